What follows belongs to an exercise in optimizing a design on an open flow for small area, a short achievable clock period and few clock cycles; a production flow would make more cautious choices. Function was checked by simulation only, so behaviour that the tests miss may differ from the original. The runs stand in the order in which they began. Some may have run side by side, so a run need not build on the results above it, and the first need not be the original design. The series may have gaps, and a smaller design here may also do less where the tests do not look. Power figures rest on the tool's default switching activity, not on a simulated workload.

===== flow/run.sh =====
#!/bin/bash
# synth_recipe.tcl (not shown) runs the flow's synth.tcl, then flattens the netlist and writes it again
# the make line also repeats each setting of config.mk as NAME=value (left out here)
make -C /OpenROAD-flow-scripts/flow DESIGN_CONFIG=/design/flow/config.mk WORK_HOME=/design/flow/orfs CLKGATE_MAP_FILE= SYNTH_SCRIPT=/design/flow/synth_recipe.tcl finish

===== flow/constraint.sdc =====
create_clock -name core_clock -period 15.0 [get_ports {clk}]
set_input_delay 3.0000 -clock core_clock [delete_from_list [all_inputs] [get_ports {clk}]]
set_output_delay 3.0000 -clock core_clock [all_outputs]
set_load 0.01 [all_outputs]

===== flow/design.v =====
`timescale 1ns / 1ps
module SimpleCPU(clk, rst, data_fromRAM, wrEn, addr_toRAM, data_toRAM, pCounter);
parameter SIZE = 14;
input clk, rst;
input wire [31:0] data_fromRAM;
output reg wrEn;
output reg [SIZE-1:0] addr_toRAM;
output reg [31:0] data_toRAM;
output reg [SIZE-1:0] pCounter;
reg [SIZE-1:0] pCounterNext;
reg [ 3:0] opcode, opcodeNext;
reg [13:0] operand1, operand2, operand1Next, operand2Next;
reg [31:0] num1, num2, num1Next, num2Next;
reg [ 2:0] state, stateNext;
always @(posedge clk) begin
  state    <= stateNext;
  pCounter <= pCounterNext;
  opcode   <= opcodeNext;
  operand1 <= operand1Next;
  operand2 <= operand2Next;
  num1     <= num1Next;
  num2     <= num2Next;
end
always @* begin
  stateNext    = state;
  pCounterNext = pCounter;
  opcodeNext   = opcode;
  operand1Next = operand1;
  operand2Next = operand2;
  num1Next     = num1;
  num2Next     = num2;
  addr_toRAM   = 0;
  wrEn         = 0;
  data_toRAM   = 0;
  if (rst) begin
    stateNext    = 0;
    pCounterNext = 0;
    opcodeNext   = 0;
    operand1Next = 0;
    operand2Next = 0;
    num1Next     = 0;
    num2Next     = 0;
    addr_toRAM   = 0;
    wrEn         = 0;
    data_toRAM   = 0;
  end else 
    case (state)
      0: begin          
         pCounterNext = pCounter;
         opcodeNext   = opcode;
         operand1Next = 0;
         operand2Next = 0;
         addr_toRAM   = pCounter;
         num1Next     = 0;
         num2Next     = 0;
         wrEn         = 0;
         data_toRAM   = 0;
         stateNext    = 1;
      end
      1: begin           
         pCounterNext = pCounter;
         opcodeNext   = data_fromRAM[31:28];
         operand1Next = data_fromRAM[27:14];
         operand2Next = data_fromRAM[13: 0];
         addr_toRAM   = data_fromRAM[27:14];
         num1Next     = 0;
         num2Next     = 0;
         wrEn         = 0;
         data_toRAM   = 0;
         if(opcodeNext == 4'b0001 || opcodeNext == 4'b0011 || opcodeNext == 4'b0101 || opcodeNext == 4'b0111 || opcodeNext == 4'b1001 || opcodeNext == 4'b1101 || opcodeNext == 4'b1111)  
	     stateNext = 5;
	 if(opcodeNext == 4'b0000 || opcodeNext == 4'b0010 || opcodeNext == 4'b0100 || opcodeNext == 4'b0110 || opcodeNext == 4'b1000 || opcodeNext == 4'b1010 || opcodeNext == 4'b1011 || opcodeNext == 4'b1100 || opcodeNext == 4'b1110)  
             stateNext = 2;
      end 
      2: begin          
         pCounterNext = pCounter;
         opcodeNext   = opcode;
         operand1Next = operand1;
         operand2Next = operand2;
         addr_toRAM   = operand2;
	 num1Next     = data_fromRAM;
	 num2Next     = 0;
	 wrEn         = 0;
	 data_toRAM   = 0;
	 if(opcodeNext == 4'b1010 || opcodeNext == 4'b1011)  
	    stateNext = 6;
	 else if(opcodeNext == 4'b1100)  
	    stateNext = 4;
	 else
            stateNext = 3;
      end
      3: begin          
	 pCounterNext = pCounter + 1;
	 opcodeNext   = opcode;
	 operand1Next = operand1;
	 operand2Next = operand2;
	 addr_toRAM   = operand1;
	 num1Next     = num1;
	 num2Next     = data_fromRAM;
	 wrEn = 1;
	 if(opcode == 4'b0000)        
	     data_toRAM = num1 + data_fromRAM;   
	 if(opcode == 4'b0010)        
	     data_toRAM = ~(num1 & num2Next);
	 if(opcode == 4'b0100) begin  
	     if(num2Next < 32)
		 data_toRAM = num1 >> num2Next;
	     else begin 
		 num2Next   = num2Next - 32;
		 data_toRAM = num1 << num2Next;
	     end
	 end
	 if(opcode == 4'b0110) begin  
	    if(num1 < num2Next)
	       data_toRAM = 1;
	    else
	       data_toRAM = 0;
	 end
	 if(opcodeNext == 4'b1000)    
	     data_toRAM = data_fromRAM;
	 if(opcode == 4'b1110)        
	     data_toRAM = num1 * data_fromRAM;
	 stateNext = 0;
      end
      4: begin    
	 opcodeNext   = opcode;
	 operand1Next = operand1;
	 operand2Next = operand2;
	 addr_toRAM   = operand1; 
	 num1Next     = num1;
	 num2Next     = data_fromRAM;
	 wrEn = 0;
	 if(data_fromRAM == 0)
	    pCounterNext = num1;				 
	 else 
	   pCounterNext = pCounter + 1;
	 stateNext = 0;	
      end
      5: begin 
         pCounterNext = pCounter + 1; 
         opcodeNext   = opcode;
         operand1Next = operand1;
         operand2Next = operand2;
         addr_toRAM   = operand1;
         num1Next     = data_fromRAM;
         num2Next     = operand2;
         wrEn         = 1;
	 if(opcodeNext == 4'b0001)   
	     data_toRAM = num1Next + operand2;
         else if(opcodeNext == 4'b0011)   
             data_toRAM = ~(num1Next & operand2);
	 if(opcodeNext == 4'b0101) begin  
	     if(operand2 < 32)       
	         data_toRAM = num1Next >> operand2;
             else begin
	         operand2Next = operand2 - 32;
	         data_toRAM = num1Next << operand2Next;
             end
	 end
	 if(opcodeNext == 4'b0111) begin  
             if(num1Next < operand2)
	         data_toRAM = 1;
	     else
	         data_toRAM = 0;
	 end
         if(opcodeNext == 4'b1001)        
             data_toRAM = operand2;			
	 if(opcodeNext == 4'b1101) begin    
	     wrEn         = 0;
             pCounterNext = data_fromRAM + operand2;
	     data_toRAM   = 32'hFFFF_FFFF;
	 end
         if(opcodeNext == 4'b1111)   
	     data_toRAM = num1Next * operand2;
	     stateNext  = 0;
      end
      6: begin
	 pCounterNext = pCounter;
         opcodeNext   = opcode;
         operand1Next = operand1;
         operand2Next = operand2;
	 if(opcode == 4'b1010) begin    
             addr_toRAM = data_fromRAM;
	     num1Next   = num1;
	     num2Next   = data_fromRAM;
	     wrEn       = 0;
	 end
         else begin   
             addr_toRAM = num1;
	     num1Next   = num1;
	     num2Next   = data_fromRAM;
             wrEn       = 0;
	 end
	     stateNext  = 7; 
      end
      7: begin 
         pCounterNext = pCounter + 1;
         opcodeNext   = opcode;
         operand1Next = operand1;
         operand2Next = operand2;
         num1Next     = num1;
         wrEn         = 1;
	 if(opcode == 4'b1010) begin   
	     addr_toRAM = operand1;
	     data_toRAM = data_fromRAM;
	 end
	     else begin   
	          addr_toRAM = num1;
	          data_toRAM = num2;
	     end
	 stateNext = 0; 
      end
      default: begin
         stateNext    = 0;
         pCounterNext = 0;
         opcodeNext   = 0;
         operand1Next = 0;
         operand2Next = 0;
         num1Next     = 0;
         num2Next     = 0;
         addr_toRAM   = 0;
         wrEn         = 0;
         data_toRAM   = 0;
       end
    endcase
end
endmodule

===== flow/config.mk =====
export PLATFORM = sky130hd
export DESIGN_NAME = SimpleCPU
export DESIGN_NICKNAME = SimpleCPU
export VERILOG_FILES = /design/flow/design.v
export SDC_FILE = /design/flow/constraint.sdc
export NUM_CORES = 4
export LEC_CHECK = 0
export CAP_MARGIN = 20
export CORE_MARGIN = 2
export CORE_UTILIZATION = 40
export SETUP_SLACK_MARGIN = 0.3
export SLEW_MARGIN = 20

==> results of run 1 <==
synth_stat cells (all sizes together) (18+ instances only):
library cell,number
fa,682
mux2i,147
clkbuf,364
xnor2,151
o21a,27
mux4,67
a22oi,77
and3,29
inv,719
nor2,537
buf,107
or3,24
o221ai,22
nor2b,21
nand2,753
nand4,26
o21ai,259
and2,352
a31oi,68
ha,277
a221oi,48
o31ai,18
o211ai,34
o22ai,50
nand3,80
nor4,28
nor3,99
xor2,63
nand2b,33
a21oi,295
a211oi,77
dfxtp,113
a21o,45
metrics by stage:
stage / instances / setup slack, ns / total power, mW / hold slack, ns / instance area (um^2)
after floorplan: 5907 / 1.25 / 1.36 / 0.445 / 45900
after global placement: 7256 / 0.582 / 1.99 / 0.458 / 48500
after detailed placement: 7256 / 0.485 / 1.99 / 0.465 / 48500
after CTS: 7288 / 0.453 / 2.43 / 0.475 / 49100
after global routing: 7289 / 0.307 / 2.61 / 0.494 / 49100
final: 7294 / 0.324 / 2.49 / 0.482 / 49100
worst max path at each step:
stage                    start        endpoint  slack, ns
2_1_floorplan  data_fromRAM[2]  data_toRAM[31]       1.25
3_3_place_gp   data_fromRAM[7]  data_toRAM[28]       0.58
3_5_place_dp   data_fromRAM[7]  data_toRAM[31]       0.48
4_1_cts        data_fromRAM[7]  data_toRAM[31]       0.45
5_1_grt        data_fromRAM[7]  data_toRAM[26]       0.31
6_report       data_fromRAM[8]  data_toRAM[31]       0.32
sequential cells by signal (all words and copies together), names as in the netlist:
name and flops:
operand1 14, state 3, opcode 4, num1 32, pCounter 14, operand2 14
num2 32
layer usage:
metal,vias to the layer above,GRT usage [%],part of all wire (%)
met5,-,0,0.029
li1,19300,-,-
met1,23100,48.6,37
met3,840,11.8,12
met4,10,26.5,8.0
met2,3085,60.3,43
power by group through the flow:
stage          Combinational [mW]  Clock [mW]  Sequential [mW]
2_1_floorplan                1.03           0            0.334
3_3_place_gp                 1.63           0            0.358
3_5_place_dp                 1.64           0            0.358
4_1_cts                      1.65       0.432            0.352
5_1_grt                      1.81       0.441            0.354
6_report                     1.70       0.429            0.354
tightest hold or removal path, stage by stage, from the launching register on:
cell and delay, ns:
dfxtp_1 0.33, nand2_1 0.06, a21oi_1 0.05
cells by family (layout without fill, tap and decap cells):
logic type / Yosys count / after routing
AOI/OAI and AO/OA: 1170 / 1170
xor gates and xnor gates: 214 / 214
adders and majority gates: 959 / 959
buffers and inverters: 1203 / 1072
DFF: 113 / 113
muxes: 226 / 226
other: 0 / 6
and+or+nand+nor: 2022 / 2022
area by class of cell:
cell class | count | area (um^2)
antenna | 6 | 15.0
clock buffer | 18 | 439
clock inverter | 14 | 131
fill | 11800 | 64900
inverter | 732 | 2750
multi-input combinational | 4591 | 39100
sequential | 113 | 2280
tap | 1512 | 1890
timing repair buffer | 308 | 2510
repair_timing:
action,CTS,global route
endpoints found under the setup margin,0,4
resized for setup,0,3
setup buffers,0,0
==> summary.md, run 1 <==
| Metric | Value |
|---|---|
| Largest net degree at the start of global routing | `78` |
| RSZ-0062 raised after global routing | `false` |
| Die X | `343 um` |
| Layout cell share with drive strength beyond 1 | `7.18%` |
| CTS H-tree lvls | `4` |
| Area share of fa/ha/maj cells after synthesis | `37.3%` |
| FP Rows | `124` |
| Fin. Hold Viols | `0` |
| Fmax | `68.1 MHz` |
| Slew HR | `17.5%` |
| Most frequent cells in the layout | `nand2_1 (753), inv_1 (714), fa_1 (682)` |
| Worst hold path depth | `2` |
| Synth Warn # | `1` |
| Number of global-route vias before repair | `46100` |
| DPL Wire Length | `175 mm` |
| NumNets Final | `6756` |
| Required @ worst endpoint | `12.00 ns` |
| Worst Skew | `0.0128 ns` |
| Worst min-delay path category | `reg2reg` |
| Root buffer cell | `clkbuf_16` |
| Vias per inst | `6.35` |
| Synth Register Bits | `113` |
| Routed WL | `234 mm` |
| Die Span Y | `343 um` |
| Most common cell on crit path | `fa_1` |
| Worst reg2reg path depth | `10` |
| Antenna violations before repair | `16` |
| CP arrival | `11.68 ns` |
| WHS Endpoint | `operand1[12]` |
| Largest family of logic cells by synthesized area | `adder cells` |
| Max FO, Critical Path | `20` |
| XOR/XNOR share of the synthesized area | `4.08%` |
| GRT Util Overall | `39.6%` |
| Post-synth top flop | `dfxtp_1` |
| Slowest stage delay, CP | `0.68 ns` |
| Area delta synth->final | `7.09%` |
| Worst Setup End Kind | `output pin` |
| Buf/Inv on CP | `5` |
| Reg-to-reg slack, setup | `10.39 ns` |
| Simple-gate share of the synthesized area | `20.4%` |
| I/O pins | `95` |
| Yosys cell types | `90` |
| Register area share after synthesis | `4.93%` |
| Gpl congestion | `1.08` |
| Multiplexer share of the synthesized area | `6.79%` |
| Internal Power | `1.10 mW` |
| CTS Buffer Depth | `2` |
| Pwr Density | `50.6 nW/um^2` |
| Syn avg cell area | `7.77 um^2` |
| CTS Hold Buffers Added | `0` |
| Startpoint types | `input port` |
| Family with the most delay on the worst path | `adder cells` |
| Share of the synthesized area in the top cell type | `29.8%` |
| Leak | `21.5 nW` |
| CTS clock-pin slew for the worst setup and hold paths | `0.07 ns` |
| First-pass GRT wire length | `335 mm` |
| Sw Ratio | `55.9%` |
| Initial Util | `40.2%` |
| Worst slew pin tran | `1.24 ns` |
| Hold Startpoint | `operand1[12]` |
| Final Max Tran Viols | `0` |
| Drt drc | `0` |
| Area leader, netlist | `fa_1` |
| Crit-path slowest cell | `nor4_1` |
| Finished Core Util | `43.1%` |
| Num Clock Sinks | `113` |
| Tmin final | `14.68 ns` |
| Synth Area in Compound Gates | `16.6%` |
| Final setup viols | `0` |
| Total number of vias | `46300` |
| Core area | `114000 um^2` |
| Gate Count Post-Synth | `5907` |
| Die area | `117000 um^2` |
| Flop pwr share | `14.2%` |
| Worst path depth | `23` |
| R2r startpoint | `operand2[2]` |
| Detailed Routing Iterations Pass 1 | `8` |
| Max-cap violation count | `0` |
| Buffers on Ports | `94` |
| Synthesized cell area | `45900 um^2` |
| Worst r2r dst | `pCounter[12]` |
| Critical path class | `in2out` |
| Maximum VDD drop | `96.8 uV` |
| CTS tree | `built` |
| EDFF count, synth | `0` |
| Status | `no timing/DRC/antenna violations` |
| Num CTS Buffers | `17` |
| Async set-reset flop share out of synthesis | `0%` |
| Clock Latency Late Sink | `0.51 ns` |
| Avg WL per Cell | `32.1 um` |
| Comb pwr share | `68.5%` |
| Net Switching | `1.39 mW` |
| Critical path cell sequence | `buf_2 -> buf_4 -> ha_1 -> fa_1 -> fa_1 -> fa_1 -> fa_1 -> fa_1 -> inv_1 -> fa_1 -> inv_1 -> ha_1 -> nand4_1 -> nor3_1 -> nand4_1 -> a31oi_1 -> a41oi_1 -> a21oi_1 -> a31oi_1 -> nand3_1 -> a41oi_1 -> nor4_1 -> clkdlybuf4s50_1` |
| Most common cell after layout, fill and taps aside | `nand2_1` |
| Synth area leaders | `fa_1 (30%), ha_1 (7.6%), nand2_1 (6.2%)` |
| DRT antenna net count | `0` |
| Clock Power Share | `17.3%` |
| Setup Total Neg Slack | `0 ns` |
| Final period util | `97.8%` |
| Detailed Route Iter0 Violations | `5828` |
| Syn nets | `6900` |
| Congestion Overflow GR | `0` |
Testbench counts, summed over its fixed seeds: cycles 171,297.
==> run 2, diff against run 1 <==
==> flow/design.v (replaced) <==
`timescale 1ns / 1ps
module SimpleCPU(clk, rst, data_fromRAM, wrEn, addr_toRAM, data_toRAM, pCounter);
parameter SIZE = 14;
parameter K = 4;                
input clk, rst;
input wire [31:0] data_fromRAM;
output wire wrEn;
output wire [SIZE-1:0] addr_toRAM;
output wire [31:0] data_toRAM;
output wire [SIZE-1:0] pCounter;
localparam ARR = 4'd0,   
           FN  = 4'd1,   
           FC  = 4'd2,   
           RL  = 4'd3,   
           R2F = 4'd4,   
           I1  = 4'd5,   
           I2  = 4'd6,   
           Z1  = 4'd7,   
           Z2  = 4'd8,   
           ZA  = 4'd9,   
           ZT  = 4'd10,  
           ML  = 4'd11,  
           MI  = 4'd12;  
reg [3:0]  state;
reg [13:0] pc;         
reg        seq;        
reg        stale;      
reg [13:0] addr_r;
reg        we_r;
reg [31:0] dout;       
reg [13:0] wa;         
reg        wv;
reg [13:0] A_r;
reg [3:0]  op;
reg [31:0] X, Y;
reg        xarr, yarr, two, rdir, xh;
assign wrEn       = we_r & ~rst;
assign addr_toRAM = addr_r;
assign data_toRAM = dout;
assign pCounter   = pc;
wire [31:0] din = data_fromRAM;
wire [3:0]  dop = din[31:28];
wire [13:0] da  = din[27:14];
wire [13:0] db  = din[13:0];
wire [13:0] wa_e = we_r ? addr_r : wa;
wire        wv_e = we_r | wv;
wire        hitA = wv_e & (da == wa_e);
wire        hitB = wv_e & (db == wa_e);
wire [13:0] pc1   = pc + 14'd1;
wire [13:0] pcur  = seq ? pc1 : pc;
wire [13:0] pnext = pc + {12'd0, seq, ~seq};
wire        dz    = (dout == 32'd0);
wire d_imm   = dop[0] & (dop != 4'd11);
wire d_useA  = ~(dop == 4'd8 || dop == 4'd9 || dop == 4'd10 || dop == 4'd12);
wire d_useB  = ~dop[0] & (dop != 4'd12) | (dop == 4'd11);
wire d_mc    = (dop == 4'd4 || dop == 4'd5 || dop == 4'd14 || dop == 4'd15);
wire d_rA    = d_useA & ~hitA;
wire d_rB    = d_useB & ~hitB;
wire [31:0] xv = xarr ? din : X;
wire [31:0] yv = yarr ? din : Y;
wire        sub = (op == 4'd6) | (op == 4'd7);
wire [32:0] sum = {1'b0, xv} + {1'b0, yv ^ {32{sub}}} + {32'd0, sub};
reg  [31:0] res;
always @* begin
  case (op)
    4'd0, 4'd1: res = sum[31:0];
    4'd2, 4'd3: res = ~(xv & yv);
    4'd6, 4'd7: res = {31'd0, ~sum[32]};
    default:    res = yv;
  endcase
end
wire [13:0] wr_addr = (op == 4'd11) ? xv[13:0] : A_r;
wire [13:0] tgt_hit = dout[13:0] + db;
wire [13:0] tgt_rd  = din[13:0] + Y[13:0];
wire        m_shift = (op == 4'd4) | (op == 4'd5);
wire        s_big   = |yv[31:6];
wire [31:0] s_onehot = 32'd1 << yv[4:0];
wire [31:0] xv_rev;
wire [31:0] acc;
wire [31:0] acc_rev;
genvar gi;
generate
  for (gi = 0; gi < 32; gi = gi + 1) begin : g_rev
    assign xv_rev[gi]  = xv[31-gi];
    assign acc_rev[gi] = acc[31-gi];
  end
endgenerate
wire        ml_last = m_shift ? (s_big | (yv[4:0] < K)) : ((yv >> K) == 32'd0);
reg [31:0] pp;
integer j;
always @* begin
  pp = 32'd0;
  for (j = 0; j < K; j = j + 1)
    if (Y[j]) pp = pp + (X << j);
end
assign acc = dout + pp;
wire mi_last = ((Y >> K) == 32'd0);
wire mi_next_last = ((Y >> (2*K)) == 32'd0);
always @(posedge clk) begin
  if (rst) begin
    state  <= FN;
    pc     <= 14'd0;
    seq    <= 1'b0;
    stale  <= 1'b0;
    addr_r <= 14'd0;
    we_r   <= 1'b0;
    dout   <= 32'd0;
    wa     <= 14'd0;
    wv     <= 1'b0;
    A_r    <= 14'd0;
    op     <= 4'd0;
    X      <= 32'd0;
    Y      <= 32'd0;
    xarr   <= 1'b0;
    yarr   <= 1'b0;
    two    <= 1'b0;
    rdir   <= 1'b0;
    xh     <= 1'b0;
  end else begin
    we_r <= 1'b0;
    case (state)
      ARR: begin
        if (we_r) begin
          wa <= addr_r;
          wv <= 1'b1;
        end
        if (stale) begin
          pc     <= pcur;
          addr_r <= pcur;
          seq    <= 1'b0;
          stale  <= 1'b0;
          state  <= FN;
        end else begin
          op   <= dop;
          A_r  <= da;
          pc   <= pcur;
          xarr <= 1'b0;
          yarr <= 1'b0;
          two  <= 1'b0;
          xh   <= 1'b0;
          if (hitA) X <= dout;
          if (d_imm) Y <= {18'd0, db};
          else if (hitB) Y <= dout;
          case (dop)
            4'd10: begin  
              yarr <= 1'b1;
              if (hitB) begin
                addr_r <= dout[13:0];
                state  <= RL;
              end else begin
                addr_r <= db;
                state  <= I1;
              end
            end
            4'd12: begin  
              Y  <= 32'd0;
              xh <= hitA;
              if (hitB) begin
                if (!dz) begin
                  addr_r <= pnext;
                  seq    <= 1'b1;
                  state  <= FN;
                end else if (hitA) begin
                  addr_r <= dout[13:0];
                  pc     <= dout[13:0];
                  seq    <= 1'b0;
                  state  <= FN;
                end else begin
                  addr_r <= da;
                  state  <= ZA;
                end
              end else begin
                addr_r <= db;
                state  <= Z1;
              end
            end
            4'd13: begin  
              if (hitA) begin
                addr_r <= tgt_hit;
                pc     <= tgt_hit;
                seq    <= 1'b0;
                state  <= FN;
              end else begin
                addr_r <= da;
                state  <= ZA;
              end
            end
            default: begin
              if (d_rB && d_rA) begin
                addr_r <= db;
                two    <= 1'b1;
                xarr   <= 1'b1;
                state  <= R2F;
              end else if (d_rB) begin
                addr_r <= db;
                yarr   <= 1'b1;
                state  <= RL;
              end else if (d_rA) begin
                addr_r <= da;
                xarr   <= 1'b1;
                state  <= RL;
              end else if (d_mc) begin
                state  <= ML;
              end else begin
                addr_r <= pnext;
                seq    <= 1'b1;
                state  <= FC;
              end
            end
          endcase
        end
      end
      R2F: begin
        addr_r <= A_r;
        state  <= RL;
      end
      RL: begin
        if (two) Y <= din;
        if (m_shift || op == 4'd14 || op == 4'd15) begin
          state <= ML;
        end else begin
          addr_r <= pc1;
          seq    <= 1'b1;
          state  <= FC;
        end
      end
      FC: begin
        dout   <= res;
        wv     <= 1'b0;
        addr_r <= wr_addr;
        we_r   <= 1'b1;
        stale  <= (wr_addr == addr_r);
        state  <= ARR;
      end
      FN: begin
        state <= ARR;
      end
      I1: begin
        state <= I2;
      end
      I2: begin
        addr_r <= din[13:0];
        state  <= RL;
      end
      Z1: begin
        addr_r <= pc1;
        state  <= Z2;
      end
      Z2: begin
        if (din != 32'd0) begin
          seq   <= 1'b1;
          state <= ARR;
        end else if (xh) begin
          addr_r <= X[13:0];
          pc     <= X[13:0];
          seq    <= 1'b0;
          state  <= FN;
        end else begin
          addr_r <= A_r;
          state  <= ZA;
        end
      end
      ZA: begin
        state <= ZT;
      end
      ZT: begin
        addr_r <= tgt_rd;
        pc     <= tgt_rd;
        seq    <= 1'b0;
        state  <= FN;
      end
      ML: begin
        if (m_shift) begin
          Y    <= s_big ? 32'd0 : s_onehot;
          rdir <= ~yv[5];
          X    <= yv[5] ? xv : xv_rev;
        end else begin
          Y    <= yv;
          X    <= xv;
          rdir <= 1'b0;
        end
        dout <= 32'd0;
        wv   <= 1'b0;
        if (ml_last) begin
          addr_r <= pc1;
          seq    <= 1'b1;
        end
        state <= MI;
      end
      MI: begin
        X <= X << K;
        Y <= Y >> K;
        if (mi_last) begin
          dout   <= rdir ? acc_rev : acc;
          we_r   <= 1'b1;
          addr_r <= A_r;
          stale  <= (A_r == addr_r);
          state  <= ARR;
        end else begin
          dout <= acc;
          if (mi_next_last) begin
            addr_r <= pc1;
            seq    <= 1'b1;
          end
        end
      end
      default: begin
        state <= FN;
        addr_r <= pc;
        seq <= 1'b0;
      end
    endcase
  end
end
endmodule
==> summary.md, run 2 <==
| Metric | Value |
|---|---|
| Met1 WL | `49.4 mm` |
| Most frequent cell after synthesis | `nor2_1` |
| Num CTS Buffers | `17` |
| Setup Total Neg Slack | `0 ns` |
| Antenna diodes | `0` |
| Synth Warn # | `1` |
| Register area share after synthesis | `13.6%` |
| Biggest regs | `X: 32 flops, Y: 32 flops, dout: 32 flops` |
| Worst slew pin tran | `1.25 ns` |
| Seq. cell area | `3390 um^2` |
| CTS Buffer Depth | `2` |
| Family with the most delay on the worst path | `compound AO/OA/AOI/OAI gates` |
| DRT antenna net count | `0` |
| Hold Slack | `0.457 ns` |
| Finished Core Util | `44.2%` |
| Buffers on Ports | `94` |
| I/O pins | `95` |
| EDFF count, synth | `0` |
| Fin. Hold Viols | `0` |
| Post-synth top flop | `dfxtp_1` |
| Congestion Overflow GR | `0` |
| Gate Count Post-Synth | `3541` |
| Design area | `27200 um^2` |
| Pwr Density | `98.6 nW/um^2` |
| CTS clock-pin slew for the worst setup and hold paths | `0.08 ns` |
| Layout cell share with drive strength beyond 1 | `7.54%` |
| Required @ worst endpoint | `15.38 ns` |
| Yosys cell types | `106` |
| Initial Util | `40.4%` |
| First-pass GRT wire length | `177 mm` |
| Slew HR | `14.8%` |
| Root buffer cell | `clkbuf_16` |
| CTS H-tree lvls | `4` |
| Die Span Y | `253 um` |
| Largest net degree at the start of global routing | `116` |
| Most frequent cells in the layout | `nor2_1 (360), nand2_1 (353), a21oi_1 (329)` |
| Status | `no timing/DRC/antenna violations` |
| CTS Hold Buffers Added | `0` |
| Core area | `61600 um^2` |
| Top sig layer | `met4` |
| Area share of fa/ha/maj cells after synthesis | `9.59%` |
| Synthesized cell area | `24900 um^2` |
| Placed cell areas | `26700 um^2` |
| Synth Register Bits | `169` |
| Syn avg cell area | `7.02 um^2` |
| Clock Latency Late Sink | `0.49 ns` |
| Simple-gate share of the synthesized area | `21.3%` |
| Setup Fix Bufs, Post-CTS | `0` |
| Detailed Route Iter0 Violations | `4867` |
| Die area | `64200 um^2` |
| Setup slack after layout | `5.55 ns` |
| CP arrival | `9.84 ns` |
| Most common cell after layout, fill and taps aside | `nor2_1` |
| Most frequent cells after synthesis | `nor2_1 (364), nand2_1 (354), a21oi_1 (330)` |
| Drt drc | `0` |
| Tmin final | `9.45 ns` |
| Final Max Tran Viols | `0` |
| Area of the multi-input gates | `20100 um^2` |
| Buf/Inv on CP | `2` |
| Synth Area in Compound Gates | `33.8%` |
| Final period util | `63.0%` |
| Met3 Wirelength | `16.7 mm` |
| Fmax | `106 MHz` |
| Routed WL | `123 mm` |
| Antenna violations before repair | `0` |
| Vias per inst | `6.72` |
| Syn nets | `3760` |
| Critical path class | `reg2reg` |
| Max-cap violation count | `0` |
| Final setup viols | `0` |
| GRT Util Overall | `37.2%` |
| Area leader, netlist | `dfxtp_1` |
| FP Rows | `91` |
| Num Clock Sinks | `169` |
| Multiplexer share of the synthesized area | `7.08%` |
| Share of the synthesized area in the top cell type | `13.6%` |
| CTS tree | `built` |
| Worst slack, placed | `5.70 ns` |
| Area delta synth->final | `9.50%` |
| Slowest stage delay, CP | `0.57 ns` |
| Synth area leaders | `dfxtp_1 (14%), ha_1 (8.9%), a21oi_1 (6.6%)` |
| Leak | `11.0 nW` |
| Worst min-delay path category | `reg2reg` |
| Total number of vias | `29200` |
| Maximum VDD drop | `78.2 uV` |
| Startpoint types | `flop` |
| Met2 wire len | `48.6 mm` |
| Worst Skew | `0.0215 ns` |
| Async set-reset flop share out of synthesis | `0%` |
| DPL Wire Length | `91.0 mm` |
| Filler Cells Inserted | `6396` |
| RSZ-0062 raised after global routing | `false` |
| Die X | `253 um` |
| Resized cells post-CTS | `0` |
| XOR/XNOR share of the synthesized area | `8.70%` |
| Largest family of logic cells by synthesized area | `compound AO/OA/AOI/OAI gates` |
| Worst Setup End Kind | `flop` |
| Max FO, Critical Path | `9` |
| Gpl congestion | `1.04` |
| Detailed Routing Iterations Pass 1 | `10` |
| Number of global-route vias before repair | `26400` |
| NumNets Final | `3720` |
| Crit-path slowest cell | `dfxtp_1` |
| Avg WL per Cell | `28.3 um` |
run 2: cell count changes in the layout (fill, tap and decap cells not counted), moves of 112 or more:
cell	change
fa_1	-674
inv_1	-600
nand2_1	-400
and2_1	-325
nor2_1	-171
buf_4	-112
run 2: final timing paths:
path / slack [ns] / cells after the start / from / end
worst min register to register: 0.46 / 2 / wa[12] / wa[12]
worst min-delay path: 0.46 / 2 / wa[12] / wa[12]
worst max-delay path: 5.55 / 44 / X[1] / dout[31]
worst max register to register: 5.55 / 44 / X[1] / dout[31]
run 2: routing by layer:
metal | vias to the layer above | track usage, %
met5 | - | 0
met4 | 0 | 20.6
met3 | 428 | 10.7
met2 | 2077 | 52.7
met1 | 13600 | 50.1
li1 | 13100 | -
run 2: cells by family (layout without fill, tap and decap cells):
| family | count (synthesis) | after routing |
|---|---|---|
| adder cells (fa/ha/maj) | 186 | 186 |
| AO/OA/AOI/OAI | 1257 | 1257 |
| multiplexers | 164 | 164 |
| XOR/XNOR | 247 | 247 |
| AND/OR/NAND/NOR | 1145 | 1145 |
| buffers and inverters | 373 | 345 |
| flip-flops | 169 | 169 |
run 2: final cells by class:
| type | count | share of cell area, % |
|---|---|---|
| tap | 837 | 3.84 |
| timing repair buffer | 198 | 6.37 |
| inverter | 116 | 1.60 |
| clock inverter | 11 | 0.427 |
| multi-input combinational | 2999 | 73.7 |
| clock buffer | 20 | 1.64 |
| sequential | 169 | 12.4 |
run 2: power by group:
part	internal [mW]	switching (mW)	leakage (nW)
Sequential	0.509	0.145	1.38
Clock	0.236	0.224	0.271
Combinational	0.544	1.03	9.32
run 2: metrics by stage:
stage | power, mW | instances
2_1_floorplan | 1.58 | 3541
3_3_place_gp | 2.14 | 4319
3_5_place_dp | 2.14 | 4319
4_1_cts | 2.60 | 4350
5_1_grt | 2.78 | 4350
6_report | 2.69 | 4350
run 2: tightest hold or removal path: stages, from the launching register on:
cell,delay [ns]
dfxtp_1,0.31
nand2_1,0.05
a21oi_1,0.05
Testbench counts for the RTL of run 2, summed over its fixed seeds: cycles 154,647.
==> run 3, diff against run 2 <==
--- a/flow/design.v
+++ b/flow/design.v
@@ -2,6 +2,7 @@
 module SimpleCPU(clk, rst, data_fromRAM, wrEn, addr_toRAM, data_toRAM, pCounter);
 parameter SIZE = 14;
 parameter K = 4;                
+parameter HIT = 1;              
 input clk, rst;
 input wire [31:0] data_fromRAM;
 output wire wrEn;
@@ -32,8 +33,8 @@
 reg        wv;
 reg [13:0] A_r;
 reg [3:0]  op;
-reg [31:0] X, Y;
-reg        xarr, yarr, two, rdir, xh;
+reg [31:0] X, Y;       
+reg        xin, yin, yd, two, rdir, xh;
 assign wrEn       = we_r & ~rst;
 assign addr_toRAM = addr_r;
 assign data_toRAM = dout;
@@ -43,7 +44,7 @@
 wire [13:0] da  = din[27:14];
 wire [13:0] db  = din[13:0];
 wire [13:0] wa_e = we_r ? addr_r : wa;
-wire        wv_e = we_r | wv;
+wire        wv_e = (we_r | wv) & (HIT != 0);
 wire        hitA = wv_e & (da == wa_e);
 wire        hitB = wv_e & (db == wa_e);
 wire [13:0] pc1   = pc + 14'd1;
@@ -56,8 +57,8 @@
 wire d_mc    = (dop == 4'd4 || dop == 4'd5 || dop == 4'd14 || dop == 4'd15);
 wire d_rA    = d_useA & ~hitA;
 wire d_rB    = d_useB & ~hitB;
-wire [31:0] xv = xarr ? din : X;
-wire [31:0] yv = yarr ? din : Y;
+wire [31:0] xv = xin ? din : dout;
+wire [31:0] yv = yin ? din : (yd ? dout : {18'd0, Y[13:0]});
 wire        sub = (op == 4'd6) | (op == 4'd7);
 wire [32:0] sum = {1'b0, xv} + {1'b0, yv ^ {32{sub}}} + {32'd0, sub};
 reg  [31:0] res;
@@ -71,7 +72,7 @@
 end
 wire [13:0] wr_addr = (op == 4'd11) ? xv[13:0] : A_r;
 wire [13:0] tgt_hit = dout[13:0] + db;
-wire [13:0] tgt_rd  = din[13:0] + Y[13:0];
+wire [13:0] tgt_rd  = din[13:0] + (op[0] ? Y[13:0] : 14'd0);
 wire        m_shift = (op == 4'd4) | (op == 4'd5);
 wire        s_big   = |yv[31:6];
 wire [31:0] s_onehot = 32'd1 << yv[4:0];
@@ -86,14 +87,17 @@
   end
 endgenerate
 wire        ml_last = m_shift ? (s_big | (yv[4:0] < K)) : ((yv >> K) == 32'd0);
-reg [31:0] pp;
+reg [31:0] cs_s, cs_c, cs_t;
 integer j;
 always @* begin
-  pp = 32'd0;
-  for (j = 0; j < K; j = j + 1)
-    if (Y[j]) pp = pp + (X << j);
+  cs_s = dout;
+  cs_c = Y[0] ? X : 32'd0;
+  for (j = 1; j < K; j = j + 1) begin
+    cs_t = Y[j] ? (X << j) : 32'd0;
+    {cs_s, cs_c} = {cs_s ^ cs_c ^ cs_t, ((cs_s & cs_c) | (cs_s & cs_t) | (cs_c & cs_t)) << 1};
+  end
 end
-assign acc = dout + pp;
+assign acc = cs_s + cs_c;
 wire mi_last = ((Y >> K) == 32'd0);
 wire mi_next_last = ((Y >> (2*K)) == 32'd0);
 always @(posedge clk) begin
@@ -111,8 +115,9 @@
     op     <= 4'd0;
     X      <= 32'd0;
     Y      <= 32'd0;
-    xarr   <= 1'b0;
-    yarr   <= 1'b0;
+    xin    <= 1'b0;
+    yin    <= 1'b0;
+    yd     <= 1'b0;
     two    <= 1'b0;
     rdir   <= 1'b0;
     xh     <= 1'b0;
@@ -133,17 +138,16 @@
         end else begin
           op   <= dop;
           A_r  <= da;
+          Y    <= {18'd0, db};
           pc   <= pcur;
-          xarr <= 1'b0;
-          yarr <= 1'b0;
+          xin  <= 1'b0;
+          yin  <= 1'b0;
+          yd   <= 1'b0;
           two  <= 1'b0;
-          xh   <= 1'b0;
-          if (hitA) X <= dout;
-          if (d_imm) Y <= {18'd0, db};
-          else if (hitB) Y <= dout;
+          xh   <= hitA;
           case (dop)
             4'd10: begin  
-              yarr <= 1'b1;
+              yin <= 1'b1;
               if (hitB) begin
                 addr_r <= dout[13:0];
                 state  <= RL;
@@ -153,8 +157,6 @@
               end
             end
             4'd12: begin  
-              Y  <= 32'd0;
-              xh <= hitA;
               if (hitB) begin
                 if (!dz) begin
                   addr_r <= pnext;
@@ -187,35 +189,42 @@
             end
             default: begin
               if (d_rB && d_rA) begin
-                addr_r <= db;
+                addr_r <= da;
                 two    <= 1'b1;
-                xarr   <= 1'b1;
+                yin    <= 1'b1;
                 state  <= R2F;
               end else if (d_rB) begin
                 addr_r <= db;
-                yarr   <= 1'b1;
+                yin    <= 1'b1;
                 state  <= RL;
               end else if (d_rA) begin
                 addr_r <= da;
-                xarr   <= 1'b1;
+                xin    <= 1'b1;
+                yd     <= d_useB;
                 state  <= RL;
-              end else if (d_mc) begin
-                state  <= ML;
               end else begin
-                addr_r <= pnext;
-                seq    <= 1'b1;
-                state  <= FC;
+                yd <= d_useB;
+                if (d_mc) begin
+                  state  <= ML;
+                end else begin
+                  addr_r <= pnext;
+                  seq    <= 1'b1;
+                  state  <= FC;
+                end
               end
             end
           endcase
         end
       end
       R2F: begin
-        addr_r <= A_r;
+        addr_r <= Y[13:0];
         state  <= RL;
       end
       RL: begin
-        if (two) Y <= din;
+        if (two) begin
+          dout <= din;
+          wv   <= 1'b0;
+        end
         if (m_shift || op == 4'd14 || op == 4'd15) begin
           state <= ML;
         end else begin
@@ -251,8 +260,8 @@
           seq   <= 1'b1;
           state <= ARR;
         end else if (xh) begin
-          addr_r <= X[13:0];
-          pc     <= X[13:0];
+          addr_r <= dout[13:0];
+          pc     <= dout[13:0];
           seq    <= 1'b0;
           state  <= FN;
         end else begin
@@ -305,9 +314,9 @@
         end
       end
       default: begin
-        state <= FN;
+        state  <= FN;
         addr_r <= pc;
-        seq <= 1'b0;
+        seq    <= 1'b0;
       end
     endcase
   end
==> summary.md, run 3 <==
| Metric | Value |
|---|---|
| Status | `no timing/DRC/antenna violations` |
| CTS H-tree lvls | `4` |
| Register area share after synthesis | `15.6%` |
| Worst reg2reg path depth | `18` |
| Maximum VDD drop | `101 uV` |
| Synthesized cell area | `21900 um^2` |
| Fin. Hold Viols | `0` |
| Max FO, Critical Path | `8` |
| RSZ-0062 raised after global routing | `false` |
| Reg-to-reg slack, setup | `8.99 ns` |
| CTS Buffer Depth | `2` |
| Most frequent cells in the layout | `nand2_1 (401), nor2_1 (287), a21oi_1 (256)` |
| Most frequent cell after synthesis | `nand2_1` |
| Total number of vias | `25700` |
| Slew HR | `16.9%` |
| Num CTS Buffers | `17` |
| Max-cap violation count | `0` |
| Area leader, netlist | `dfxtp_1` |
| Syn nets | `3296` |
| Final Max Tran Viols | `0` |
| Seq. cell area | `3410 um^2` |
| Gate Count Post-Synth | `3078` |
| Initial Util | `40.6%` |
| GRT Util Overall | `44.2%` |
| I/O pins | `95` |
| Pwr Density | `96.3 nW/um^2` |
| DPL Wire Length | `94.0 mm` |
| Synth area leaders | `dfxtp_1 (16%), fa_1 (8.4%), nand2_1 (6.9%)` |
| Antenna violations before repair | `5` |
| Critical path class | `in2reg` |
| Worst min-delay path category | `reg2reg` |
| Synth Warn # | `1` |
| Buffers on Ports | `94` |
| Vias per inst | `6.86` |
| Yosys cell types | `96` |
| Worst Setup End Kind | `flop` |
| Detailed Route Iter0 Violations | `4161` |
| CTS tree | `built` |
| Gpl congestion | `1.01` |
| Core area | `53900 um^2` |
| Num Clock Sinks | `170` |
| Root buffer cell | `clkbuf_16` |
| DRT antenna net count | `0` |
| Hold Startpoint | `wa[9]` |
| Number of global-route vias before repair | `23800` |
| Area delta synth->final | `10.4%` |
| Setup Fix Bufs, Post-CTS | `0` |
| Fmax | `138 MHz` |
| Detailed Routing Iterations Pass 1 | `10` |
| Post-synth top flop | `dfxtp_1` |
| Required @ worst endpoint | `15.35 ns` |
| Syn avg cell area | `7.11 um^2` |
| NumNets Final | `3262` |
| Most frequent cells after synthesis | `nand2_1 (402), nor2_1 (289), a21oi_1 (258)` |
| Layout cell share with drive strength beyond 1 | `6.61%` |
| Synth Register Bits | `170` |
| Area of the multi-input gates | `17000 um^2` |
| Tmin final | `7.26 ns` |
| Routed WL | `128 mm` |
| Die X | `238 um` |
| Startpoint types | `input port` |
| CP arrival | `7.61 ns` |
| FP Rows | `85` |
| Clock Latency Late Sink | `0.51 ns` |
| Finished Core Util | `44.8%` |
| Resized cells post-CTS | `0` |
| Worst Skew | `0.0168 ns` |
| Crit. Startpoint | `data_fromRAM[13]` |
| Worst hold path depth | `2` |
| Die Span Y | `238 um` |
| CTS clock-pin slew for the worst setup and hold paths | `0.08 ns` |
| Setup Total Neg Slack | `0 ns` |
| Largest net degree at the start of global routing | `70` |
| CTS Hold Buffers Added | `0` |
| Drt drc | `0` |
| First-pass GRT wire length | `179 mm` |
| Most common cell after layout, fill and taps aside | `nand2_1` |
| Async set-reset flop share out of synthesis | `0%` |
| Filler Cells Inserted | `5579` |
| Final period util | `48.4%` |
| Final setup viols | `0` |
| Share of the synthesized area in the top cell type | `15.6%` |
| Congestion Overflow GR | `0` |
| Die area | `56600 um^2` |
| Leak | `9.29 nW` |
| R2r startpoint | `Y[0]` |
| Avg WL per Cell | `34.1 um` |
| Biggest regs | `X: 32 flops, Y: 32 flops, dout: 32 flops` |
| Worst slew pin tran | `1.24 ns` |
| EDFF count, synth | `0` |
[run 3: cell count changes after synthesis, sizes merged, moves of 36 or more]
cell | previous run | this run
fa | 8 | 92
a211oi | 86 | 39
a21oi | 332 | 260
and2 | 28 | 89
ha | 177 | 92
nor2 | 365 | 289
nand2 | 358 | 403
inv | 115 | 168
xnor2 | 159 | 98
mux2i | 114 | 78
a21o | 94 | 28
[run 3: logic make-up after synthesis]
group,Yosys count,share of synthesized area (%)
buffers and inverters,411,7.34
DFF,170,15.6
xor gates and xnor gates,183,7.32
muxes,97,4.73
adders and majority gates,184,13.7
AOI/OAI and AO/OA,933,28.1
and+or+nand+nor,1100,23.3
[run 3: final timing paths]
| kind | end |
|---|---|
| max reg2reg | dout[4] |
| max | dout[27] |
| min reg2reg | wa[9] |
| min | wa[9] |
[run 3: final cells by class]
class,count,area share [%]
well taps,696,3.60
clock buffers,18,1.78
inverters,169,2.63
flip-flops and latches,170,14.1
clock inverters,14,0.647
diodes,1,0.0104
repair buffers,189,6.84
multi-input cells,2497,70.4
[run 3: layer usage]
metal	routed length [um]	part of all wire [%]	track usage (%)
met4	10400	8.1	30.8
met3	15000	12	10.6
met2	52400	41	64.0
met5	0	0	0
met1	50100	39	57.9
[run 3: where the power goes]
group	internal (mW)	total [mW]	leakage (nW)	switching (mW)
sequential	0.494	0.618	1.38	0.124
combinational	0.385	1.22	7.63	0.839
clock	0.235	0.485	0.277	0.250
[run 3: metrics by stage]
step                      total power [mW]  instance area, um^2  std cells  setup slack (ns)  hold WS (ns)
final                                 2.33                24200       3754              7.74         0.457
after global routing                  2.38                24200       3753              7.67         0.484
after CTS                             2.27                24100       3753              7.95         0.459
after detailed placement              1.79                23600       3721              7.42         0.449
after global placement                1.79                23600       3721              7.49         0.443
after floorplan                       1.24                21900       3078              8.34         0.436
[run 3: worst max-delay path, stage by stage]
cell	delay, ns
clkdlybuf4s50_1	0.74
mux2i_1	0.80
xor2_1	0.15
ha_1	0.45
a21oi_1	0.27
a21boi_0	0.16
a311oi_1	0.35
nor2_1	0.07
a211oi_1	0.53
o2bb2ai_1	0.36
nor3_1	0.11
or3_1	0.33
a31oi_1	0.17
a211oi_1	0.09
Testbench counts for the RTL of run 3, summed over its fixed seeds: cycles 154,647.
==> run 4, diff against run 3 <==
--- a/flow/design.v
+++ b/flow/design.v
@@ -35,7 +35,8 @@
 reg [3:0]  op;
 reg [31:0] X, Y;       
 reg        xin, yin, yd, two, rdir, xh;
-assign wrEn       = we_r & ~rst;
+reg        rst_q;      
+assign wrEn       = we_r & ~rst & ~rst_q;
 assign addr_toRAM = addr_r;
 assign data_toRAM = dout;
 assign pCounter   = pc;
@@ -71,7 +72,6 @@
   endcase
 end
 wire [13:0] wr_addr = (op == 4'd11) ? xv[13:0] : A_r;
-wire [13:0] tgt_hit = dout[13:0] + db;
 wire [13:0] tgt_rd  = din[13:0] + (op[0] ? Y[13:0] : 14'd0);
 wire        m_shift = (op == 4'd4) | (op == 4'd5);
 wire        s_big   = |yv[31:6];
@@ -100,8 +100,10 @@
 assign acc = cs_s + cs_c;
 wire mi_last = ((Y >> K) == 32'd0);
 wire mi_next_last = ((Y >> (2*K)) == 32'd0);
+always @(posedge clk)
+  rst_q <= rst;
 always @(posedge clk) begin
-  if (rst) begin
+  if (rst_q) begin
     state  <= FN;
     pc     <= 14'd0;
     seq    <= 1'b0;
@@ -177,15 +179,8 @@
               end
             end
             4'd13: begin  
-              if (hitA) begin
-                addr_r <= tgt_hit;
-                pc     <= tgt_hit;
-                seq    <= 1'b0;
-                state  <= FN;
-              end else begin
-                addr_r <= da;
-                state  <= ZA;
-              end
+              addr_r <= da;
+              state  <= ZA;
             end
             default: begin
               if (d_rB && d_rA) begin
==> flow/flow/run.sh (new file) <==
#!/bin/bash
set -euo pipefail
bash standard.sh SETUP_SLACK_MARGIN=8.5 finish > standard_flow.log 2>&1
==> flow/standard.sh (new file) <==
#!/bin/bash
# synth_recipe.tcl (not shown) runs the flow's synth.tcl, then flattens the netlist and writes it again
# the make line also repeats each setting of config.mk as NAME=value (left out here)
make -C /OpenROAD-flow-scripts/flow DESIGN_CONFIG=/design/flow/config.mk WORK_HOME=/design/flow/orfs CLKGATE_MAP_FILE= SYNTH_SCRIPT=/design/flow/synth_recipe.tcl "${@:-finish}"
removed: flow/run.sh
==> summary.md, run 4 <==
| Metric | Value |
|---|---|
| Status | `no timing/DRC/antenna violations` |
| Hold Slack | `0.456 ns` |
| Maximum VDD drop | `104 uV` |
| Die Span Y | `232 um` |
| Final period util | `44.3%` |
| CTS tree | `built` |
| Initial Util | `40.4%` |
| Synth Warn # | `1` |
| RSZ-0062 raised after global routing | `true` |
| Num CTS Buffers | `17` |
| Slew HR | `19.6%` |
| Critical path class | `in2reg` |
| NumNets Final | `3041` |
| Die X | `232 um` |
| Detailed Route Iter0 Violations | `3697` |
| CTS Hold Buffers Added | `0` |
| Largest net degree at the start of global routing | `68` |
| Syn nets | `3064` |
| Final Max Tran Viols | `0` |
| Worst min-delay path category | `reg2reg` |
| Biggest regs | `X: 32 flops, Y: 32 flops, dout: 32 flops` |
| FP Rows | `83` |
| Pwr Density | `104 nW/um^2` |
| Most common cell after layout, fill and taps aside | `nand2_1` |
| Final setup viols | `0` |
| Clock Latency Late Sink | `0.52 ns` |
| Total number of vias | `23700` |
| CP arrival | `7.11 ns` |
| Buffers on Ports | `94` |
| Congestion Overflow GR | `0` |
| CTS clock-pin slew for the worst setup and hold paths | `0.07 ns` |
| DRT antenna net count | `0` |
| GRT Util Overall | `39.4%` |
| Setup Total Neg Slack | `0 ns` |
| Die area | `53700 um^2` |
| Detailed Routing Iterations Pass 1 | `6` |
| Tmin final | `6.65 ns` |
| Worst Setup End Kind | `flop` |
| Leak | `8.65 nW` |
| Gate Count Post-Synth | `2860` |
| Final Power | `2.40 mW` |
| Post-synth top flop | `dfxtp_1` |
| Share of the synthesized area in the top cell type | `16.5%` |
| Root buffer cell | `clkbuf_16` |
| I/O pins | `95` |
| Startpoint types | `input port` |
| Number of global-route vias before repair | `21600` |
| Crit-path slowest cell | `clkdlybuf4s50_1` |
| Antenna violations before repair | `1` |
| Drt drc | `0` |
| Synthesized cell area | `20700 um^2` |
| Max-cap violation count | `0` |
| Setup slack after layout | `8.35 ns` |
| Gpl congestion | `1.05` |
| Vias per inst | `6.71` |
| CTS H-tree lvls | `4` |
| Worst slew pin tran | `1.19 ns` |
| Area delta synth->final | `11.4%` |
| Yosys cell types | `89` |
| Avg WL per Cell | `30.6 um` |
| EDFF count, synth | `0` |
| Most common cell on crit path | `a21oi_1` |
| Filler Cells Inserted | `5372` |
| Synth Register Bits | `171` |
| Most frequent cell after synthesis | `nand2_1` |
| Required @ worst endpoint | `15.47 ns` |
| Core area | `51300 um^2` |
| Slowest stage delay, CP | `0.74 ns` |
| Layout cell share with drive strength beyond 1 | `7.16%` |
| Syn avg cell area | `7.25 um^2` |
| Num Clock Sinks | `171` |
| Synth area leaders | `dfxtp_1 (17%), fa_1 (8.8%), nand2_1 (6.9%)` |
| Register area share after synthesis | `16.5%` |
| CTS Buffer Depth | `2` |
| Worst slack, placed | `7.08 ns` |
| Max FO, Critical Path | `8` |
| DPL Wire Length | `79.5 mm` |
| Worst Skew | `0.0162 ns` |
| Fin. Hold Viols | `0` |
| Async set-reset flop share out of synthesis | `0%` |
| Critical path cell sequence | `clkdlybuf4s50_1 -> a21oi_1 -> xor2_1 -> ha_1 -> a21oi_1 -> o21ai_0 -> a211oi_1 -> o21a_1 -> o221ai_1 -> a2111oi_1 -> nor3_1 -> a2111oi_0 -> a211o_1` |
| Most frequent cells in the layout | `nand2_1 (380), nor2_1 (236), o21ai_0 (206)` |
| Fmax | `150 MHz` |
| First-pass GRT wire length | `154 mm` |
| Most frequent cells after synthesis | `nand2_1 (380), nor2_1 (242), o21ai_0 (207)` |
| Routed WL | `108 mm` |
| Area leader, netlist | `dfxtp_1` |
[run 4: logic make-up after synthesis]
| group | count (synthesis) | share of synthesized area (%) |
|---|---|---|
| AND/OR/NAND/NOR | 980 | 22.1 |
| AO/OA/AOI/OAI | 865 | 28.0 |
| buffers and inverters | 404 | 7.58 |
| flip-flops | 171 | 16.5 |
| adder cells (fa/ha/maj) | 170 | 13.6 |
| XOR/XNOR | 169 | 7.14 |
| multiplexers | 101 | 5.09 |
[run 4: metal layers]
metal / global-route usage, % / part of all wire (%)
met2: 55.0 / 40
met4: 19.0 / 5.6
met5: 0.460 / 0.029
met1: 54.2 / 42
met3: 12.7 / 13
[run 4: worst max-delay path, delay by kind of cell]
family / cells / cell delay, ns
fa+ha+maj: 1 / 0.27
compound gates: 9 / 2.80
xor+xnor: 1 / 0.14
buf+inv: 1 / 0.74
simple gates: 1 / 0.15
[run 4: layout make-up]
class                      instances  area, um^2  area share (%)
antenna                            1        2.50          0.0108
clock buffer                      18         439            1.90
clock inverter                    14         178           0.769
inverter                         185         694            3.01
multi-input combinational       2285       15900            69.0
sequential                       171        3430            14.8
tap                              680         851            3.68
timing repair buffer             177        1550            6.73
[run 4: metrics by stage]
stage | utilization (%) | area, um^2 | cells
after floorplan | - | 20700 | 2860
after global placement | 43.5 | 22300 | 3496
after detailed placement | 43.5 | 22300 | 3496
after CTS | 44.8 | 23000 | 3528
after global routing | 45.0 | 23100 | 3530
final | 45.0 | 23100 | 3531
[run 4: power breakdown]
group	internal (mW)	total [mW]	switching [mW]
combinational	0.417	1.26	0.842
sequential	0.504	0.648	0.144
clock	0.257	0.498	0.241
total	1.18	2.40	1.23
[run 4: final timing paths]
check,startpoint,endpoint,slack [ns],depth (start not counted)
worst max register to register,Y[1],dout[6],8.90,18
worst min-delay path,wa[4],wa[4],0.46,2
worst min register to register,wa[4],wa[4],0.46,2
worst max-delay path,data_fromRAM[18],dout[0],8.35,13
[run 4: timing repair]
item | CTS | global route
gates resized for setup | 23 | 16
pin swaps | 1 | 2
endpoints found under the setup margin | 28 | 34
buffers inserted | 0 | 1
Testbench counts for the RTL of run 4, summed over its fixed seeds: cycles 154,775.
==> run 5, diff against run 4 <==
--- a/flow/design.v
+++ b/flow/design.v
@@ -44,10 +44,9 @@
 wire [3:0]  dop = din[31:28];
 wire [13:0] da  = din[27:14];
 wire [13:0] db  = din[13:0];
-wire [13:0] wa_e = we_r ? addr_r : wa;
-wire        wv_e = (we_r | wv) & (HIT != 0);
-wire        hitA = wv_e & (da == wa_e);
-wire        hitB = wv_e & (db == wa_e);
+wire        wv_e = wv & (HIT != 0);
+wire        hitA = wv_e & (da == wa);
+wire        hitB = wv_e & (db == wa);
 wire [13:0] pc1   = pc + 14'd1;
 wire [13:0] pcur  = seq ? pc1 : pc;
 wire [13:0] pnext = pc + {12'd0, seq, ~seq};
@@ -86,20 +85,41 @@
     assign acc_rev[gi] = acc[31-gi];
   end
 endgenerate
-wire        ml_last = m_shift ? (s_big | (yv[4:0] < K)) : ((yv >> K) == 32'd0);
-reg [31:0] cs_s, cs_c, cs_t;
+wire [31:0] y_load  = m_shift ? (s_big ? 32'd0 : s_onehot) : yv;
+wire signed [31:0] y_loads = y_load;
+wire [31:0] yl_k    = y_loads >>> K;
+wire        ml_last = (yl_k == {32{y_load[K-1]}});
+reg        cb;
+reg [31:0] cs_s, cs_c, cs_t, cs_n;
+reg        b2, b1, b0, bneg, bone, btwo;
 integer j;
 always @* begin
   cs_s = dout;
-  cs_c = Y[0] ? X : 32'd0;
-  for (j = 1; j < K; j = j + 1) begin
-    cs_t = Y[j] ? (X << j) : 32'd0;
-    {cs_s, cs_c} = {cs_s ^ cs_c ^ cs_t, ((cs_s & cs_c) | (cs_s & cs_t) | (cs_c & cs_t)) << 1};
+  cs_c = 32'd0;
+  cs_n = 32'd0;
+  for (j = 0; j < K/2; j = j + 1) begin
+    b2 = Y[2*j+1];
+    b1 = Y[2*j];
+    b0 = (j == 0) ? cb : Y[2*j-1];
+    bneg = b2 & ~(b1 & b0);
+    bone = b1 ^ b0;
+    btwo = (b2 & ~b1 & ~b0) | (~b2 & b1 & b0);
+    cs_t = ((bone ? X : 32'd0) | (btwo ? (X << 1) : 32'd0)) << (2*j);
+    cs_t = cs_t ^ {32{bneg}};
+    cs_n[j] = bneg;
+    if (j == 0) begin
+      cs_c = cs_t;
+    end else begin
+      {cs_s, cs_c} = {cs_s ^ cs_c ^ cs_t, (((cs_s & cs_c) | (cs_s & cs_t) | (cs_c & cs_t)) << 1) | {31'd0, cs_n[j-1]}};
+    end
   end
 end
-assign acc = cs_s + cs_c;
-wire mi_last = ((Y >> K) == 32'd0);
-wire mi_next_last = ((Y >> (2*K)) == 32'd0);
+assign acc = cs_s + cs_c + {31'd0, cs_n[K/2-1]};
+wire signed [31:0] Ys = Y;
+wire [31:0] y_k  = Ys >>> K;
+wire [31:0] y_2k = Ys >>> (2*K);
+wire mi_last      = (y_k  == {32{Y[K-1]}});
+wire mi_next_last = (y_2k == {32{Y[2*K-1]}});
 always @(posedge clk)
   rst_q <= rst;
 always @(posedge clk) begin
@@ -123,14 +143,11 @@
     two    <= 1'b0;
     rdir   <= 1'b0;
     xh     <= 1'b0;
+    cb     <= 1'b0;
   end else begin
     we_r <= 1'b0;
     case (state)
       ARR: begin
-        if (we_r) begin
-          wa <= addr_r;
-          wv <= 1'b1;
-        end
         if (stale) begin
           pc     <= pcur;
           addr_r <= pcur;
@@ -230,7 +247,8 @@
       end
       FC: begin
         dout   <= res;
-        wv     <= 1'b0;
+        wa     <= wr_addr;
+        wv     <= 1'b1;
         addr_r <= wr_addr;
         we_r   <= 1'b1;
         stale  <= (wr_addr == addr_r);
@@ -274,12 +292,12 @@
         state  <= FN;
       end
       ML: begin
+        Y    <= y_load;
+        cb   <= 1'b0;
         if (m_shift) begin
-          Y    <= s_big ? 32'd0 : s_onehot;
           rdir <= ~yv[5];
           X    <= yv[5] ? xv : xv_rev;
         end else begin
-          Y    <= yv;
           X    <= xv;
           rdir <= 1'b0;
         end
@@ -292,10 +310,13 @@
         state <= MI;
       end
       MI: begin
-        X <= X << K;
-        Y <= Y >> K;
+        X  <= X << K;
+        Y  <= y_k;
+        cb <= Y[K-1];
         if (mi_last) begin
           dout   <= rdir ? acc_rev : acc;
+          wa     <= A_r;
+          wv     <= 1'b1;
           we_r   <= 1'b1;
           addr_r <= A_r;
           stale  <= (A_r == addr_r);
==> summary.md, run 5 <==
| Metric | Value |
|---|---|
| Status | `no timing/DRC/antenna violations` |
| Most frequent cells in the layout | `nand2_1 (341), nor2_1 (242), a21oi_1 (239)` |
| Most frequent cells after synthesis | `nand2_1 (343), nor2_1 (247), a21oi_1 (240)` |
| Critical path class | `in2reg` |
| Simple-gate share of the synthesized area | `21.0%` |
| Crit. Startpoint | `data_fromRAM[11]` |
| Worst Skew | `0.0207 ns` |
| Die X | `231 um` |
| Share of the synthesized area in the top cell type | `16.8%` |
| Area share of fa/ha/maj cells after synthesis | `8.39%` |
| Die Span Y | `231 um` |
| DRT antenna net count | `0` |
| Number of global-route vias before repair | `23500` |
| Multiplexer share of the synthesized area | `4.26%` |
| Avg WL per Cell | `35.0 um` |
| Fin. Hold Viols | `0` |
| CTS H-tree lvls | `4` |
| First-pass GRT wire length | `176 mm` |
| Max FO, Critical Path | `10` |
| Drt drc | `0` |
| Synth Area in Compound Gates | `32.7%` |
| Hold Startpoint | `two` |
| Root buffer cell | `clkbuf_16` |
| Max-cap violation count | `0` |
| Num Clock Sinks | `172` |
| Register area share after synthesis | `16.8%` |
| Biggest regs | `X: 32 flops, Y: 32 flops, dout: 32 flops` |
| Vias per inst | `7.02` |
| Area delta synth->final | `12.7%` |
| CTS Hold Buffers Added | `0` |
| Congestion Overflow GR | `0` |
| Pwr Density | `161 nW/um^2` |
| Required @ worst endpoint | `15.41 ns` |
| DPL Wire Length | `91.2 mm` |
| Post-synth top flop | `dfxtp_1` |
| Antenna violations before repair | `5` |
| Gpl congestion | `1.06` |
| Detailed Routing Iterations Pass 1 | `7` |
| Largest family of logic cells by synthesized area | `compound AO/OA/AOI/OAI gates` |
| CTS tree | `built` |
| Final Max Tran Viols | `0` |
| Slew HR | `20.6%` |
| R2r startpoint | `Y[0]` |
| CTS clock-pin slew for the worst setup and hold paths | `0.09 ns` |
| CP arrival | `6.96 ns` |
| Maximum VDD drop | `111 uV` |
| I/O pins | `95` |
| Synth Warn # | `1` |
| NumNets Final | `3030` |
| Die area | `53200 um^2` |
| EDFF count, synth | `0` |
| Fmax | `153 MHz` |
| Worst Setup End Kind | `flop` |
| Area leader, netlist | `dfxtp_1` |
| Most common cell after layout, fill and taps aside | `nand2_1` |
| Final period util | `43.7%` |
| Initial Util | `40.2%` |
| Routed WL | `125 mm` |
| CTS Buffer Depth | `2` |
| Worst slew pin tran | `1.18 ns` |
| Syn nets | `3038` |
| Clock Latency Late Sink | `0.52 ns` |
| Synthesized cell area | `20600 um^2` |
| Syn avg cell area | `7.12 um^2` |
| Startpoint types | `input port` |
| RSZ-0062 raised after global routing | `true` |
| Largest net degree at the start of global routing | `66` |
| Detailed Route Iter0 Violations | `3685` |
| Gate Count Post-Synth | `2888` |
| Final Power | `3.72 mW` |
| Setup Total Neg Slack | `0 ns` |
| GRT Util Overall | `46.1%` |
| Async set-reset flop share out of synthesis | `0%` |
| XOR/XNOR share of the synthesized area | `10.1%` |
| Tmin final | `6.55 ns` |
| Yosys cell types | `91` |
| Most frequent cell after synthesis | `nand2_1` |
| Leak | `8.77 nW` |
| Layout cell share with drive strength beyond 1 | `9.33%` |
| Synth Register Bits | `172` |
| Buffers on Ports | `94` |
| Worst min-delay path category | `reg2reg` |
| Final setup viols | `0` |
| Num CTS Buffers | `17` |
| Synth area leaders | `dfxtp_1 (17%), xnor2_1 (6.6%), nand2_1 (6.3%)` |
| FP Rows | `83` |
| Total number of vias | `25100` |
| Core area | `51100 um^2` |
run 5: cell types whose count changed after synthesis, moves of 31 or more:
cell	before	now
xnor2_1	105	156
o21ai_0	207	160
fa_1	91	35
a222oi_1	47	16
nand2_1	380	343
and2_1	92	25
a22oi_1	35	131
a21oi_1	192	240
inv_1	185	103
run 5: where the power goes:
part           total [mW]  leakage, nW  internal (mW)  switching [mW]
clock               0.495        0.298          0.228           0.268
sequential          0.681         1.40          0.521           0.160
combinational        2.54         7.08          0.805            1.74
total                3.72         8.77           1.55            2.17
run 5: repair_timing:
item / 4_1_cts / 5_1_grt
setup buffers: 4 / 2
cloned: 0 / 0
gates resized for setup: 36 / 36
pin swaps: 2 / 1
setup endpoints to repair: 38 / 39
run 5: area by class of cell:
class                      count  area (um^2)
fill                        5374        27900
antenna                        3         7.51
clock buffer                  17          425
timing repair buffer         219         1880
clock inverter                15          186
sequential                   172         3450
tap                          680          851
inverter                     105          398
multi-input combinational   2365        16000
run 5: critical path: stages:
cell and delay, ns:
clkdlybuf4s50_1 0.40, buf_4 0.24, nand2_1 0.11, o21a_2 0.40
inv_1 0.25, ha_1 0.44, a211o_1 0.39, nor3_2 0.38
a2111oi_4 0.15, o21ai_2 0.26, a31oi_2 0.14, a221oi_1 0.37
mux2i_1 0.13, a221o_1 0.26
run 5: kinds of logic (layout without fill, tap and decap cells):
family	Yosys count	after routing
DFF	172	172
and+or+nand+nor	936	936
adders and majority gates	117	117
xor gates and xnor gates	237	237
other	0	3
muxes	82	82
buffers and inverters	351	356
AOI/OAI and AO/OA	993	993
run 5: worst paths after layout:
path	endpoint	slack [ns]	cells past startpoint
setup / recovery	dout[30]	8.45	14
hold / removal	two	0.47	2
setup reg to reg	dout[30]	8.63	17
hold reg to reg	two	0.47	2
run 5: layer usage:
layer  wire [um]  global-route usage [%]  up-vias
met4       13000                    39.9        4
met2       52600                    69.0     1890
met1       45800                    54.4    12000
met3       13600                    12.3      567
li1            -                       -    10600
met5          47                   0.460        -
run 5: through the flow:
stage / instance area (um^2) / utilization [%] / instances / setup slack, ns / hold slack, ns
2_1_floorplan: 20600 / - / 2888 / 8.65 / 0.436
3_3_place_gp: 22300 / 43.7 / 3534 / 6.91 / 0.453
3_5_place_dp: 22300 / 43.7 / 3534 / 6.88 / 0.461
4_1_cts: 23000 / 45.1 / 3570 / 8.38 / 0.475
5_1_grt: 23100 / 45.3 / 3573 / 8.34 / 0.520
6_report: 23200 / 45.3 / 3576 / 8.45 / 0.473
Testbench counts for the RTL of run 5, summed over its fixed seeds: cycles 154,534.
==> run 6, diff against run 5 <==
--- a/flow/design.v
+++ b/flow/design.v
@@ -36,7 +36,7 @@
 reg [31:0] X, Y;       
 reg        xin, yin, yd, two, rdir, xh;
 reg        rst_q;      
-assign wrEn       = we_r & ~rst & ~rst_q;
+assign wrEn       = we_r & ~rst;
 assign addr_toRAM = addr_r;
 assign data_toRAM = dout;
 assign pCounter   = pc;
@@ -71,7 +71,7 @@
   endcase
 end
 wire [13:0] wr_addr = (op == 4'd11) ? xv[13:0] : A_r;
-wire [13:0] tgt_rd  = din[13:0] + (op[0] ? Y[13:0] : 14'd0);
+wire [13:0] tgt_rd  = sum[13:0];    
 wire        m_shift = (op == 4'd4) | (op == 4'd5);
 wire        s_big   = |yv[31:6];
 wire [31:0] s_onehot = 32'd1 << yv[4:0];
@@ -122,6 +122,11 @@
 wire mi_next_last = (y_2k == {32{Y[2*K-1]}});
 always @(posedge clk)
   rst_q <= rst;
+always @(posedge clk)
+  if (state == ML)
+    X <= (m_shift & ~yv[5]) ? xv_rev : xv;
+  else
+    X <= X << K;
 always @(posedge clk) begin
   if (rst_q) begin
     state  <= FN;
@@ -135,7 +140,6 @@
     wv     <= 1'b0;
     A_r    <= 14'd0;
     op     <= 4'd0;
-    X      <= 32'd0;
     Y      <= 32'd0;
     xin    <= 1'b0;
     yin    <= 1'b0;
@@ -150,7 +154,6 @@
       ARR: begin
         if (stale) begin
           pc     <= pcur;
-          addr_r <= pcur;
           seq    <= 1'b0;
           stale  <= 1'b0;
           state  <= FN;
@@ -176,6 +179,8 @@
               end
             end
             4'd12: begin  
+              Y   <= 32'd0;
+              xin <= 1'b1;
               if (hitB) begin
                 if (!dz) begin
                   addr_r <= pnext;
@@ -196,6 +201,7 @@
               end
             end
             4'd13: begin  
+              xin    <= 1'b1;
               addr_r <= da;
               state  <= ZA;
             end
@@ -250,7 +256,7 @@
         wa     <= wr_addr;
         wv     <= 1'b1;
         addr_r <= wr_addr;
-        we_r   <= 1'b1;
+        we_r   <= ~rst;
         stale  <= (wr_addr == addr_r);
         state  <= ARR;
       end
@@ -294,13 +300,7 @@
       ML: begin
         Y    <= y_load;
         cb   <= 1'b0;
-        if (m_shift) begin
-          rdir <= ~yv[5];
-          X    <= yv[5] ? xv : xv_rev;
-        end else begin
-          X    <= xv;
-          rdir <= 1'b0;
-        end
+        rdir <= m_shift & ~yv[5];
         dout <= 32'd0;
         wv   <= 1'b0;
         if (ml_last) begin
@@ -310,14 +310,13 @@
         state <= MI;
       end
       MI: begin
-        X  <= X << K;
         Y  <= y_k;
         cb <= Y[K-1];
         if (mi_last) begin
           dout   <= rdir ? acc_rev : acc;
           wa     <= A_r;
           wv     <= 1'b1;
-          we_r   <= 1'b1;
+          we_r   <= ~rst;
           addr_r <= A_r;
           stale  <= (A_r == addr_r);
           state  <= ARR;
@@ -331,7 +330,6 @@
       end
       default: begin
         state  <= FN;
-        addr_r <= pc;
         seq    <= 1'b0;
       end
     endcase
==> flow/flow/run.sh (replaced) <==
#!/bin/bash
set -euo pipefail
bash standard.sh SETUP_SLACK_MARGIN=9 finish > standard_flow.log 2>&1
==> summary.md, run 6 <==
| Metric | Value |
|---|---|
| Status | `no timing/DRC/antenna violations` |
| DRT antenna net count | `0` |
| Maximum VDD drop | `90.7 uV` |
| Synth area leaders | `dfxtp_1 (18%), nand2_1 (5.6%), a21oi_1 (5.5%)` |
| Setup slack after layout | `8.69 ns` |
| Clock Latency Late Sink | `0.53 ns` |
| Slew HR | `14.2%` |
| Final Max Tran Viols | `0` |
| Num CTS Buffers | `17` |
| RSZ-0062 raised after global routing | `true` |
| Final Power | `3.30 mW` |
| Drt drc | `0` |
| Routed WL | `114 mm` |
| Syn avg cell area | `7.11 um^2` |
| Area delta synth->final | `25.8%` |
| Core area | `47500 um^2` |
| Tmin final | `6.31 ns` |
| Worst min-delay path category | `reg2reg` |
| Worst r2r dst | `dout[29]` |
| Detailed Routing Iterations Pass 1 | `8` |
| Synth Warn # | `1` |
| Area share of fa/ha/maj cells after synthesis | `7.93%` |
| Die Span Y | `223 um` |
| Multiplexer share of the synthesized area | `4.13%` |
| Met3 GRT Util | `16.1%` |
| Worst reg2reg path depth | `17` |
| Filler Cells Inserted | `4654` |
| Initial Util | `40.3%` |
| Worst slew pin tran | `1.28 ns` |
| Avg WL per Cell | `32.6 um` |
| Async set-reset flop share out of synthesis | `0%` |
| Post-synth top flop | `dfxtp_1` |
| Synthesized cell area | `19200 um^2` |
| Worst Skew | `0.0224 ns` |
| Pwr Density | `137 nW/um^2` |
| Number of global-route vias before repair | `22400` |
| Root buffer cell | `clkbuf_16` |
| Synth Register Bits | `172` |
| DPL Wire Length | `79.5 mm` |
| Vias per inst | `7.01` |
| Fmax | `159 MHz` |
| Final setup viols | `0` |
| Fin. Hold Viols | `0` |
| Detailed Route Iter0 Violations | `4250` |
| Share of the synthesized area in the top cell type | `18.0%` |
| Total number of vias | `24400` |
| CTS tree | `built` |
| Die area | `49700 um^2` |
| Synth Area in Compound Gates | `32.7%` |
| Setup Total Neg Slack | `0 ns` |
| CP arrival | `3.31 ns` |
| Largest net degree at the start of global routing | `68` |
| Largest family of logic cells by synthesized area | `compound AO/OA/AOI/OAI gates` |
| Critical path class | `in2out` |
| I/O pins | `95` |
| Final period util | `42.0%` |
| Reg-to-reg slack, setup | `9.30 ns` |
| Simple-gate share of the synthesized area | `21.3%` |
| First-pass GRT wire length | `159 mm` |
| Most frequent cell after synthesis | `nand2_1` |
| GRT Util Overall | `44.1%` |
| Gate Count Post-Synth | `2697` |
| CTS H-tree lvls | `4` |
| Required @ worst endpoint | `12.00 ns` |
| Worst Setup End Kind | `output pin` |
| Gpl congestion | `1.05` |
| R2r startpoint | `Y[0]` |
| Hold Startpoint | `op[0]` |
| Congestion Overflow GR | `0` |
| Die X | `223 um` |
| Syn nets | `2832` |
| Worst hold path depth | `2` |
| M2 GR Usage | `63.8%` |
| XOR/XNOR share of the synthesized area | `9.78%` |
| Leak | `9.27 nW` |
| Most frequent cells in the layout | `nand2_1 (271), nor2_1 (256), buf_4 (211)` |
| NumNets Final | `2982` |
| Antenna violations before repair | `4` |
| Buffers on Ports | `94` |
| Area leader, netlist | `dfxtp_1` |
| Num Clock Sinks | `172` |
| CTS clock-pin slew for the worst setup and hold paths | `0.08 ns` |
| Worst slack, placed | `7.22 ns` |
| CTS Buffer Depth | `2` |
| Register area share after synthesis | `18.0%` |
| WHS Endpoint | `op[0]` |
| Met1 Track Usage GR | `54.0%` |
| Layout cell share with drive strength beyond 1 | `17.8%` |
| Most frequent cells after synthesis | `nand2_1 (284), nor2_1 (261), a21oi_1 (210)` |
| Biggest regs | `X: 32 flops, Y: 32 flops, dout: 32 flops` |
| Startpoint types | `input port` |
| Yosys cell types | `75` |
| Gr busiest metal | `met2` |
| EDFF count, synth | `0` |
| Max-cap violation count | `0` |
| FP Rows | `80` |
| CTS Hold Buffers Added | `0` |
| Max FO, Critical Path | `2` |
| Most common cell after layout, fill and taps aside | `nand2_1` |
[run 6: worst max-delay path by stage]
stage	endpoint	start	cells after the start
CTS	wrEn	rst	3
global route	wrEn	rst	3
detailed placement	addr_r[1]	data_fromRAM[31]	12
global placement	addr_r[2]	data_fromRAM[31]	12
finish	wrEn	rst	3
floorplan	addr_r[6]	data_fromRAM[15]	13
[run 6: critical path, cell delays in order]
cell     delay, ns
buf_8         0.10
nor2b_4       0.10
buf_6         0.11
[run 6: through the flow]
| step | utilization [%] | hold slack, ns | cell area, um^2 | std cells |
|---|---|---|---|---|
| floorplan | - | 0.437 | 19300 | 2697 |
| global placement | 44.2 | 0.444 | 21000 | 3293 |
| detailed placement | 44.2 | 0.454 | 21000 | 3293 |
| CTS | 48.5 | 0.466 | 23100 | 3418 |
| global route | 50.7 | 0.521 | 24100 | 3475 |
| finish | 50.7 | 0.472 | 24100 | 3480 |
[run 6: final cells by class]
cell class	instances	area, um^2	share of cell area (%)
inverters	102	385	1.60
diodes	5	12.5	0.0519
flip-flops and latches	172	3450	14.3
repair buffers	344	3140	13.0
clock buffers	19	453	1.88
well taps	615	769	3.19
multi-input cells	2210	15700	65.2
clock inverters	13	171	0.711
[run 6: routing by layer]
metal | vias to the layer above | wire, um
met1 | 11600 | 41800
met5 | - | 70
met4 | 4 | 9770
li1 | 10300 | -
met2 | 1899 | 46600
met3 | 536 | 15300
[run 6: timing repair]
action | 4_1_cts | 5_1_grt
resized for setup | 210 | 147
pin swaps | 60 | 63
setup endpoints to repair | 62 | 52
gates cloned | 1 | 1
setup buffers | 92 | 54
[run 6: logic make-up after synthesis]
kind of cell             count (synthesis)
multiplexers                            77
adder cells (fa/ha/maj)                101
flip-flops                             172
buffers and inverters                  316
XOR/XNOR                               214
AND/OR/NAND/NOR                        879
AO/OA/AOI/OAI                          938
[run 6: power by group]
part	switching [mW]	leakage [nW]	total [mW]	internal, mW
Clock	0.242	0.308	0.504	0.262
Sequential	0.150	1.40	0.662	0.512
Combinational	1.37	7.56	2.13	0.758
Testbench counts for the RTL of run 6, summed over its fixed seeds: cycles 154,534.
==> run 7, diff against run 6 <==
--- a/flow/design.v
+++ b/flow/design.v
@@ -74,7 +74,7 @@
 wire [13:0] tgt_rd  = sum[13:0];    
 wire        m_shift = (op == 4'd4) | (op == 4'd5);
 wire        s_big   = |yv[31:6];
-wire [31:0] s_onehot = 32'd1 << yv[4:0];
+wire [31:0] s_onehot = 32'd1 << yv[2:0];    
 wire [31:0] xv_rev;
 wire [31:0] acc;
 wire [31:0] acc_rev;
@@ -122,9 +122,10 @@
 wire mi_next_last = (y_2k == {32{Y[2*K-1]}});
 always @(posedge clk)
   rst_q <= rst;
+wire [31:0] x_load = (m_shift & ~yv[5]) ? xv_rev : xv;
 always @(posedge clk)
   if (state == ML)
-    X <= (m_shift & ~yv[5]) ? xv_rev : xv;
+    X <= m_shift ? (x_load << {yv[4:3], 3'd0}) : x_load;
   else
     X <= X << K;
 always @(posedge clk) begin
==> summary.md, run 7 <==
| Metric | Value |
|---|---|
| Leak | `8.22 nW` |
| Num CTS Buffers | `17` |
| DRT antenna net count | `0` |
| Number of global-route vias before repair | `22200` |
| Biggest regs | `X: 32 flops, Y: 32 flops, dout: 32 flops` |
| Congestion Overflow GR | `0` |
| FP Rows | `80` |
| CTS Buffer Depth | `2` |
| Core area | `47900 um^2` |
| Largest net degree at the start of global routing | `67` |
| First-pass GRT wire length | `167 mm` |
| Vias per inst | `7.16` |
| Flop pwr share | `19.1%` |
| Gpl congestion | `1.10` |
| GRT Util Overall | `46.3%` |
| Routed WL | `119 mm` |
| Worst Setup End Kind | `output pin` |
| Most frequent cells in the layout | `nand2_1 (281), nor2_1 (265), a21oi_1 (254)` |
| Most frequent cell after synthesis | `nand2_1` |
| Filler Cells Inserted | `4975` |
| DPL Wire Length | `89.5 mm` |
| Async set-reset flop share out of synthesis | `0%` |
| I/O pins | `95` |
| Max FO, Critical Path | `2` |
| Worst Skew | `0.0163 ns` |
| EDFF count, synth | `0` |
| Critical path class | `in2out` |
| Required @ worst endpoint | `12.00 ns` |
| Gate Count Post-Synth | `2759` |
| Register area share after synthesis | `17.7%` |
| Yosys cell types | `93` |
| Total number of vias | `24300` |
| Worst slew pin tran | `1.32 ns` |
| Detailed Route Iter0 Violations | `3465` |
| Status | `no timing/DRC/antenna violations` |
| NumNets Final | `2892` |
| Pwr Density | `150 nW/um^2` |
| R2r startpoint | `Y[1]` |
| Crit. Startpoint | `rst` |
| Post-synth top flop | `dfxtp_1` |
| Final Max Tran Viols | `0` |
| Fin. Hold Viols | `0` |
| Net Switching | `1.90 mW` |
| Internal Power | `1.44 mW` |
| Comb pwr share | `66.5%` |
| Sw Ratio | `56.9%` |
| Maximum VDD drop | `109 uV` |
| Die Span Y | `225 um` |
| Fmax | `159 MHz` |
| Synth Warn # | `1` |
| Syn nets | `2894` |
| Share of the synthesized area in the top cell type | `17.7%` |
| Clock Power Share | `14.4%` |
| Gr busiest metal | `met2` |
| Tmin final | `6.30 ns` |
| Crit-path slowest cell | `buf_8` |
| Area delta synth->final | `14.1%` |
| Worst min-delay path category | `reg2reg` |
| Antenna violations before repair | `6` |
| Met3 GRT Util | `14.4%` |
| Most common cell after layout, fill and taps aside | `nand2_1` |
| Synth Register Bits | `172` |
| Slew HR | `11.4%` |
| Syn avg cell area | `7.07 um^2` |
| CP arrival | `3.30 ns` |
| Clock Latency Late Sink | `0.53 ns` |
| Most frequent cells after synthesis | `nand2_1 (281), nor2_1 (271), a21oi_1 (257)` |
| Startpoint types | `input port` |
| Layout cell share with drive strength beyond 1 | `10.6%` |
| CTS tree | `built` |
| Hold Slack | `0.472 ns` |
| Synth area leaders | `dfxtp_1 (18%), xnor2_1 (7.2%), a21oi_1 (6.6%)` |
| Hold Startpoint | `op[0]` |
| Critical path cell sequence | `buf_8 -> nor2b_4 -> buf_6` |
| Worst reg2reg path depth | `18` |
| CTS H-tree lvls | `4` |
| Detailed Routing Iterations Pass 1 | `8` |
| Drt drc | `0` |
| Synthesized cell area | `19500 um^2` |
| Die area | `50500 um^2` |
| Num Clock Sinks | `172` |
| CTS clock-pin slew for the worst setup and hold paths | `0.08 ns` |
| Final period util | `42.0%` |
| Root buffer cell | `clkbuf_16` |
| M2 GR Usage | `68.6%` |
| Finished Core Util | `46.4%` |
| Buffers on Ports | `94` |
| Slowest stage delay, CP | `0.10 ns` |
| Max-cap violation count | `0` |
| Met1 Track Usage GR | `55.2%` |
| Worst hold path depth | `2` |
| RSZ-0062 raised after global routing | `true` |
| Die X | `225 um` |
| Setup Total Neg Slack | `0 ns` |
| Final setup viols | `0` |
| Initial Util | `40.7%` |
| Layout Cells excl Fill | `3389` |
| Avg WL per Cell | `35.2 um` |
| DP Cell Count | `3331` |
| Area leader, netlist | `dfxtp_1` |
-- run 7: cell types whose count changed after synthesis, moves of 10 or more --
cell and change:
inv_1 +10, nor2_1 +10, xor2_1 -47, a211oi_1 -25, o211ai_1 -14, a22oi_1 +14, a21oi_1 +47, nand3_1 +18
xnor2_1 +52, a222oi_1 -19, o21ai_1 +10, buf_1 +10, a221oi_1 +21
-- run 7: cell families (layout without fill, tap and decap cells) --
| group | Yosys count | count (layout) | share of synthesized area (%) |
|---|---|---|---|
| flip-flops | 172 | 172 | 17.7 |
| AO/OA/AOI/OAI | 974 | 974 | 33.1 |
| other | 0 | 4 | 0 |
| XOR/XNOR | 219 | 219 | 9.84 |
| AND/OR/NAND/NOR | 876 | 877 | 20.7 |
| multiplexers | 79 | 79 | 4.20 |
| adder cells (fa/ha/maj) | 101 | 101 | 7.79 |
| buffers and inverters | 338 | 348 | 6.67 |
-- run 7: area by class of cell --
cell class | count | area [um^2] | share of cell area (%)
Timing Repair Buffer | 203 | 1790 | 8.06
Antenna cell | 4 | 10.0 | 0.0450
Clock inverter | 15 | 154 | 0.692
Multi-Input combinational cell | 2250 | 15200 | 68.4
Clock buffer | 17 | 425 | 1.91
Sequential cell | 172 | 3450 | 15.5
Inverter | 113 | 424 | 1.91
Tap cell | 615 | 769 | 3.46
-- run 7: per-stage QoR --
| step | setup WS, ns | total power [mW] | area, um^2 |
|---|---|---|---|
| after floorplan | 8.89 | 1.83 | 19500 |
| after global placement | 7.51 | 2.66 | 21100 |
| after detailed placement | 7.49 | 2.67 | 21100 |
| after CTS | 8.70 | 3.20 | 22100 |
| after global routing | 8.69 | 3.43 | 22200 |
| final | 8.70 | 3.34 | 22200 |
-- run 7: power by group through the flow --
stage	Sequential (mW)	Clock, mW	Combinational [mW]
4_1_cts	0.629	0.481	2.09
2_1_floorplan	0.593	0	1.23
5_1_grt	0.637	0.497	2.30
6_report	0.637	0.481	2.22
3_5_place_dp	0.639	0	2.03
3_3_place_gp	0.638	0	2.03
-- run 7: final timing paths --
kind | to | slack (ns)
setup / recovery | wrEn | 8.70
hold / removal | op[0] | 0.47
setup reg to reg | dout[29] | 9.27
hold reg to reg | op[0] | 0.47
-- run 7: what timing repair did --
item                                    CTS  global route
pin swaps                                10             8
buffers inserted                         12             6
resized for setup                       118            67
endpoints found under the setup margin   69            45
hold buffers                              0             0
cloned                                    2             1
-- run 7: worst max-delay path: cells and delay by family --
kind / cells / cell delay [ns]
buffers and inverters: 2 / 0.20
AND/OR/NAND/NOR: 1 / 0.10
-- run 7: routing by layer --
layer	routed length [um]	share of wire, %	up-vias
li1	-	-	10200
met1	43200	36	11600
met2	49800	42	1933
met3	14500	12	544
met4	11700	9.8	4
met5	18	0.015	-
Testbench counts for the RTL of run 7, summed over its fixed seeds: cycles 149,944.
==> run 8, diff against run 7 <==
--- a/flow/design.v
+++ b/flow/design.v
@@ -24,7 +24,6 @@
            MI  = 4'd12;  
 reg [3:0]  state;
 reg [13:0] pc;         
-reg        seq;        
 reg        stale;      
 reg [13:0] addr_r;
 reg        we_r;
@@ -48,8 +47,6 @@
 wire        hitA = wv_e & (da == wa);
 wire        hitB = wv_e & (db == wa);
 wire [13:0] pc1   = pc + 14'd1;
-wire [13:0] pcur  = seq ? pc1 : pc;
-wire [13:0] pnext = pc + {12'd0, seq, ~seq};
 wire        dz    = (dout == 32'd0);
 wire d_imm   = dop[0] & (dop != 4'd11);
 wire d_useA  = ~(dop == 4'd8 || dop == 4'd9 || dop == 4'd10 || dop == 4'd12);
@@ -132,7 +129,6 @@
   if (rst_q) begin
     state  <= FN;
     pc     <= 14'd0;
-    seq    <= 1'b0;
     stale  <= 1'b0;
     addr_r <= 14'd0;
     we_r   <= 1'b0;
@@ -154,15 +150,12 @@
     case (state)
       ARR: begin
         if (stale) begin
-          pc     <= pcur;
-          seq    <= 1'b0;
           stale  <= 1'b0;
           state  <= FN;
         end else begin
           op   <= dop;
           A_r  <= da;
           Y    <= {18'd0, db};
-          pc   <= pcur;
           xin  <= 1'b0;
           yin  <= 1'b0;
           yd   <= 1'b0;
@@ -184,13 +177,12 @@
               xin <= 1'b1;
               if (hitB) begin
                 if (!dz) begin
-                  addr_r <= pnext;
-                  seq    <= 1'b1;
+                  addr_r <= pc1;
+                  pc     <= pc1;
                   state  <= FN;
                 end else if (hitA) begin
                   addr_r <= dout[13:0];
                   pc     <= dout[13:0];
-                  seq    <= 1'b0;
                   state  <= FN;
                 end else begin
                   addr_r <= da;
@@ -226,8 +218,8 @@
                 if (d_mc) begin
                   state  <= ML;
                 end else begin
-                  addr_r <= pnext;
-                  seq    <= 1'b1;
+                  addr_r <= pc1;
+                  pc     <= pc1;
                   state  <= FC;
                 end
               end
@@ -248,7 +240,7 @@
           state <= ML;
         end else begin
           addr_r <= pc1;
-          seq    <= 1'b1;
+          pc     <= pc1;
           state  <= FC;
         end
       end
@@ -277,12 +269,11 @@
       end
       Z2: begin
         if (din != 32'd0) begin
-          seq   <= 1'b1;
+          pc    <= pc1;
           state <= ARR;
         end else if (xh) begin
           addr_r <= dout[13:0];
           pc     <= dout[13:0];
-          seq    <= 1'b0;
           state  <= FN;
         end else begin
           addr_r <= A_r;
@@ -295,7 +286,6 @@
       ZT: begin
         addr_r <= tgt_rd;
         pc     <= tgt_rd;
-        seq    <= 1'b0;
         state  <= FN;
       end
       ML: begin
@@ -306,7 +296,7 @@
         wv   <= 1'b0;
         if (ml_last) begin
           addr_r <= pc1;
-          seq    <= 1'b1;
+          pc     <= pc1;
         end
         state <= MI;
       end
@@ -325,13 +315,12 @@
           dout <= acc;
           if (mi_next_last) begin
             addr_r <= pc1;
-            seq    <= 1'b1;
+            pc     <= pc1;
           end
         end
       end
       default: begin
         state  <= FN;
-        seq    <= 1'b0;
       end
     endcase
   end
==> flow/flow/run.sh (replaced) <==
#!/bin/bash
set -euo pipefail
bash standard.sh SETUP_SLACK_MARGIN=9 "BUFFER_PORTS_ARGS=-buffer_cell sky130_fd_sc_hd__buf_1" finish > standard_flow.log 2>&1
==> summary.md, run 8 <==
| Metric | Value |
|---|---|
| DRT antenna net count | `0` |
| Startpoint types | `input port` |
| Detailed Routing Iterations Pass 1 | `7` |
| Largest family of logic cells by synthesized area | `compound AO/OA/AOI/OAI gates` |
| Num Clock Sinks | `171` |
| Worst Setup End Kind | `output pin` |
| Status | `no timing/DRC/antenna violations` |
| Fmax | `158 MHz` |
| Final period util | `42.2%` |
| Register area share after synthesis | `18.3%` |
| Worst slew pin tran | `1.22 ns` |
| Gpl congestion | `1.04` |
| Worst Skew | `0.0137 ns` |
| First-pass GRT wire length | `151 mm` |
| Synthesized cell area | `18700 um^2` |
| Setup Total Neg Slack | `0 ns` |
| Required @ worst endpoint | `12.00 ns` |
| Multiplexer share of the synthesized area | `4.82%` |
| Most frequent cell after synthesis | `nand2_1` |
| Worst min-delay path category | `reg2reg` |
| Area leader, netlist | `dfxtp_1` |
| Die area | `48500 um^2` |
| Area share of fa/ha/maj cells after synthesis | `7.87%` |
| Layout cell share with drive strength beyond 1 | `11.4%` |
| Congestion Overflow GR | `0` |
| Synth Warn # | `1` |
| Filler Cells Inserted | `4856` |
| Pwr Density | `140 nW/um^2` |
| Final setup viols | `0` |
| Finished Core Util | `45.5%` |
| Leak | `7.91 nW` |
| Drt drc | `0` |
| DPL Wire Length | `81.7 mm` |
| Syn avg cell area | `7.16 um^2` |
| Num CTS Buffers | `17` |
| Critical path class | `in2out` |
| XOR/XNOR share of the synthesized area | `9.85%` |
| EDFF count, synth | `0` |
| DP Cell Count | `3202` |
| Max FO, Critical Path | `2` |
| Total number of vias | `23000` |
| Vias per inst | `7.04` |
| Die X | `220 um` |
| CP arrival | `3.33 ns` |
| Tmin final | `6.33 ns` |
| FP Rows | `79` |
| Most frequent cells after synthesis | `nand2_1 (312), nor2_1 (238), a21oi_1 (219)` |
| Layout Cells excl Fill | `3261` |
| Yosys cell types | `88` |
| I/O pins | `95` |
| CTS clock-pin slew for the worst setup and hold paths | `0.08 ns` |
| GRT Util Overall | `44.0%` |
| Antenna violations before repair | `4` |
| Simple-gate share of the synthesized area | `19.4%` |
| Post-synth top flop | `dfxtp_1` |
| Most common cell after layout, fill and taps aside | `nand2_1` |
| Final Power | `2.96 mW` |
| Most frequent cells in the layout | `nand2_1 (307), nor2_1 (232), a21oi_1 (215)` |
| Root buffer cell | `clkbuf_16` |
| Maximum VDD drop | `88.4 uV` |
| CTS Hold Buffers Added | `0` |
| Fin. Hold Viols | `0` |
| Area delta synth->final | `12.7%` |
| Synth Register Bits | `171` |
| Biggest regs | `X: 32 flops, Y: 32 flops, dout: 32 flops` |
| Routed WL | `110 mm` |
| CTS Buffer Depth | `2` |
| Async set-reset flop share out of synthesis | `0%` |
| Synth area leaders | `dfxtp_1 (18%), xnor2_1 (7.2%), nand2_1 (6.3%)` |
| Initial Util | `40.4%` |
| Die Span Y | `220 um` |
| Clock Latency Late Sink | `0.52 ns` |
| Avg WL per Cell | `33.8 um` |
| Detailed Route Iter0 Violations | `3786` |
| CTS tree | `built` |
| Max-cap violation count | `0` |
| Slew HR | `18.1%` |
| Largest net degree at the start of global routing | `71` |
| Share of the synthesized area in the top cell type | `18.3%` |
| Buffers on Ports | `94` |
| RSZ-0062 raised after global routing | `true` |
| CTS H-tree lvls | `4` |
| Synth Area in Compound Gates | `33.2%` |
| Number of global-route vias before repair | `20200` |
| Final Max Tran Viols | `0` |
| Gate Count Post-Synth | `2613` |
| Syn nets | `2745` |
| Core area | `46400 um^2` |
| NumNets Final | `2768` |
## run 8: cell types whose count changed in the layout (fill, tap and decap cells not counted), sizes merged, moves of 18 or more
cell	previous run	this run
nand3	66	46
buf	113	208
nor3	61	43
a21oi	258	220
o22ai	55	24
inv	121	102
nor2	271	246
o21ai	195	228
clkdlybuf4s50	62	0
nand2	281	312
## run 8: critical path, cell delays in order
cell	delay (ns)
buf_8	0.10
nor2b_4	0.12
buf_6	0.11
## run 8: kinds of logic after synthesis
group / count (synthesis)
AO/OA/AOI/OAI: 933
AND/OR/NAND/NOR: 807
buffers and inverters: 308
XOR/XNOR: 208
flip-flops: 171
adder cells (fa/ha/maj): 98
multiplexers: 88
## run 8: where the power goes
group          internal, mW  switching [mW]  total (mW)
logic                 0.581            1.26        1.85
registers             0.505           0.134       0.639
clock network         0.221           0.251       0.472
## run 8: layout make-up
class	count	area [um^2]	area share, %
antenna	5	12.5	0.0593
clock buffer	17	425	2.02
clock inverter	15	149	0.706
inverter	97	368	1.74
multi-input combinational	2135	14600	69.2
sequential	171	3430	16.3
tap	607	759	3.60
timing repair buffer	214	1360	6.44
## run 8: metal layers
layer / track usage [%] / share of wire, % / vias up
met5: 0 / 0.015 / -
met4: 20.0 / 5.7 / 2
met3: 16.5 / 14 / 364
met2: 60.2 / 39 / 1823
met1: 60.5 / 41 / 11100
li1: - / - / 9657
## run 8: final timing paths
kind / slack, ns / end / cells after the start / start
worst max register to register: 9.08 / dout[11] / 16 / Y[3]
worst min register to register: 0.47 / two / 2 / two
worst min-delay path: 0.47 / two / 2 / two
worst max-delay path: 8.67 / wrEn / 3 / rst
## run 8: through the flow
stage | area [um^2] | hold slack (ns) | setup slack (ns)
after global routing | 21100 | 0.502 | 8.67
after global placement | 19800 | 0.445 | 7.64
final | 21100 | 0.470 | 8.67
after floorplan | 18800 | 0.433 | 8.89
after CTS | 20700 | 0.470 | 8.70
after detailed placement | 19900 | 0.460 | 7.60
## run 8: timing repair
action                     4_1_cts  5_1_grt
cloned                           0        2
setup buffers                   10       10
setup endpoints to repair       56       55
pin swaps                        7       20
gates resized for setup         57       63
Testbench counts for the RTL of run 8, summed over its fixed seeds: cycles 149,944.
==> run 9, diff against run 8 <==
--- a/flow/design.v
+++ b/flow/design.v
@@ -55,7 +55,7 @@
 wire d_rA    = d_useA & ~hitA;
 wire d_rB    = d_useB & ~hitB;
 wire [31:0] xv = xin ? din : dout;
-wire [31:0] yv = yin ? din : (yd ? dout : {18'd0, Y[13:0]});
+wire [31:0] yv = yin ? din : (yd ? dout : Y);
 wire        sub = (op == 4'd6) | (op == 4'd7);
 wire [32:0] sum = {1'b0, xv} + {1'b0, yv ^ {32{sub}}} + {32'd0, sub};
 reg  [31:0] res;
@@ -200,9 +200,9 @@
             end
             default: begin
               if (d_rB && d_rA) begin
-                addr_r <= da;
+                addr_r <= db;
                 two    <= 1'b1;
-                yin    <= 1'b1;
+                xin    <= 1'b1;
                 state  <= R2F;
               end else if (d_rB) begin
                 addr_r <= db;
@@ -228,14 +228,12 @@
         end
       end
       R2F: begin
-        addr_r <= Y[13:0];
+        addr_r <= A_r;
         state  <= RL;
       end
       RL: begin
-        if (two) begin
-          dout <= din;
-          wv   <= 1'b0;
-        end
+        if (two)
+          Y <= din;
         if (m_shift || op == 4'd14 || op == 4'd15) begin
           state <= ML;
         end else begin
==> summary.md, run 9 <==
| Metric | Value |
|---|---|
| Synth Warn # | `1` |
| Die area | `48000 um^2` |
| Worst Setup End Kind | `output pin` |
| Multiplexer share of the synthesized area | `6.07%` |
| Status | `no timing/DRC/antenna violations` |
| Detailed Route Iter0 Violations | `4022` |
| Die Span Y | `219 um` |
| Crit-path slowest cell | `buf_8` |
| Most frequent cell after synthesis | `nor2_1` |
| Slowest stage delay, CP | `0.10 ns` |
| Slew HR | `23.9%` |
| DRT antenna net count | `0` |
| Startpoint types | `input port` |
| Fmax | `159 MHz` |
| Most frequent cells in the layout | `nor2_1 (288), nand2_1 (238), a21oi_1 (212)` |
| Share of the synthesized area in the top cell type | `18.5%` |
| Congestion Overflow GR | `0` |
| Final Power | `2.97 mW` |
| Root buffer cell | `clkbuf_16` |
| Num Clock Sinks | `171` |
| Gpl congestion | `1.03` |
| Syn nets | `2697` |
| I/O pins | `95` |
| Total number of vias | `22600` |
| Routed WL | `110 mm` |
| Clock Latency Late Sink | `0.52 ns` |
| Tmin final | `6.30 ns` |
| Drt drc | `0` |
| Worst hold path depth | `2` |
| FP Rows | `78` |
| RSZ-0062 raised after global routing | `true` |
| Largest family of logic cells by synthesized area | `compound AO/OA/AOI/OAI gates` |
| DP Cell Count | `3162` |
| Detailed Routing Iterations Pass 1 | `7` |
| Die X | `219 um` |
| CTS clock-pin slew for the worst setup and hold paths | `0.08 ns` |
| Critical path class | `in2out` |
| Antenna diodes | `0` |
| Gate Count Post-Synth | `2565` |
| Critical path cell sequence | `buf_8 -> nor2b_4 -> buf_6` |
| Area delta synth->final | `13.5%` |
| CP arrival | `3.30 ns` |
| Max-cap violation count | `0` |
| Final Max Tran Viols | `0` |
| Worst min-delay path category | `reg2reg` |
| Yosys cell types | `80` |
| Buffers on Ports | `94` |
| Pwr Density | `141 nW/um^2` |
| Maximum VDD drop | `79.6 uV` |
| Post-synth top flop | `dfxtp_1` |
| Antenna violations before repair | `4` |
| Final period util | `42.0%` |
| Leak | `8.00 nW` |
| Largest net degree at the start of global routing | `62` |
| Number of global-route vias before repair | `20200` |
| Worst Skew | `0.0187 ns` |
| Area leader, netlist | `dfxtp_1` |
| Vias per inst | `7.03` |
| Worst reg2reg path depth | `17` |
| Fin. Hold Viols | `0` |
| Num CTS Buffers | `17` |
| Synth area leaders | `dfxtp_1 (19%), nor2_1 (5.9%), a21oi_1 (5.8%)` |
| Synth Area in Compound Gates | `31.9%` |
| Core area | `45500 um^2` |
| Async set-reset flop share out of synthesis | `0%` |
| CTS H-tree lvls | `4` |
| Max FO, Critical Path | `2` |
| Biggest regs | `X: 32 flops, Y: 32 flops, dout: 32 flops` |
| Layout Cells excl Fill | `3220` |
| Most frequent cells after synthesis | `nor2_1 (292), nand2_1 (241), a21oi_1 (216)` |
| Synth Register Bits | `171` |
| CTS tree | `built` |
| XOR/XNOR share of the synthesized area | `9.71%` |
| Synthesized cell area | `18500 um^2` |
| Avg WL per Cell | `34.2 um` |
| Simple-gate share of the synthesized area | `19.8%` |
| Setup Total Neg Slack | `0 ns` |
| First-pass GRT wire length | `154 mm` |
| GRT Util Overall | `45.2%` |
| DPL Wire Length | `84.9 mm` |
| Worst slew pin tran | `1.13 ns` |
| Most common cell after layout, fill and taps aside | `nor2_1` |
| Initial Util | `40.7%` |
| Layout cell share with drive strength beyond 1 | `11.7%` |
| Syn avg cell area | `7.21 um^2` |
| Area share of fa/ha/maj cells after synthesis | `7.97%` |
| NumNets Final | `2739` |
| CTS Buffer Depth | `2` |
| EDFF count, synth | `0` |
| Final setup viols | `0` |
| Register area share after synthesis | `18.5%` |
| Required @ worst endpoint | `12.00 ns` |
run 9: changes by cell type in the layout (fill, tap and decap cells not counted), moves of 16 or more:
cell,before,now
nand2_1,307,238
nand3_1,45,61
o21ai_0,190,160
nor2_1,232,288
xor2_1,49,82
xnor2_1,145,120
mux2i_1,69,50
run 9: final timing paths:
kind / from / to / slack (ns)
worst max-delay path: rst / wrEn / 8.70
worst min-delay path: rdir / rdir / 0.47
worst max register to register: Y[1] / dout[19] / 9.34
worst min register to register: rdir / rdir / 0.47
run 9: timing repair:
action | in CTS | in global routing
resized for setup | 84 | 40
hold buffers | 0 | 0
gates cloned | 1 | 0
setup endpoints to repair | 56 | 44
setup buffers | 5 | 20
pin swaps | 3 | 12
run 9: per-stage QoR:
| step | cell area [um^2] | utilization (%) | hold WS [ns] | setup WS [ns] |
|---|---|---|---|---|
| after global placement | 19700 | 43.3 | 0.448 | 7.66 |
| after CTS | 20700 | 45.4 | 0.471 | 8.70 |
| final | 21000 | 46.2 | 0.474 | 8.70 |
| after global routing | 21000 | 46.2 | 0.491 | 8.68 |
| after floorplan | 18600 | - | 0.437 | 8.89 |
| after detailed placement | 19700 | 43.3 | 0.463 | 7.60 |
run 9: critical path: cells and delay by family:
kind	cells	cell delay, ns
buffers and inverters	2	0.20
AND/OR/NAND/NOR	1	0.09
run 9: final cells by class:
class	instances	area, um^2
clock buffers	19	464
clock inverters	13	106
fillers	4740	24500
inverters	97	367
multi-input cells	2107	14500
flip-flops and latches	171	3430
well taps	600	751
repair buffers	213	1360
run 9: power by group:
part           switching [mW]  total, mW  internal (mW)
Sequential              0.108      0.613          0.505
Combinational            1.29       1.88          0.592
Clock                   0.244      0.474          0.230
run 9: routing by layer:
| layer | GRT usage (%) | wire length, um |
|---|---|---|
| met1 | 62.0 | 45100 |
| met2 | 61.7 | 42400 |
| met3 | 12.9 | 14200 |
| met4 | 28.1 | 8380 |
| met5 | 0.833 | 66 |
run 9: cells by family after synthesis:
group	after synthesis
AO/OA/AOI/OAI	891
AND/OR/NAND/NOR	810
buffers and inverters	287
XOR/XNOR	205
flip-flops	171
multiplexers	103
adder cells (fa/ha/maj)	98
Testbench counts for the RTL of run 9, summed over its fixed seeds: cycles 149,944.
==> run 10, diff against run 9 <==
--- a/flow/design.v
+++ b/flow/design.v
@@ -56,8 +56,37 @@
 wire d_rB    = d_useB & ~hitB;
 wire [31:0] xv = xin ? din : dout;
 wire [31:0] yv = yin ? din : (yd ? dout : Y);
+reg        cb;
+reg [31:0] cs_s, cs_c, cs_t, cs_n;
+reg        b2, b1, b0, bneg, bone, btwo;
+integer j;
+always @* begin
+  cs_s = dout;
+  cs_c = 32'd0;
+  cs_n = 32'd0;
+  for (j = 0; j < K/2; j = j + 1) begin
+    b2 = Y[2*j+1];
+    b1 = Y[2*j];
+    b0 = (j == 0) ? cb : Y[2*j-1];
+    bneg = b2 & ~(b1 & b0);
+    bone = b1 ^ b0;
+    btwo = (b2 & ~b1 & ~b0) | (~b2 & b1 & b0);
+    cs_t = ((bone ? X : 32'd0) | (btwo ? (X << 1) : 32'd0)) << (2*j);
+    cs_t = cs_t ^ {32{bneg}};
+    cs_n[j] = bneg;
+    if (j == 0) begin
+      cs_c = cs_t;
+    end else begin
+      {cs_s, cs_c} = {cs_s ^ cs_c ^ cs_t, (((cs_s & cs_c) | (cs_s & cs_t) | (cs_c & cs_t)) << 1) | {31'd0, cs_n[j-1]}};
+    end
+  end
+end
 wire        sub = (op == 4'd6) | (op == 4'd7);
-wire [32:0] sum = {1'b0, xv} + {1'b0, yv ^ {32{sub}}} + {32'd0, sub};
+wire        in_mi = (state == MI);
+wire [31:0] add_p = in_mi ? cs_s : xv;
+wire [31:0] add_q = in_mi ? cs_c : (yv ^ {32{sub}});
+wire        add_c = in_mi ? cs_n[K/2-1] : sub;
+wire [32:0] sum = {1'b0, add_p} + {1'b0, add_q} + {32'd0, add_c};
 reg  [31:0] res;
 always @* begin
   case (op)
@@ -86,32 +115,7 @@
 wire signed [31:0] y_loads = y_load;
 wire [31:0] yl_k    = y_loads >>> K;
 wire        ml_last = (yl_k == {32{y_load[K-1]}});
-reg        cb;
-reg [31:0] cs_s, cs_c, cs_t, cs_n;
-reg        b2, b1, b0, bneg, bone, btwo;
-integer j;
-always @* begin
-  cs_s = dout;
-  cs_c = 32'd0;
-  cs_n = 32'd0;
-  for (j = 0; j < K/2; j = j + 1) begin
-    b2 = Y[2*j+1];
-    b1 = Y[2*j];
-    b0 = (j == 0) ? cb : Y[2*j-1];
-    bneg = b2 & ~(b1 & b0);
-    bone = b1 ^ b0;
-    btwo = (b2 & ~b1 & ~b0) | (~b2 & b1 & b0);
-    cs_t = ((bone ? X : 32'd0) | (btwo ? (X << 1) : 32'd0)) << (2*j);
-    cs_t = cs_t ^ {32{bneg}};
-    cs_n[j] = bneg;
-    if (j == 0) begin
-      cs_c = cs_t;
-    end else begin
-      {cs_s, cs_c} = {cs_s ^ cs_c ^ cs_t, (((cs_s & cs_c) | (cs_s & cs_t) | (cs_c & cs_t)) << 1) | {31'd0, cs_n[j-1]}};
-    end
-  end
-end
-assign acc = cs_s + cs_c + {31'd0, cs_n[K/2-1]};
+assign acc = sum[31:0];    
 wire signed [31:0] Ys = Y;
 wire [31:0] y_k  = Ys >>> K;
 wire [31:0] y_2k = Ys >>> (2*K);
==> summary.md, run 10 <==
| Metric | Value |
|---|---|
| Gate Count Post-Synth | `2483` |
| Die X | `215 um` |
| GRT Util Overall | `44.1%` |
| Maximum VDD drop | `73.4 uV` |
| DRT antenna net count | `0` |
| Async set-reset flop share out of synthesis | `0%` |
| Syn nets | `2584` |
| Required @ worst endpoint | `12.00 ns` |
| Area delta synth->final | `16.5%` |
| Most frequent cell after synthesis | `nor2_1` |
| Fin. Hold Viols | `0` |
| Drt drc | `0` |
| Most frequent cells in the layout | `nor2_1 (290), nand2_1 (263), a21oi_1 (211)` |
| Die Span Y | `215 um` |
| Routed WL | `105 mm` |
| EDFF count, synth | `0` |
| Synth Warn # | `1` |
| CTS tree | `built` |
| NumNets Final | `2645` |
| Die area | `46100 um^2` |
| Most frequent cells after synthesis | `nor2_1 (291), nand2_1 (266), a21oi_1 (221)` |
| Worst slew pin tran | `1.12 ns` |
| Antenna violations before repair | `3` |
| Leak | `7.40 nW` |
| Root buffer cell | `clkbuf_16` |
| Clock Latency Late Sink | `0.53 ns` |
| Layout cell share with drive strength beyond 1 | `14.1%` |
| Setup slack after layout | `8.70 ns` |
| Core area | `44000 um^2` |
| Share of the synthesized area in the top cell type | `19.3%` |
| Register area share after synthesis | `19.3%` |
| Final Max Tran Viols | `0` |
| Detailed Routing Iterations Pass 1 | `9` |
| Largest net degree at the start of global routing | `73` |
| Layout Cells excl Fill | `3151` |
| I/O pins | `95` |
| Total number of vias | `22000` |
| CP arrival | `3.30 ns` |
| Worst slack, placed | `7.54 ns` |
| Detailed Route Iter0 Violations | `3595` |
| Setup Total Neg Slack | `0 ns` |
| Synth area leaders | `dfxtp_1 (19%), a21oi_1 (6.2%), nor2_1 (6.1%)` |
| Num Clock Sinks | `171` |
| Vias per inst | `6.98` |
| Post-synth top flop | `dfxtp_1` |
| RSZ-0062 raised after global routing | `true` |
| Worst min-delay path category | `reg2reg` |
| Synth Register Bits | `171` |
| Status | `no timing/DRC/antenna violations` |
| Synthesized cell area | `17800 um^2` |
| Area of the multi-input gates | `14000 um^2` |
| Number of global-route vias before repair | `20400` |
| Final setup viols | `0` |
| FP Rows | `77` |
| CTS Buffer Depth | `2` |
| Worst Setup End Kind | `output pin` |
| Biggest regs | `X: 32 flops, Y: 32 flops, dout: 32 flops` |
| Initial Util | `40.3%` |
| Area leader, netlist | `dfxtp_1` |
| DPL Wire Length | `74.5 mm` |
| Slew HR | `25.0%` |
| Finished Core Util | `47.0%` |
| Most common cell after layout, fill and taps aside | `nor2_1` |
| CTS H-tree lvls | `4` |
| Buffers on Ports | `94` |
| CTS clock-pin slew for the worst setup and hold paths | `0.08 ns` |
| Yosys cell types | `85` |
| Num CTS Buffers | `17` |
| Max FO, Critical Path | `2` |
| Pwr Density | `159 nW/um^2` |
| Final period util | `42.0%` |
| Avg WL per Cell | `33.3 um` |
| Fmax | `159 MHz` |
| Critical path class | `in2out` |
| Max-cap violation count | `0` |
| Startpoint types | `input port` |
| Hold Slack | `0.465 ns` |
| Filler Cells Inserted | `4591` |
| Congestion Overflow GR | `0` |
| DP Cell Count | `3056` |
| Worst Skew | `0.0149 ns` |
| Syn avg cell area | `7.15 um^2` |
| Tmin final | `6.30 ns` |
| Seq. cell area | `3430 um^2` |
| First-pass GRT wire length | `148 mm` |
| Gpl congestion | `1.05` |
[run 10: worst max-delay path, cell delays in order]
cell and delay, ns:
buf_8 0.10, nor2b_4 0.10, buf_6 0.10
[run 10: path summary, 6_finish.rpt]
kind	cells after the start	slack [ns]	startpoint	endpoint
worst max register to register	18	9.72	state[0]	pc[12]
worst min-delay path	2	0.46	op[0]	op[0]
worst max-delay path	3	8.70	rst	wrEn
worst min register to register	2	0.46	op[0]	op[0]
[run 10: layer usage]
layer | vias up | global-route usage [%] | part of all wire (%)
li1 | 9292 | - | -
met1 | 10500 | 52.7 | 36
met2 | 1696 | 66.4 | 43
met3 | 550 | 12.4 | 12
met4 | 4 | 35.2 | 9.8
met5 | - | 0 | 0.020
[run 10: cell type report]
cell class              count  share of cell area [%]
multi-input cells        2059                    67.7
diodes                      2                  0.0242
inverters                  41                   0.744
repair buffers            254                    8.35
flip-flops and latches    171                    16.6
clock buffers              19                    2.14
well taps                 592                    3.58
clock inverters            13                   0.864
[run 10: where the power goes]
part | internal, mW | total [mW] | switching [mW]
sequential | 0.524 | 0.667 | 0.143
combinational | 0.695 | 2.12 | 1.43
clock | 0.271 | 0.511 | 0.240
[run 10: through the flow]
stage	power, mW	area, um^2
5_1_grt	3.40	20700
4_1_cts	3.07	20000
2_1_floorplan	1.76	17800
3_5_place_dp	2.52	18900
3_3_place_gp	2.51	18900
6_report	3.30	20700
[run 10: kinds of logic after synthesis]
kind of cell / count (synthesis) / synth area share [%]
XOR/XNOR: 177 / 8.73
adder cells (fa/ha/maj): 67 / 6.11
flip-flops: 171 / 19.3
AND/OR/NAND/NOR: 824 / 21.1
multiplexers: 121 / 7.38
AO/OA/AOI/OAI: 868 / 31.7
buffers and inverters: 255 / 5.72
[run 10: timing repair]
action / 4_1_cts / 5_1_grt
pin swaps: 9 / 43
hold buffers: 0 / 0
endpoints found under the setup margin: 61 / 58
buffers inserted: 16 / 41
gates resized for setup: 76 / 94
cloned: 2 / 1
Testbench counts for the RTL of run 10, summed over its fixed seeds: cycles 149,944.
==> run 11, diff against run 10 <==
--- a/flow/design.v
+++ b/flow/design.v
@@ -28,8 +28,7 @@
 reg [13:0] addr_r;
 reg        we_r;
 reg [31:0] dout;       
-reg [13:0] wa;         
-reg        wv;
+reg        wv;         
 reg [13:0] A_r;
 reg [3:0]  op;
 reg [31:0] X, Y;       
@@ -44,8 +43,8 @@
 wire [13:0] da  = din[27:14];
 wire [13:0] db  = din[13:0];
 wire        wv_e = wv & (HIT != 0);
-wire        hitA = wv_e & (da == wa);
-wire        hitB = wv_e & (db == wa);
+wire        hitA = wv_e & (da == A_r);
+wire        hitB = wv_e & (db == A_r);
 wire [13:0] pc1   = pc + 14'd1;
 wire        dz    = (dout == 32'd0);
 wire d_imm   = dop[0] & (dop != 4'd11);
@@ -137,7 +136,6 @@
     addr_r <= 14'd0;
     we_r   <= 1'b0;
     dout   <= 32'd0;
-    wa     <= 14'd0;
     wv     <= 1'b0;
     A_r    <= 14'd0;
     op     <= 4'd0;
@@ -158,7 +156,8 @@
           state  <= FN;
         end else begin
           op   <= dop;
-          A_r  <= da;
+          if (dop != 4'd13) A_r <= da;
+          if (dop == 4'd12) wv <= 1'b0;
           Y    <= {18'd0, db};
           xin  <= 1'b0;
           yin  <= 1'b0;
@@ -248,8 +247,7 @@
       end
       FC: begin
         dout   <= res;
-        wa     <= wr_addr;
-        wv     <= 1'b1;
+        wv     <= (op != 4'd11);    
         addr_r <= wr_addr;
         we_r   <= ~rst;
         stale  <= (wr_addr == addr_r);
@@ -307,7 +305,6 @@
         cb <= Y[K-1];
         if (mi_last) begin
           dout   <= rdir ? acc_rev : acc;
-          wa     <= A_r;
           wv     <= 1'b1;
           we_r   <= ~rst;
           addr_r <= A_r;
==> summary.md, run 11 <==
| Metric | Value |
|---|---|
| Synthesized cell area | `17600 um^2` |
| Syn nets | `2569` |
| Gate Count Post-Synth | `2468` |
| Yosys cell types | `93` |
| Number of global-route vias before repair | `20100` |
| RSZ-0062 raised after global routing | `true` |
| Share of the synthesized area in the top cell type | `17.8%` |
| CP arrival | `3.30 ns` |
| Synth Warn # | `1` |
| DRT antenna net count | `0` |
| Met1 Track Usage GR | `51.8%` |
| Design area | `20300 um^2` |
| Area of the multi-input gates | `14000 um^2` |
| Die X | `214 um` |
| Vias per inst | `7.04` |
| Startpoint types | `input port` |
| Final period util | `42.0%` |
| Biggest regs | `X: 32 flops, Y: 32 flops, dout: 32 flops` |
| Most frequent cells after synthesis | `nand2_1 (308), nor2_1 (237), o21ai_0 (224)` |
| Worst Setup End Kind | `output pin` |
| Most common cell after layout, fill and taps aside | `nand2_1` |
| Status | `no timing/DRC/antenna violations` |
| DP Cell Count | `3018` |
| M2 GR Usage | `61.4%` |
| Worst slew pin tran | `1.13 ns` |
| Max-cap violation count | `0` |
| CTS tree | `built` |
| Layout Cells excl Fill | `3103` |
| CTS Hold Buffers Added | `0` |
| Slowest stage delay, CP | `0.10 ns` |
| Pwr Density | `130 nW/um^2` |
| Async set-reset flop share out of synthesis | `0%` |
| Synth Register Bits | `157` |
| Reg-to-reg slack, setup | `9.80 ns` |
| CTS Buffer Depth | `2` |
| Congestion Overflow GR | `0` |
| Avg WL per Cell | `32.7 um` |
| Layout cell share with drive strength beyond 1 | `14.6%` |
| Filler Cells Inserted | `4385` |
| Fin. Hold Viols | `0` |
| Total number of vias | `21800` |
| Worst Skew | `0.0168 ns` |
| Most frequent cells in the layout | `nand2_1 (304), nor2_1 (228), o21ai_0 (204)` |
| Crit-path slowest cell | `buf_8` |
| Final Max Tran Viols | `0` |
| Die area | `45800 um^2` |
| First-pass GRT wire length | `143 mm` |
| Clock Latency Late Sink | `0.52 ns` |
| Detailed Route Iter0 Violations | `3507` |
| Seq. cell area | `3150 um^2` |
| Family with the most delay on the worst path | `buffers and inverters` |
| Max FO, Critical Path | `2` |
| Met3 GRT Util | `13.7%` |
| Critical path cell sequence | `buf_8 -> nor2b_4 -> buf_6` |
| Buf/Inv on CP | `2` |
| Post-synth top flop | `dfxtp_1` |
| Area delta synth->final | `15.4%` |
| Required @ worst endpoint | `12.00 ns` |
| Final setup viols | `0` |
| Most frequent cell after synthesis | `nand2_1` |
| Routed WL | `101 mm` |
| Synth area leaders | `dfxtp_1 (18%), nand2_1 (6.6%), o21ai_0 (6.4%)` |
| GRT Util Overall | `42.7%` |
| NumNets Final | `2606` |
| Register area share after synthesis | `17.8%` |
| DPL Wire Length | `71.0 mm` |
| Placed cell areas | `18700 um^2` |
| I/O pins | `95` |
| Buffers on Ports | `94` |
| Antenna diodes | `0` |
| Detailed Routing Iterations Pass 1 | `9` |
| Leak | `6.91 nW` |
| Area leader, netlist | `dfxtp_1` |
| CTS clock-pin slew for the worst setup and hold paths | `0.07 ns` |
| Gr busiest metal | `met2` |
| Gpl congestion | `1.11` |
| Die Span Y | `214 um` |
| Antenna violations before repair | `5` |
| Tmin final | `6.30 ns` |
| Initial Util | `40.7%` |
| Maximum VDD drop | `65.6 uV` |
| CTS H-tree lvls | `4` |
| Largest net degree at the start of global routing | `76` |
| Hold Slack | `0.470 ns` |
| Num Clock Sinks | `157` |
| FP Rows | `76` |
| Core area | `43300 um^2` |
| Root buffer cell | `clkbuf_16` |
| Syn avg cell area | `7.14 um^2` |
| Slew HR | `23.7%` |
| EDFF count, synth | `0` |
| Drt drc | `0` |
| Num CTS Buffers | `17` |
| Fmax | `159 MHz` |
| Setup Total Neg Slack | `0 ns` |
| Worst min-delay path category | `reg2reg` |
| Critical path class | `in2out` |
[run 11: worst paths after layout]
check | from | to | cells after the start
worst min-delay path | op[0] | op[0] | 2
worst max register to register | state[2] | dout[6] | 16
worst max-delay path | rst | wrEn | 3
worst min register to register | op[0] | op[0] | 2
[run 11: kinds of logic after synthesis]
family	share of synthesized area [%]
muxes	6.91
adders and majority gates	6.16
and+or+nand+nor	20.0
AOI/OAI and AO/OA	34.3
DFF	17.8
xor gates and xnor gates	8.55
buffers and inverters	6.26
[run 11: worst reg2reg max path: stages, from the launching register on]
cell and delay, ns:
dfxtp_1 0.31, buf_4 0.24, nor4bb_4 0.33, buf_4 0.56
buf_4 0.76, nor2_1 0.18, a21oi_2 0.16, ha_2 0.35
a21oi_1 0.15, o21ai_1 0.11, o41ai_2 0.49, o21ai_2 0.24
nor3_4 0.23, o21bai_1 0.12, xnor2_1 0.18, a222oi_1 0.56
nor3_1 0.10
[run 11: final cells by class]
type,instances,share of cell area [%]
multi-input combinational,2040,69.0
clock inverter,11,0.646
inverter,41,0.756
clock buffer,21,2.26
timing repair buffer,248,8.26
tap,585,3.60
sequential,157,15.5
[run 11: through the flow]
| stage | setup slack [ns] | util [%] | total power [mW] |
|---|---|---|---|
| final | 8.70 | 47.0 | 2.65 |
| after global routing | 8.69 | 47.0 | 2.72 |
| after CTS | 8.70 | 45.1 | 2.47 |
| after detailed placement | 7.79 | 43.1 | 1.98 |
| after floorplan | 8.89 | - | 1.44 |
| after global placement | 7.82 | 43.1 | 1.97 |
[run 11: what timing repair did]
action | 4_1_cts | 5_1_grt
endpoints found under the hold margin | 0 | 0
pin swaps | 7 | 31
endpoints found under the setup margin | 61 | 59
gates resized for setup | 67 | 99
gates cloned | 0 | 1
setup buffers | 5 | 47
[run 11: report_power, final]
part / internal, mW / leakage [nW] / switching (mW)
registers: 0.470 / 1.28 / 0.127
logic: 0.522 / 5.37 / 1.06
clock network: 0.254 / 0.269 / 0.218
total: 1.25 / 6.91 / 1.40
[run 11: layer usage]
layer	share of wire (%)	up-vias	wire length (um)
met2	40	1793	41000
met1	36	10300	36700
met3	13	525	13500
met5	0.045	-	46
met4	10	6	10300
li1	-	9197	-
Testbench counts for the RTL of run 11, summed over its fixed seeds: cycles 149,944.
==> run 12, diff against run 11 <==
==> flow/flow/run.sh (replaced) <==
#!/bin/bash
set -euo pipefail
bash standard.sh SETUP_SLACK_MARGIN=8.75 "BUFFER_PORTS_ARGS=-buffer_cell sky130_fd_sc_hd__buf_1" finish > standard_flow.log 2>&1
==> summary.md, run 12 <==
| Metric | Value |
|---|---|
| Status | `no timing/DRC/antenna violations` |
| Max-cap violation count | `0` |
| Most frequent cell after synthesis | `nand2_1` |
| Root buffer cell | `clkbuf_16` |
| Pwr Density | `130 nW/um^2` |
| I/O pins | `95` |
| Maximum VDD drop | `84.3 uV` |
| Required @ worst endpoint | `12.00 ns` |
| EDFF count, synth | `0` |
| Detailed Routing Iterations Pass 1 | `11` |
| Detailed Route Iter0 Violations | `3425` |
| Finished Core Util | `45.4%` |
| Most frequent cells in the layout | `nand2_1 (306), nor2_1 (230), o21ai_0 (213)` |
| Synth Area in Compound Gates | `34.3%` |
| Syn nets | `2569` |
| Die X | `214 um` |
| Congestion Overflow GR | `0` |
| NumNets Final | `2577` |
| XOR/XNOR share of the synthesized area | `8.55%` |
| M2 GR Usage | `63.2%` |
| Final Power | `2.55 mW` |
| Final setup viols | `0` |
| Met3 GRT Util | `11.0%` |
| CP arrival | `3.32 ns` |
| Syn avg cell area | `7.14 um^2` |
| First-pass GRT wire length | `144 mm` |
| Area leader, netlist | `dfxtp_1` |
| CTS tree | `built` |
| Share of the synthesized area in the top cell type | `17.8%` |
| Multiplexer share of the synthesized area | `6.91%` |
| Gpl congestion | `1.03` |
| Biggest regs | `X: 32 flops, Y: 32 flops, dout: 32 flops` |
| Most common cell after layout, fill and taps aside | `nand2_1` |
| Largest net degree at the start of global routing | `75` |
| Register area share after synthesis | `17.8%` |
| Worst slew pin tran | `1.22 ns` |
| CTS clock-pin slew for the worst setup and hold paths | `0.07 ns` |
| Gate Count Post-Synth | `2468` |
| Simple-gate share of the synthesized area | `20.0%` |
| CTS Buffer Depth | `2` |
| Worst min-delay path category | `reg2reg` |
| Async set-reset flop share out of synthesis | `0%` |
| Worst Setup End Kind | `output pin` |
| FP Rows | `76` |
| Avg WL per Cell | `32.8 um` |
| Leak | `6.66 nW` |
| Total number of vias | `21200` |
| Setup Total Neg Slack | `0 ns` |
| Slew HR | `17.9%` |
| Vias per inst | `6.90` |
| Most frequent cells after synthesis | `nand2_1 (308), nor2_1 (237), o21ai_0 (224)` |
| Startpoint types | `input port` |
| Largest family of logic cells by synthesized area | `compound AO/OA/AOI/OAI gates` |
| Final period util | `42.1%` |
| Synthesized cell area | `17600 um^2` |
| Buffers on Ports | `94` |
| Synth area leaders | `dfxtp_1 (18%), nand2_1 (6.6%), o21ai_0 (6.4%)` |
| Critical path class | `in2out` |
| Synth Warn # | `1` |
| Area delta synth->final | `11.4%` |
| Met1 Track Usage GR | `53.7%` |
| Layout Cells excl Fill | `3075` |
| Antenna violations before repair | `2` |
| Tmin final | `6.32 ns` |
| Fin. Hold Viols | `0` |
| Gr busiest metal | `met2` |
| CTS Hold Buffers Added | `0` |
| Die Span Y | `214 um` |
| Die area | `45800 um^2` |
| Family with the most delay on the worst path | `buffers and inverters` |
| Critical path cell sequence | `buf_6 -> nor2b_1 -> buf_2` |
| Max FO, Critical Path | `2` |
| Slowest stage delay, CP | `0.14 ns` |
| Final Max Tran Viols | `0` |
| GRT Util Overall | `42.9%` |
| Num CTS Buffers | `17` |
| Number of global-route vias before repair | `19600` |
| Initial Util | `40.7%` |
| Post-synth top flop | `dfxtp_1` |
| Num Clock Sinks | `157` |
| Core area | `43300 um^2` |
| Crit-path slowest cell | `buf_2` |
| Routed WL | `101 mm` |
| RSZ-0062 raised after global routing | `true` |
| DP Cell Count | `3029` |
| Drt drc | `0` |
| Worst Skew | `0.0114 ns` |
| DRT antenna net count | `0` |
| Yosys cell types | `93` |
| Synth Register Bits | `157` |
| Fmax | `158 MHz` |
| CTS H-tree lvls | `4` |
| Clock Latency Late Sink | `0.52 ns` |
| Layout cell share with drive strength beyond 1 | `11.8%` |
| Buf/Inv on CP | `2` |
| Area share of fa/ha/maj cells after synthesis | `6.16%` |
| DPL Wire Length | `73.7 mm` |
## run 12: cell types whose count changed in the layout (fill, tap and decap cells not counted), sizes merged
| cell | before | now |
|---|---|---|
| clkdlybuf4s15 | 1 | 2 |
| clkbuf | 28 | 23 |
| buf | 240 | 216 |
| diode | 0 | 1 |
| clkinv | 0 | 1 |
| clkinvlp | 6 | 4 |
| bufinv | 2 | 1 |
| inv | 44 | 45 |
## run 12: path summary, 6_finish.rpt
check             cells past startpoint      end  slack (ns)   from
setup reg to reg                     18  dout[8]        9.66   Y[1]
hold / removal                        2    op[0]        0.46  op[0]
hold reg to reg                       2    op[0]        0.46  op[0]
setup / recovery                      3     wrEn        8.68    rst
## run 12: kinds of logic after synthesis
kind of cell / Yosys count
buf+inv: 271
simple gates: 779
xor+xnor: 172
flops: 157
compound gates: 908
mux: 114
fa+ha+maj: 67
## run 12: what timing repair did
item	CTS	global route
setup buffers	3	9
pin swaps	1	9
gates resized for setup	34	41
setup endpoints to repair	53	41
hold endpoints to repair	0	0
## run 12: through the flow
step | setup slack, ns | hold slack (ns) | area [um^2]
after floorplan | 8.74 | 0.437 | 17600
after global placement | 7.60 | 0.445 | 18700
after detailed placement | 7.63 | 0.450 | 18700
after CTS | 8.68 | 0.460 | 19400
after global routing | 8.65 | 0.485 | 19600
final | 8.68 | 0.461 | 19600
## run 12: routing by layer
metal	wire length (um)	vias to the layer above
li1	-	9152
met2	42000	1576
met3	11300	384
met4	8850	0
met5	0	-
met1	38700	10100
## run 12: layout make-up
type / count / area [um^2]
multi-input combinational: 2040 / 13700
tap: 585 / 732
inverter: 41 / 154
antenna: 1 / 2.50
sequential: 157 / 3150
timing repair buffer: 219 / 1340
fill: 4548 / 23600
clock buffer: 22 / 474
clock inverter: 10 / 104
## run 12: worst register-to-register path, cell delays in order, from the launching register on
cell,delay (ns)
dfxtp_1,0.56
ha_1,0.21
nand2b_2,0.10
buf_4,0.48
xor2_1,0.57
fa_1,0.53
nor2_1,0.13
a21oi_1,0.07
ha_1,0.52
a21o_1,0.26
a21o_1,0.14
o31ai_2,0.09
a2111oi_2,0.36
buf_4,0.19
nor3_2,0.07
o21bai_1,0.26
xor2_2,0.17
a222oi_1,0.39
nor3_1,0.09
## run 12: power by group
group,switching (mW),internal (mW)
Sequential,0.121,0.470
Combinational,1.02,0.475
Clock,0.223,0.243

-- re-timing with driven ports --
The results above use ideal ports. As a check the final layouts listed here were re-extracted and re-timed, cells and wires unchanged.
Step 1 sets driving cells, clkbuf_16 on the clock port and buf_2 on the other inputs (assumed; they add their load-dependent delay and slew).
Step 2 adds t to the input delays and takes it off the output delays; t is the mean of the earliest and latest rising clock arrival at the registers after step 1. Input paths then give back, and output paths get back, about the clock's delay inside the block.
a / b / c = no drivers / after step 1 / after step 2; a / b = the first two.
run | shift t [ns] | setup slack, ns | clock arrival spread, ns | pins driven straight from the clock port
run 1 | 0.569 | 0.324 / 0.293 / 0.293 | 0.017 / 0.017 | 1
run 2 | 0.544 | 5.547 / 5.547 / 5.547 | 0.022 / 0.021 | 1
run 3 | 0.561 | 7.739 / 7.740 / 7.179 | 0.016 / 0.016 | 1
run 4 | 0.562 | 8.355 / 8.384 / 7.822 | 0.016 / 0.017 | 1
run 5 | 0.577 | 8.448 / 8.492 / 7.914 | 0.021 / 0.021 | 1
run 6 | 0.584 | 8.695 / 8.640 / 8.363 | 0.023 / 0.022 | 1
run 7 | 0.585 | 8.704 / 8.660 / 8.455 | 0.016 / 0.016 | 1
run 8 | 0.570 | 8.667 / 8.624 / 8.446 | 0.013 / 0.014 | 1
run 9 | 0.567 | 8.700 / 8.658 / 8.455 | 0.018 / 0.019 | 1
run 10 | 0.581 | 8.698 / 8.657 / 8.324 | 0.016 / 0.015 | 1
run 11 | 0.567 | 8.703 / 8.660 / 8.393 | 0.017 / 0.017 | 1
run 12 | 0.571 | 8.681 / 8.649 / 8.253 | 0.012 / 0.011 | 1
After both steps every run listed still meets setup and hold. For run 3, which loses most, drivers alone change the setup slack by +0.001 ns; drivers and shift together by -0.560 ns.
